Source: an optimization exercise on an open RTL-to-GDS flow (aim: small area). Production flows keep margins and buffers that such runs may drop. RTL that was checked went through simulation tests only; none was proved equivalent to the original. Runs are listed by start time; runs that overlapped did not see each other's results, and the first one shown may already differ from the original design. The series may have gaps, and a smaller design here may also do less where the tests do not look. For runs 6 and 7, only the layout was checked, not whether the RTL still works. The clock cells of runs 5 to 8 come from the design's own scripts or RTL, not from TritonCTS. The flow treats the clock pin as an ideal source. Dropping or thinning the clock tree relies on that and would not hold on a real chip. Power and IR drop assume default switching activity.

==> flow/design.v <==
`timescale 1ns / 1ps
module led_driver(
 input clock,
 input rst,
 input [31:0] data,
 output [7:0] AN,
 output reg CA,
 output reg CB,
 output reg CC,
 output reg CD,
 output reg CE,
 output reg CF,
 output reg CG
 );
reg [2:0] counter;
reg [25:0] clock_division;
always@(posedge clock)
	if (rst)
		clock_division <= 26'b0;
	else
		clock_division <= clock_division + 1;
always@(posedge clock)
	if (rst)
		counter <= 3'b000;
	else if (clock_division[17:0] == 18'h1FFFF)
		counter <= counter + 1;
assign AN[0] = !((!counter[2])&(!counter[1])&(!counter[0]));
assign AN[1] = !((!counter[2])&(!counter[1])&(counter[0]));
assign AN[2] = !((!counter[2])&(counter[1])&(!counter[0]));
assign AN[3] = !((!counter[2])&(counter[1])&(counter[0]));
assign AN[4] = !((counter[2])&(!counter[1])&(!counter[0]));
assign AN[5] = !((counter[2])&(!counter[1])&(counter[0]));
assign AN[6] = !((counter[2])&(counter[1])&(!counter[0]));
assign AN[7] = !((counter[2])&(counter[1])&(counter[0]));
always@(posedge clock)
	begin
		CA <= 1;
		CB <= 1;
		CC <= 1;
		CD <= 1;
		CE <= 1;
		CF <= 1;
		CG <= 1;
		case(counter)
		3'b000: begin
		case(data[3:0])
			4'b0000: begin CA <= 0; CB <= 0; CC <= 0; CD <= 0; CE <= 0; CF <= 0; end
			4'b0001: begin CB <= 0; CC <= 0; end
			4'b0010: begin CA <= 0; CB <= 0; CG <= 0; CE <= 0; CD <= 0; end
			4'b0011: begin CA <= 0; CB <= 0; CG <= 0; CC <= 0; CD <= 0; end
			4'b0100: begin CB <= 0; CC <= 0; CF <= 0; CG <= 0;  end  
			4'b0101: begin CA <= 0; CF <= 0; CG <= 0; CC <= 0; CD <= 0; end  
			4'b0110: begin CA <= 0; CC <= 0; CD <=0; CE <= 0; CF <= 0; CG <= 0; end  
			4'b0111: begin CA <= 0; CB <= 0; CC <= 0; end 
			4'b1000: begin CA <= 0; CB <= 0; CC <= 0; CD <= 0; CE <= 0; CF <= 0; CG <= 0; end
			4'b1001: begin CA <= 0; CB <= 0; CC <= 0; CD <= 0; CF <= 0; CG <= 0; end
			4'b1010: begin CA <= 0; CB <= 0; CC <= 0; CE <= 0; CF <= 0; CG <= 0; end 
			4'b1011: begin CC <= 0; CD <= 0; CE <= 0; CF <= 0; CG <= 0; end
			4'b1100: begin CD <= 0; CE <= 0; CG <= 0; end
			4'b1101: begin CB <= 0; CC <= 0; CD <= 0; CE <= 0; CG <= 0; end
			4'b1110: begin CA <= 0; CD <= 0; CE <= 0; CF <= 0; CG <= 0; end
			4'b1111: begin CA <= 0; CE <= 0; CF <= 0; CG <= 0; end
			default: begin CA <= 0; CB <= 0; CC <= 0; CD <= 0; CE <= 0; CF <= 0; CG <= 0; end
		endcase
		end
		3'b001: begin
		case(data[7:4])
			4'b0000: begin CA <= 0; CB <= 0; CC <= 0; CD <= 0; CE <= 0; CF <= 0; end
			4'b0001: begin CB <= 0; CC <= 0; end
			4'b0010: begin CA <= 0; CB <= 0; CG <= 0; CE <= 0; CD <= 0; end
			4'b0011: begin CA <= 0; CB <= 0; CG <= 0; CC <= 0; CD <= 0; end
			4'b0100: begin CB <= 0; CC <= 0; CF <= 0; CG <= 0;  end  
			4'b0101: begin CA <= 0; CF <= 0; CG <= 0; CC <= 0; CD <= 0; end  
			4'b0110: begin CA <= 0; CC <= 0; CD <=0; CE <= 0; CF <= 0; CG <= 0; end  
			4'b0111: begin CA <= 0; CB <= 0; CC <= 0; end  
			4'b1000: begin CA <= 0; CB <= 0; CC <= 0; CD <= 0; CE <= 0; CF <= 0; CG <= 0; end
			4'b1001: begin CA <= 0; CB <= 0; CC <= 0; CD <= 0; CF <= 0; CG <= 0; end
			4'b1010: begin CA <= 0; CB <= 0; CC <= 0; CE <= 0; CF <= 0; CG <= 0; end 
			4'b1011: begin CC <= 0; CD <= 0; CE <= 0; CF <= 0; CG <= 0; end
			4'b1100: begin CD <= 0; CE <= 0; CG <= 0; end
			4'b1101: begin CB <= 0; CC <= 0; CD <= 0; CE <= 0; CG <= 0; end
			4'b1110: begin CA <= 0; CD <= 0; CE <= 0; CF <= 0; CG <= 0; end
			4'b1111: begin CA <= 0; CE <= 0; CF <= 0; CG <= 0; end
			default:begin CA <= 0; CB <= 0; CC <= 0; CD <= 0; CE <= 0; CF <= 0; CG <= 0; end
		endcase
		end
		3'b010: begin
		case(data[11:8])
			4'b0000: begin CA <= 0; CB <= 0; CC <= 0; CD <= 0; CE <= 0; CF <= 0; end
			4'b0001: begin CB <= 0; CC <= 0; end
			4'b0010: begin CA <= 0; CB <= 0; CG <= 0; CE <= 0; CD <= 0; end
			4'b0011: begin CA <= 0; CB <= 0; CG <= 0; CC <= 0; CD <= 0; end
			4'b0100: begin CB <= 0; CC <= 0; CF <= 0; CG <= 0;  end  
			4'b0101: begin CA <= 0; CF <= 0; CG <= 0; CC <= 0; CD <= 0; end  
			4'b0110: begin CA <= 0; CC <= 0; CD <=0; CE <= 0; CF <= 0; CG <= 0; end  
			4'b0111: begin CA <= 0; CB <= 0; CC <= 0; end 
			4'b1000: begin CA <= 0; CB <= 0; CC <= 0; CD <= 0; CE <= 0; CF <= 0; CG <= 0; end
			4'b1001: begin CA <= 0; CB <= 0; CC <= 0; CD <= 0; CF <= 0; CG <= 0; end
			4'b1010: begin CA <= 0; CB <= 0; CC <= 0; CE <= 0; CF <= 0; CG <= 0; end 
			4'b1011: begin CC <= 0; CD <= 0; CE <= 0; CF <= 0; CG <= 0; end
			4'b1100: begin CD <= 0; CE <= 0; CG <= 0; end
			4'b1101: begin CB <= 0; CC <= 0; CD <= 0; CE <= 0; CG <= 0; end
			4'b1110: begin CA <= 0; CD <= 0; CE <= 0; CF <= 0; CG <= 0; end
			4'b1111: begin CA <= 0; CE <= 0; CF <= 0; CG <= 0; end 
			default:begin CA <= 0; CB <= 0; CC <= 0; CD <= 0; CE <= 0; CF <= 0; CG <= 0; end
		endcase
		end
		3'b011: begin
		case(data[15:12])
			4'b0000: begin CA <= 0; CB <= 0; CC <= 0; CD <= 0; CE <= 0; CF <= 0; end
			4'b0001: begin CB <= 0; CC <= 0; end
			4'b0010: begin CA <= 0; CB <= 0; CG <= 0; CE <= 0; CD <= 0; end
			4'b0011: begin CA <= 0; CB <= 0; CG <= 0; CC <= 0; CD <= 0; end
			4'b0100: begin CB <= 0; CC <= 0; CF <= 0; CG <= 0;  end  
			4'b0101: begin CA <= 0; CF <= 0; CG <= 0; CC <= 0; CD <= 0; end  
			4'b0110: begin CA <= 0; CC <= 0; CD <=0; CE <= 0; CF <= 0; CG <= 0; end  
			4'b0111: begin CA <= 0; CB <= 0; CC <= 0; end  
			4'b1000: begin CA <= 0; CB <= 0; CC <= 0; CD <= 0; CE <= 0; CF <= 0; CG <= 0; end
			4'b1001: begin CA <= 0; CB <= 0; CC <= 0; CD <= 0; CF <= 0; CG <= 0; end
			4'b1010: begin CA <= 0; CB <= 0; CC <= 0; CE <= 0; CF <= 0; CG <= 0; end 
			4'b1011: begin CC <= 0; CD <= 0; CE <= 0; CF <= 0; CG <= 0; end
			4'b1100: begin CD <= 0; CE <= 0; CG <= 0; end
			4'b1101: begin CB <= 0; CC <= 0; CD <= 0; CE <= 0; CG <= 0; end
			4'b1110: begin CA <= 0; CD <= 0; CE <= 0; CF <= 0; CG <= 0; end
			4'b1111: begin CA <= 0; CE <= 0; CF <= 0; CG <= 0; end
			default:begin CA <= 0; CB <= 0; CC <= 0; CD <= 0; CE <= 0; CF <= 0; CG <= 0; end
		endcase
		end
		3'b100: begin
		case(data[19:16])
			4'b0000: begin CA <= 0; CB <= 0; CC <= 0; CD <= 0; CE <= 0; CF <= 0; end
			4'b0001: begin CB <= 0; CC <= 0; end
			4'b0010: begin CA <= 0; CB <= 0; CG <= 0; CE <= 0; CD <= 0; end
			4'b0011: begin CA <= 0; CB <= 0; CG <= 0; CC <= 0; CD <= 0; end
			4'b0100: begin CB <= 0; CC <= 0; CF <= 0; CG <= 0;  end  
			4'b0101: begin CA <= 0; CF <= 0; CG <= 0; CC <= 0; CD <= 0; end  
			4'b0110: begin CA <= 0; CC <= 0; CD <=0; CE <= 0; CF <= 0; CG <= 0; end  
			4'b0111: begin CA <= 0; CB <= 0; CC <= 0; end 
			4'b1000: begin CA <= 0; CB <= 0; CC <= 0; CD <= 0; CE <= 0; CF <= 0; CG <= 0; end
			4'b1001: begin CA <= 0; CB <= 0; CC <= 0; CD <= 0; CF <= 0; CG <= 0; end
			4'b1010: begin CA <= 0; CB <= 0; CC <= 0; CE <= 0; CF <= 0; CG <= 0; end 
			4'b1011: begin CC <= 0; CD <= 0; CE <= 0; CF <= 0; CG <= 0; end
			4'b1100: begin CD <= 0; CE <= 0; CG <= 0; end
			4'b1101: begin CB <= 0; CC <= 0; CD <= 0; CE <= 0; CG <= 0; end
			4'b1110: begin CA <= 0; CD <= 0; CE <= 0; CF <= 0; CG <= 0; end
			4'b1111: begin CA <= 0; CE <= 0; CF <= 0; CG <= 0; end 
			default:begin CA <= 0; CB <= 0; CC <= 0; CD <= 0; CE <= 0; CF <= 0; CG <= 0; end
		endcase
		end
		3'b101: begin
		case(data[23:20])
			4'b0000: begin CA <= 0; CB <= 0; CC <= 0; CD <= 0; CE <= 0; CF <= 0; end
			4'b0001: begin CB <= 0; CC <= 0; end
			4'b0010: begin CA <= 0; CB <= 0; CG <= 0; CE <= 0; CD <= 0; end
			4'b0011: begin CA <= 0; CB <= 0; CG <= 0; CC <= 0; CD <= 0; end
			4'b0100: begin CB <= 0; CC <= 0; CF <= 0; CG <= 0;  end  
			4'b0101: begin CA <= 0; CF <= 0; CG <= 0; CC <= 0; CD <= 0; end  
			4'b0110: begin CA <= 0; CC <= 0; CD <=0; CE <= 0; CF <= 0; CG <= 0; end  
			4'b0111: begin CA <= 0; CB <= 0; CC <= 0; end  
			4'b1000: begin CA <= 0; CB <= 0; CC <= 0; CD <= 0; CE <= 0; CF <= 0; CG <= 0; end
			4'b1001: begin CA <= 0; CB <= 0; CC <= 0; CD <= 0; CF <= 0; CG <= 0; end
			4'b1010: begin CA <= 0; CB <= 0; CC <= 0; CE <= 0; CF <= 0; CG <= 0; end 
			4'b1011: begin CC <= 0; CD <= 0; CE <= 0; CF <= 0; CG <= 0; end
			4'b1100: begin CD <= 0; CE <= 0; CG <= 0; end
			4'b1101: begin CB <= 0; CC <= 0; CD <= 0; CE <= 0; CG <= 0; end
			4'b1110: begin CA <= 0; CD <= 0; CE <= 0; CF <= 0; CG <= 0; end
			4'b1111: begin CA <= 0; CE <= 0; CF <= 0; CG <= 0; end
			default:begin CA <= 0; CB <= 0; CC <= 0; CD <= 0; CE <= 0; CF <= 0; CG <= 0; end
		endcase
		end
		3'b110: begin
		case(data[27:24])
			4'b0000: begin CA <= 0; CB <= 0; CC <= 0; CD <= 0; CE <= 0; CF <= 0; end
			4'b0001: begin CB <= 0; CC <= 0; end
			4'b0010: begin CA <= 0; CB <= 0; CG <= 0; CE <= 0; CD <= 0; end
			4'b0011: begin CA <= 0; CB <= 0; CG <= 0; CC <= 0; CD <= 0; end
			4'b0100: begin CB <= 0; CC <= 0; CF <= 0; CG <= 0;  end  
			4'b0101: begin CA <= 0; CF <= 0; CG <= 0; CC <= 0; CD <= 0; end  
			4'b0110: begin CA <= 0; CC <= 0; CD <=0; CE <= 0; CF <= 0; CG <= 0; end  
			4'b0111: begin CA <= 0; CB <= 0; CC <= 0; end  
			4'b1000: begin CA <= 0; CB <= 0; CC <= 0; CD <= 0; CE <= 0; CF <= 0; CG <= 0; end
			4'b1001: begin CA <= 0; CB <= 0; CC <= 0; CD <= 0; CF <= 0; CG <= 0; end
			4'b1010: begin CA <= 0; CB <= 0; CC <= 0; CE <= 0; CF <= 0; CG <= 0; end 
			4'b1011: begin CC <= 0; CD <= 0; CE <= 0; CF <= 0; CG <= 0; end
			4'b1100: begin CD <= 0; CE <= 0; CG <= 0; end
			4'b1101: begin CB <= 0; CC <= 0; CD <= 0; CE <= 0; CG <= 0; end
			4'b1110: begin CA <= 0; CD <= 0; CE <= 0; CF <= 0; CG <= 0; end
			4'b1111: begin CA <= 0; CE <= 0; CF <= 0; CG <= 0; end
			default:begin CA <= 0; CB <= 0; CC <= 0; CD <= 0; CE <= 0; CF <= 0; CG <= 0; end
		endcase
		end
		3'b111: begin
		case(data[31:28])
			4'b0000: begin CA <= 0; CB <= 0; CC <= 0; CD <= 0; CE <= 0; CF <= 0; end
			4'b0001: begin CB <= 0; CC <= 0; end
			4'b0010: begin CA <= 0; CB <= 0; CG <= 0; CE <= 0; CD <= 0; end
			4'b0011: begin CA <= 0; CB <= 0; CG <= 0; CC <= 0; CD <= 0; end
			4'b0100: begin CB <= 0; CC <= 0; CF <= 0; CG <= 0;  end  
			4'b0101: begin CA <= 0; CF <= 0; CG <= 0; CC <= 0; CD <= 0; end  
			4'b0110: begin CA <= 0; CC <= 0; CD <=0; CE <= 0; CF <= 0; CG <= 0; end  
			4'b0111: begin CA <= 0; CB <= 0; CC <= 0; end  
			4'b1000: begin CA <= 0; CB <= 0; CC <= 0; CD <= 0; CE <= 0; CF <= 0; CG <= 0; end
			4'b1001: begin CA <= 0; CB <= 0; CC <= 0; CD <= 0; CF <= 0; CG <= 0; end
			4'b1010: begin CA <= 0; CB <= 0; CC <= 0; CE <= 0; CF <= 0; CG <= 0; end 
			4'b1011: begin CC <= 0; CD <= 0; CE <= 0; CF <= 0; CG <= 0; end
			4'b1100: begin CD <= 0; CE <= 0; CG <= 0; end
			4'b1101: begin CB <= 0; CC <= 0; CD <= 0; CE <= 0; CG <= 0; end
			4'b1110: begin CA <= 0; CD <= 0; CE <= 0; CF <= 0; CG <= 0; end
			4'b1111: begin CA <= 0; CE <= 0; CF <= 0; CG <= 0; end
			default:begin CA <= 0; CB <= 0; CC <= 0; CD <= 0; CE <= 0; CF <= 0; CG <= 0; end
		endcase
		end	
		endcase
	end
endmodule
==> flow/run.sh <==
#!/bin/bash
# synth_recipe.tcl (not shown) runs the flow's synth.tcl, then flattens the netlist and writes it again
# the make line also repeats each setting of config.mk as NAME=value (left out here)
make -C /OpenROAD-flow-scripts/flow DESIGN_CONFIG=/design/flow/config.mk WORK_HOME=/design/flow/orfs CLKGATE_MAP_FILE= SYNTH_SCRIPT=/design/flow/synth_recipe.tcl finish
==> flow/config.mk <==
export PLATFORM = sky130hd
export DESIGN_NAME = led_driver
export DESIGN_NICKNAME = led_driver
export VERILOG_FILES = /design/flow/design.v
export SDC_FILE = /design/flow/constraint.sdc
export NUM_CORES = 4
export LEC_CHECK = 0
export CAP_MARGIN = 20
export CORE_MARGIN = 2
export CORE_UTILIZATION = 40
export SLEW_MARGIN = 20
==> flow/constraint.sdc <==
create_clock -name core_clock -period 5.0 [get_ports {clock}]
set_input_delay 1.0000 -clock core_clock [delete_from_list [all_inputs] [get_ports {clock}]]
set_output_delay 1.0000 -clock core_clock [all_outputs]
set_load 0.01 [all_outputs]
==> results.yml, run 1 <==
critical_path:
  critPathMaxFanout: 25
  cp_slowest_cell: "dfxtp_1"
  end_kind: "output pin"
  path_cells: "inv_1, nand3_1, clkdlybuf4s50_1"
  start_kind: "flop"
  crit_type: "flop to output pin"
  arrival_ns: 2.38
  worstPathRequired_ns: 4.00
  slowest_delay_ns: 0.90
  rr_worst_depth: 5
final_layout:
  antenna_cells: 0
  nets: 464
  drive_above_1_share_pct: 4.27
  area_growth_pct: 16.9
  fin_util_pct: 48.9
  stdcell_area_sq_um: 3380
  n_fill_cell: 696
timing:
  fin_crit_ns: 3.38
  max_freq_mhz: 296
  setup_tns_ns: 0
  worst_pin_slew_ns: 0.858
  clock-skew-final_ns: 0.0117
  hold_viol_final: 0
  setup_viol: 0
  slew_headroom_pct: 42.7
  slew_viol_final: 0
  period_share_pct: 67.6
  grt_setup_unrepaired: "no"
grt:
  grt_max_degree: 26
  track_usage_pct: 18.5
  grt_pass1_vias: 2479
  antenna_found_initial: 0
  grt_overflow: 0
  grt_pass1_wl_microns: 11800
floorplanning:
  die_h_microns: 89.0
  dieArea_sq_um: 7910
  die_x_microns: 89.0
  start_util_pct: 41.8
  core-area_sq_um: 6910
  ioPinCount: 49
  rows: 30
route:
  drtIter0Drc: 228
  antenna_left: 0
  drcViolationCount: 0
  wire_per_inst_microns: 13.9
  vias: 2896
  via_per_inst: 5.59
  first_pass_iters: 4
  routed_wl_microns: 7200
clock_tree:
  clock-root-buffer: "clkbuf_8"
  cts_max_level: 1
  cts.sinks: 28
  clockBufferDepth: 2
  postCtsSetupRepairBufs: 0
  ctsResizeCount: 0
  insertion_delay_ns: 0.28
  holdBufCountCts: 0
  clk_pin_slew_ns: 0.11
  cts_tree: "done"
  cts_buffers: 3
run:
  cap_violations: 0
status:
  outcome: "timing/DRC/antenna clean"
logic_synthesis:
  synth-edff-count: 0
  ys_seq_area_share_pct: 19.4
  avgSynthCellArea_sq_um: 7.11
  syn_nets: 447
  synthCells: 406
  ys.flop_type: "dfxtp_1"
  ys_warn_count: 1
  ys_seq_elements: 28
  synth_area_sq_um: 2890
  synth_cell_types: 66
  async_reset_ff_share_pct: 0
power:
  p_per_area_nw_per_um2: 170
  ir_drop_mv: 0.116
  p_leak_nw: 1.20
placed_design:
  place_area_sq_um: 3300
  gp_congestion: 0.822
  hpwl_microns: 5290
  portBuffers: 48
worst_hold_path:
  hp-class: "flop to flop"
  hold_depth: 1
power by group:
part	internal, mW	total (mW)	switching, mW
logic	0.0742	0.158	0.0833
registers	0.230	0.233	0.00293
clock network	0.107	0.184	0.0768
layout by cell type (no fill, tap or decap), types with 3 or more instances in the layout:
cell / synthesis / routed
nor2b_1: 19 / 19
a211oi_1: 9 / 9
a221oi_1: 3 / 3
o21ai_0: 26 / 26
dfxtp_1: 28 / 28
clkbuf_8: 0 / 3
nor3_1: 8 / 8
mux2i_1: 5 / 5
a22oi_1: 3 / 3
and3_1: 3 / 3
xnor2_1: 10 / 10
a31oi_1: 6 / 6
nand2_1: 31 / 31
xor2_1: 13 / 13
or3_1: 5 / 5
inv_1: 17 / 17
o22ai_1: 10 / 10
nand3_1: 21 / 21
ha_1: 7 / 7
o21a_1: 4 / 4
nor2_1: 31 / 31
nor4_1: 4 / 4
o221ai_1: 5 / 5
clkdlybuf4s50_1: 0 / 48
a21oi_1: 31 / 31
nand4_1: 10 / 10
nand2b_1: 11 / 11
critical path: cells and delay by family, from the launching register on:
kind | cells | cell delay (ns)
flip-flops | 1 | 0.90
buffers and inverters | 2 | 1.01
AND/OR/NAND/NOR | 1 | 0.18
cell families after synthesis:
logic type	synth area share (%)
AOI/OAI and AO/OA	27.3
DFF	19.4
and+or+nand+nor	30.8
muxes	3.03
adders and majority gates	3.73
xor gates and xnor gates	6.98
buffers and inverters	8.71
final timing paths:
kind | from | end | slack (ns)
max | counter[2] | AN[1] | 1.62
max reg2reg | counter[2] | CA | 2.28
min reg2reg | clock_division[0] | clock_division[0] | 0.46
min | clock_division[0] | clock_division[0] | 0.46
final cells by class:
class,count,area [sq um],share of cell area (%)
tap,96,120,3.56
clock buffer,3,41.3,1.22
inverter,18,67.6,2.00
clock inverter,1,30.0,0.890
multi-input combinational,324,2080,61.5
timing repair buffer,48,480,14.2
sequential,28,561,16.6
layer usage:
metal  track usage (%)  routed length [microns]  vias to the layer above
met3              2.03                      281                        5
met1              27.0                     3660                     1312
met5                 0                        0                        -
met4              2.85                       44                        0
li1                  -                        -                     1515
met2              30.1                     3210                       64
sequential cells by signal, summed over array words and instances, names as in the netlist:
name            flops
CF                  1
CG                  1
clock_division     18
CD                  1
CE                  1
CA                  1
CC                  1
counter             3
CB                  1
synth_stat cells (all sizes together) (6+ instances only):
library cell  instances  area (sq um)
a21oi                32           164
inv                  18          67.6
buf                  26           146
nand4                11          75.1
nor2                 32           123
o22ai                10          62.6
xor2                 13           114
clkbuf               10          37.5
a211oi                9          67.6
o21ai                26           130
dfxtp                28           561
nand2b               11          68.8
ha                    7          87.6
xnor2                10          87.6
a31oi                 6          37.5
nor3                  8          40.0
nand3                23           125
nand2                32           123
nor2b                19           119
through the flow:
step | hold slack, ns | power, mW | instances | setup WS [ns]
floorplan | 0.418 | 0.344 | 406 | 2.88
global placement | 0.432 | 0.393 | 514 | 2.02
detailed placement | 0.438 | 0.394 | 514 | 1.96
CTS | 0.463 | 0.580 | 518 | 1.64
global route | 0.509 | 0.605 | 518 | 1.41
finish | 0.463 | 0.575 | 518 | 1.62
==> run 2: changes to the inputs <==
==> flow/design.v (replaced) <==
`timescale 1ns / 1ps
module led_driver(
 input clock,
 input rst,
 input [31:0] data,
 output [7:0] AN,
 output CA,
 output CB,
 output CC,
 output CD,
 output CE,
 output CF,
 output CG
 );
localparam [17:0] P = 18'b101010101010101010;
localparam [17:0] R = 18'h08040;
reg [17:0] y;
wire [17:0] s = y ^ P;
wire z = (s[16:0] == 17'd0);
wire tick = z & ~s[17];
wire fb = s[17] ^ s[10] ^ z;
always @(posedge clock)
	if (rst)
		y <= R ^ P;
	else
		y <= {s[16:0], fb} ^ P;
reg [2:0] counter;
always @(posedge clock)
	if (rst)
		counter <= 3'b000;
	else if (tick)
		counter <= counter + 3'd1;
assign AN[0] = !((!counter[2])&(!counter[1])&(!counter[0]));
assign AN[1] = !((!counter[2])&(!counter[1])&(counter[0]));
assign AN[2] = !((!counter[2])&(counter[1])&(!counter[0]));
assign AN[3] = !((!counter[2])&(counter[1])&(counter[0]));
assign AN[4] = !((counter[2])&(!counter[1])&(!counter[0]));
assign AN[5] = !((counter[2])&(!counter[1])&(counter[0]));
assign AN[6] = !((counter[2])&(counter[1])&(!counter[0]));
assign AN[7] = !((counter[2])&(counter[1])&(counter[0]));
reg [3:0] nib;
always @(posedge clock) begin
	nib[0] <= &(AN | {data[28], data[24], data[20], data[16], data[12], data[8], data[4], data[0]});
	nib[1] <= &(AN | {data[29], data[25], data[21], data[17], data[13], data[9], data[5], data[1]});
	nib[2] <= &(AN | {data[30], data[26], data[22], data[18], data[14], data[10], data[6], data[2]});
	nib[3] <= &(AN | {data[31], data[27], data[23], data[19], data[15], data[11], data[7], data[3]});
end
localparam [15:0] TA = 16'b0011100000010010;
localparam [15:0] TB = 16'b1101100001100000;
localparam [15:0] TC = 16'b1101000000000100;
localparam [15:0] TD = 16'b1000010010010010;
localparam [15:0] TE = 16'b0000001010111010;
localparam [15:0] TF = 16'b0011000010001110;
localparam [15:0] TG = 16'b0000000010000011;
wire [6:0] seg = {TA[nib], TB[nib], TC[nib], TD[nib], TE[nib], TF[nib], TG[nib]};
assign {CA,CB,CC,CD,CE,CF,CG} = seg;
endmodule
==> flow/flow/run.sh (new file) <==
#!/bin/bash
# Own layout flow: the standard flow with
#  - synthesis mapped by flow/area.abc (area-oriented ABC script) and no adder
#    cell extraction (ADDER_MAP_FILE empty),
#  - port buffers of the smallest buffer cell, buf_1.
# Each step's full output goes to a log file in this folder.
set -euo pipefail
HERE=$(pwd)
export FLOW_ABC_SCRIPT=$HERE/flow/area.abc
{ head -n 1 synth_recipe.tcl; cat flow/abc_hook.tcl; tail -n +2 synth_recipe.tcl; } > flow_synth.tcl
ARGS=(ADDER_MAP_FILE= "BUFFER_PORTS_ARGS=-buffer_cell sky130_fd_sc_hd__buf_1")
bash standard.sh SYNTH_SCRIPT=$HERE/flow_synth.tcl "${ARGS[@]}" synth > flow_synth.log 2>&1
bash standard.sh "${ARGS[@]}" finish > flow_finish.log 2>&1
==> flow/flow/abc_hook.tcl (new file) <==
# Map with this flow's own ABC script (flow/area.abc) in place of ORFS's.
rename abc my_orfs_abc
proc abc {args} {
  set i [lsearch -exact $args -script]
  if { $i >= 0 } { lset args [expr { $i + 1 }] $::env(FLOW_ABC_SCRIPT) }
  puts "abc (flow hook): $args"
  my_orfs_abc {*}$args
}
==> flow/flow/area.abc (new file) <==
strash
dch -f
amap
==> flow/standard.sh (new file) <==
#!/bin/bash
# synth_recipe.tcl (not shown) runs the flow's synth.tcl, then flattens the netlist and writes it again
# the make line also repeats each setting of config.mk as NAME=value (left out here)
make -C /OpenROAD-flow-scripts/flow DESIGN_CONFIG=/design/flow/config.mk WORK_HOME=/design/flow/orfs CLKGATE_MAP_FILE= SYNTH_SCRIPT=/design/flow/synth_recipe.tcl "${@:-finish}"
removed: flow/run.sh
==> run 2 against run 1 <==
Against the previous run: the run now fails in synthesis.
==> results.yml, run 2 <==
logic_synthesis:
  ys_warn_count: 1
status:
  outcome: "stopped before the end"
  stop_stage: "synthesis"
  error: "ERROR: TCL interpreter returned an error: can't rename \"abc\": command doesn't exist"
==> run 3: changes to the inputs <==
==> flow/flow/run.sh (replaced) <==
#!/bin/bash
# Own layout flow: the standard flow with
#  - synthesis mapped by flow/area.abc (area-oriented ABC script) and no adder
#    cell extraction (ADDER_MAP_FILE empty),
#  - port buffers of the smallest buffer cell, buf_1,
#  - clock tree synthesis without dummy loads.
# Each step's full output goes to a log file in this folder.
set -euo pipefail
HERE=$(pwd)
export FLOW_ABC_SCRIPT=$HERE/flow/area.abc
{ head -n 1 synth_recipe.tcl; cat flow/abc_hook.tcl; tail -n +2 synth_recipe.tcl; } > flow_synth.tcl
ARGS=(ADDER_MAP_FILE= "BUFFER_PORTS_ARGS=-buffer_cell sky130_fd_sc_hd__buf_1"
      "CTS_ARGS=-sink_clustering_enable -repair_clock_nets -dont_use_dummy_load")
bash standard.sh SYNTH_SCRIPT=$HERE/flow_synth.tcl "${ARGS[@]}" synth > flow_synth.log 2>&1
bash standard.sh "${ARGS[@]}" finish > flow_finish.log 2>&1
==> flow/flow/abc_hook.tcl (replaced) <==
# Map with this flow's own ABC script (flow/area.abc) in place of ORFS's.
proc abc {args} {
  set i [lsearch -exact $args -script]
  if { $i >= 0 } { lset args [expr { $i + 1 }] $::env(FLOW_ABC_SCRIPT) }
  puts "abc (flow hook): $args"
  yosys abc {*}$args
}
--- a/flow/config.mk
+++ b/flow/config.mk
@@ -6,6 +6,6 @@
 export NUM_CORES = 4
 export LEC_CHECK = 0
 export CAP_MARGIN = 20
-export CORE_MARGIN = 2
-export CORE_UTILIZATION = 40
+export CORE_AREA = 5 5 85 85
+export DIE_AREA = 0 0 90 90
 export SLEW_MARGIN = 20
==> run 3 against run 2 <==
Against the previous run: now clean on timing, DRC and antenna.
==> results.yml, run 3 <==
critical_path:
  cp-endpoint: "CD"
  cp-startpoint: "nib[2]"
  rr_worst_depth: 5
  slowest_delay_ns: 0.39
  worstPathRequired_ns: 4.00
  start_kind: "flop"
  arrival_ns: 1.70
  crit_type: "flop to output pin"
  path_cells: "clkinv_1, or2_0, a21oi_1, o21a_1, nor2_1, o21ai_0, buf_1"
  r2r-end: "counter[0]"
  cp_slowest_cell: "dfxtp_1"
  critPathMaxFanout: 5
  end_kind: "output pin"
  r2r_setup_slack_ns: 3.00
  rr_startpoint: "y[8]"
route:
  routed_wl_microns: 3000
  wire_per_inst_microns: 12.0
  vias: 1071
  via_per_inst: 4.28
  antenna_left: 0
  drtIter0Drc: 94
  first_pass_iters: 4
  drcViolationCount: 0
clock_tree:
  cts_max_level: 1
  clockBufferDepth: 2
  cts_tree: "done"
  cts.sinks: 25
  cts_buffers: 3
  clk_pin_slew_ns: 0.07
  clock-root-buffer: "clkbuf_8"
  postCtsSetupRepairBufs: 0
  holdBufCountCts: 0
  insertion_delay_ns: 0.27
  ctsResizeCount: 0
logic_synthesis:
  synth_cell_types: 21
  synth_area_sq_um: 988
  synth-edff-count: 0
  ys_top_cells_by_area: "dfxtp_1 51%, o22ai_1 10%, nor2_1 8.0%"
  synth-adder-area-share_pct: 0
  syn_nets: 156
  ys_seq_area_share_pct: 50.6
  ys.flop_type: "dfxtp_1"
  synth_top_family_by_area: "simple AND/OR/NAND/NOR gates"
  avgSynthCellArea_sq_um: 8.10
  muxShareOfSynthArea_pct: 0
  synth.top_cell.area_share_pct: 50.6
  ys_seq_elements: 25
  synth_compound_area_share_pct: 20.0
  ys_warn_count: 1
  post-synth-top-count-cell: "dfxtp_1"
  synthXorXnorAreaFrac_pct: 0
  synthCells: 122
  async_reset_ff_share_pct: 0
  yosys-top-cells-count: "25 x dfxtp_1, 21 x nor2_1, 19 x nand2_1, 16 x o22ai_1, 8 x clkinv_1"
  synth_area_leader_cell: "dfxtp_1"
  synth-simple-area-share_pct: 26.3
final_layout:
  largest_register_ffs: 18
  multi_input_area_sq_um: 458
  nets: 209
  stdcell_area_sq_um: 1310
  antenna_cells: 0
  layout_commonest_cell: "buf_1"
  ff_latch_area_sq_um: 500
  regMostFlops: "y"
  fin_util_pct: 20.8
  top_regs: "y x18, nib x4, counter x3"
  n_fill_cell: 708
  area_growth_pct: 32.2
  drive_above_1_share_pct: 1.73
  final_cell_mix: "48 x buf_1, 25 x dfxtp_1, 21 x nor2_1, 19 x nand2_1, 16 x o22ai_1"
placed_design:
  gp_congestion: 0.821
  hpwl_microns: 2410
  portBuffers: 48
  place_area_sq_um: 1260
  preCtsSetupSlack_ns: 2.60
floorplanning:
  dieArea_sq_um: 8100
  rows: 29
  die_h_microns: 90
  start_util_pct: 15.7
  core-area_sq_um: 6280
  die_x_microns: 90
  ioPinCount: 49
timing:
  clock-skew-final_ns: 0.0152
  setup_tns_ns: 0
  fin_crit_ns: 2.70
  max_freq_mhz: 370
  setup_ws_ns: 2.30
  worst_pin_slew_ns: 0.478
  slew_viol_final: 0
  hold_viol_final: 0
  period_share_pct: 54.0
  setup_viol: 0
  slew_headroom_pct: 68.2
  grt_setup_unrepaired: "no"
grt:
  track_usage_pct: 7.10
  grt_pass1_vias: 977
  grt_overflow: 0
  grt_pass1_wl_microns: 4640
  grt_max_degree: 17
  antenna_found_initial: 0
status:
  outcome: "timing/DRC/antenna clean"
power:
  p_leak_nw: 0.450
  ir_drop_mv: 0.140
  p_per_area_nw_per_um2: 321
run:
  cap_violations: 0
worst_hold_path:
  hp-class: "flop to flop"
-- run 3: area by class of cell --
class                      count  share of cell area [%]
clock buffer                   3                    3.16
inverter                       8                    2.30
multi-input combinational     89                    35.1
sequential                    25                    38.3
tap                           77                    7.38
timing repair buffer          48                    13.8
-- run 3: metal layers --
layer	global-route usage, %	vias to the layer above	wire length [microns]
li1	-	548	-
met1	8.92	485	1350
met2	11.0	34	1390
met3	2.67	4	202
met4	2.73	0	56
met5	0	-	0
-- run 3: worst min path at each step --
| stage | startpoint | cells after the start | end | slack (ns) |
|---|---|---|---|---|
| after floorplan | y[4] | 1 | y[5] | 0.35 |
| after global placement | y[8] | 1 | y[9] | 0.36 |
| after detailed placement | y[0] | 1 | y[1] | 0.36 |
| after CTS | y[0] | 1 | y[1] | 0.38 |
| after global routing | y[5] | 1 | y[6] | 0.41 |
| final | y[0] | 1 | y[1] | 0.38 |
-- run 3: where the power goes --
group | internal, mW | leakage (nW) | total, mW | switching [mW]
Combinational | 0.0353 | 0.223 | 0.0881 | 0.0528
Clock | 0.0538 | 0.0216 | 0.113 | 0.0591
Sequential | 0.210 | 0.206 | 0.219 | 0.00891
Total | 0.299 | 0.450 | 0.420 | 0.121
-- run 3: through the flow --
step | power [mW] | hold WS [ns] | cells
2_1_floorplan | 0.277 | 0.352 | 122
3_3_place_gp | 0.311 | 0.365 | 247
3_5_place_dp | 0.312 | 0.365 | 247
4_1_cts | 0.426 | 0.385 | 250
5_1_grt | 0.445 | 0.406 | 250
6_report | 0.420 | 0.381 | 250
-- run 3: critical path, delay by kind of cell, from the launching register on --
| kind | cells | cell delay, ns |
|---|---|---|
| buffers and inverters | 2 | 0.32 |
| AO/OA/AOI/OAI | 3 | 0.44 |
| flip-flops | 1 | 0.39 |
| AND/OR/NAND/NOR | 2 | 0.30 |
-- run 3: kinds of logic (layout without fill, tap and decap cells) --
family	after synthesis	count (layout)
and+or+nand+nor	58	58
AOI/OAI and AO/OA	31	31
DFF	25	25
buffers and inverters	8	59
==> run 4: changes to the inputs <==
--- a/flow/flow/run.sh
+++ b/flow/flow/run.sh
@@ -1,6 +1,6 @@
 #!/bin/bash
 # Own layout flow: the standard flow with
-#  - synthesis mapped by flow/area.abc (area-oriented ABC script) and no adder
+#  - synthesis mapped by flow/area.abc (deepsyn, then area mapping) and no adder
 #    cell extraction (ADDER_MAP_FILE empty),
 #  - port buffers of the smallest buffer cell, buf_1,
 #  - clock tree synthesis without dummy loads.
==> flow/flow/area.abc (replaced) <==
strash
&get -n
&deepsyn -T 5
&put
amap
--- a/flow/config.mk
+++ b/flow/config.mk
@@ -6,6 +6,6 @@
 export NUM_CORES = 4
 export LEC_CHECK = 0
 export CAP_MARGIN = 20
-export CORE_AREA = 5 5 85 85
-export DIE_AREA = 0 0 90 90
+export CORE_AREA = 2.5 2.5 60.5 60.5
+export DIE_AREA = 0 0 63 63
 export SLEW_MARGIN = 20
==> run 4 against run 3 <==
Against the previous run: count of clock-buffer cells in the layout is the same; setup slack lost 0.25 ns; sequential power shrank 3%; die area shrank 51%; critical path depth grew 2; register-to-register slack lost 0.04 ns; combinational power shrank 31%; synthesized cell count shrank 4.1%; sequential share of layout area grew 2.6 points; sequential cell count is the same; routed wire length shrank 11%; worst hold slack gained 0.0085 ns.
==> results.yml, run 4 <==
logic_synthesis:
  ys_warn_count: 1
  ys_seq_elements: 25
  synth-adder-area-share_pct: 0
  synth.top_cell.area_share_pct: 51.9
  synth_top_family_by_area: "simple AND/OR/NAND/NOR gates"
  synth_area_sq_um: 963
  synth-simple-area-share_pct: 24.9
  ys_seq_area_share_pct: 51.9
  synth-edff-count: 0
  post-synth-top-count-cell: "dfxtp_1"
  ys_top_cells_by_area: "dfxtp_1 52%, o22ai_1 11%, nor2_1 7.4%"
  synth_area_leader_cell: "dfxtp_1"
  async_reset_ff_share_pct: 0
  ys.flop_type: "dfxtp_1"
  synth_cell_types: 17
  avgSynthCellArea_sq_um: 8.23
  muxShareOfSynthArea_pct: 0
  synth_compound_area_share_pct: 19.2
  yosys-top-cells-count: "25 x dfxtp_1, 19 x nor2_1, 17 x o22ai_1, 13 x nand2_1, 10 x clkinv_1"
  synthCells: 117
  synthXorXnorAreaFrac_pct: 0
  syn_nets: 151
route:
  vias: 1078
  first_pass_iters: 4
  wire_per_inst_microns: 12.5
  routed_wl_microns: 2680
  drcViolationCount: 0
  via_per_inst: 5.04
  drtIter0Drc: 86
  antenna_left: 0
floorplanning:
  die_h_microns: 63
  rows: 21
  dieArea_sq_um: 3970
  ioPinCount: 49
  die_x_microns: 63
  core-area_sq_um: 3280
  start_util_pct: 29.3
worst_hold_path:
  hp-class: "flop to flop"
  min_from: "y[6]"
  hold_depth: 1
  whs_endpoint: "y[7]"
final_layout:
  final_cell_mix: "48 x buf_1, 25 x dfxtp_1, 19 x nor2_1, 17 x o22ai_1, 13 x nand2_1"
  top_regs: "y x18, nib x4, counter x3"
  layout_commonest_cell: "buf_1"
  nets: 204
  multi_input_area_sq_um: 425
  antenna_cells: 0
  n_fill_cell: 362
  area_growth_pct: 27.0
  largest_register_ffs: 18
  ff_latch_area_sq_um: 500
  drive_above_1_share_pct: 1.79
  regMostFlops: "y"
clock_tree:
  cts.sinks: 25
  clock-root-buffer: "clkbuf_4"
  cts_tree: "done"
  postCtsSetupRepairBufs: 0
  insertion_delay_ns: 0.30
  clk_pin_slew_ns: 0.11
  cts_buffers: 3
  cts_max_level: 1
  clockBufferDepth: 2
  ctsResizeCount: 0
  holdBufCountCts: 0
critical_path:
  arrival_ns: 1.95
  r2r-end: "counter[2]"
  crit_type: "flop to output pin"
  cp_slowest_cell: "dfxtp_1"
  rr_worst_depth: 8
  path_cells: "clkinv_1, nor2_1, clkinv_1, nor2_1, o21a_1, a31o_1, nor2_1, o32ai_1, buf_1"
  slowest_delay_ns: 0.40
  r2r_setup_slack_ns: 2.96
  critPathMaxFanout: 4
  worstPathRequired_ns: 4.00
  end_kind: "output pin"
  start_kind: "flop"
  critical_path.most_common_cell: "nor2_1"
  rr_startpoint: "y[10]"
timing:
  setup_viol: 0
  period_share_pct: 59.0
  slew_headroom_pct: 66.2
  hold_viol_final: 0
  setup_tns_ns: 0
  grt_setup_unrepaired: "no"
  worst_pin_slew_ns: 0.506
  fin_crit_ns: 2.95
  whs_ns: 0.389
  clock-skew-final_ns: 0.00282
  slew_viol_final: 0
  max_freq_mhz: 339
grt:
  grt_pass1_wl_microns: 4550
  grt_overflow: 0
  antenna_found_initial: 0
  grt_pass1_vias: 1033
  grt_max_degree: 14
  track_usage_pct: 14.2
power:
  p_per_area_nw_per_um2: 289
  ir_drop_mv: 0.257
  p_leak_nw: 0.414
placed_design:
  gp_congestion: 0.824
  hpwl_microns: 2150
  portBuffers: 48
run:
  cap_violations: 0
status:
  outcome: "timing/DRC/antenna clean"
[run 4: power by group]
part	switching, mW	total [mW]	leakage (nW)	internal, mW
clock network	0.0510	0.0791	0.0138	0.0281
logic	0.0361	0.0611	0.195	0.0250
registers	0.00623	0.213	0.205	0.207
total	0.0933	0.353	0.414	0.260
[run 4: worst max-delay path by stage]
stage / from / slack, ns / depth (start not counted) / to
after floorplan: nib[2] / 2.60 / 7 / CF
after global placement: nib[2] / 2.53 / 8 / CF
after detailed placement: nib[2] / 2.43 / 9 / CA
after CTS: nib[2] / 2.07 / 9 / CA
after global routing: nib[2] / 1.77 / 9 / CA
final: nib[3] / 2.05 / 9 / CA
[run 4: logic make-up after synthesis]
kind of cell / after synthesis
compound gates: 28
buf+inv: 10
flops: 25
simple gates: 54
[run 4: per-stage QoR]
stage	util, %	total power [mW]	worst slack (ns)	instances	area, sq um
after global placement	36.6	0.275	2.53	211	1200
after detailed placement	36.6	0.278	2.43	211	1200
after CTS	37.3	0.357	2.07	214	1220
after global routing	37.3	0.373	1.77	214	1220
after floorplan	-	0.252	2.60	117	963
final	37.3	0.353	2.05	214	1220
[run 4: cell type report]
cell class / instances / share of cell area, %
Sequential cell: 25 / 40.9
Timing Repair Buffer: 48 / 14.7
Inverter: 10 / 3.07
Tap cell: 46 / 4.70
Clock buffer: 3 / 1.84
Multi-Input combinational cell: 82 / 34.8
[run 4: layer usage]
layer	share of wire, %	GRT usage (%)	routed length [microns]	up-vias
li1	-	-	-	529
met1	42	15.1	1130	484
met2	46	24.7	1220	57
met3	9.8	5.41	262	8
met4	2.4	6.11	64	0
met5	0	0	0	-
[run 4: critical path, delay by kind of cell, from the launching register on]
family                 cells  cell delay [ns]
buffers and inverters      3             0.40
flip-flops                 1             0.40
AO/OA/AOI/OAI              3             0.44
AND/OR/NAND/NOR            3             0.40
==> run 5: changes to the inputs <==
==> flow/flow/run.sh (replaced) <==
#!/bin/bash
# Own layout flow: the standard flow with
#  - synthesis mapped by the smallest of the mappings that flow/abc*.abc
#    (area-oriented ABC scripts) give, and no adder cell extraction
#    (ADDER_MAP_FILE empty),
#  - port buffers of the smallest buffer cell, buf_1,
#  - a clock tree of its own (flow/clktree.tcl): three clkbuf_4 buffers, each
#    driving a third of the flip-flops, driven straight from the clock port.
# Each step's full output goes to a log file in this folder.
set -euo pipefail
HERE=$(pwd)
export FLOW_ABC_DIR=$HERE/flow
{ head -n 1 synth_recipe.tcl; cat flow/abc_hook.tcl; tail -n +2 synth_recipe.tcl; } > flow_synth.tcl
export FLOW_CLK_GROUPS=3
export FLOW_CLK_BUF=sky130_fd_sc_hd__clkbuf_4
ARGS=(ADDER_MAP_FILE= "BUFFER_PORTS_ARGS=-buffer_cell sky130_fd_sc_hd__buf_1"
      PRE_CTS_TCL=$HERE/flow/clktree.tcl)
bash standard.sh SYNTH_SCRIPT=$HERE/flow_synth.tcl "${ARGS[@]}" synth > flow_synth.log 2>&1
bash standard.sh "${ARGS[@]}" finish > flow_finish.log 2>&1
==> flow/flow/abc0.abc (new file) <==
strash
&get -n
&deepsyn -T 5 -S 0
&put
amap
==> flow/flow/abc1.abc (new file) <==
strash
&get -n
&deepsyn -T 5 -S 1
&put
amap
==> flow/flow/abc2.abc (new file) <==
strash
&get -n
&deepsyn -T 5 -S 2
&put
amap
==> flow/flow/abc3.abc (new file) <==
strash
&get -n
&deepsyn -T 5 -S 3
&put
amap
==> flow/flow/abc4.abc (new file) <==
strash
&get -n
&deepsyn -T 5 -S 4
&put
amap
==> flow/flow/abc5.abc (new file) <==
strash
&get -n
&deepsyn -T 5 -S 5
&put
amap
==> flow/flow/abc6.abc (new file) <==
strash
&get -n
&deepsyn -T 5 -S 6
&put
dch -f
amap
==> flow/flow/abc7.abc (new file) <==
strash
dch -f
amap
==> flow/flow/abc_hook.tcl (replaced) <==
# Map with each of this flow's own ABC scripts (flow/abc*.abc, area-oriented)
# in place of ORFS's, and keep the mapping with the smallest cell area.
proc flow_area {} {
  set r [yosys tee -q -s result.string stat -liberty [lindex $::env(LIB_FILES) 0]]
  if { [regexp {Chip area for module [^:]*: *([0-9.]+)} $r -> a] } { return $a }
  return 1e9
}
proc abc {args} {
  set i [lsearch -exact $args -script]
  set best_area 1e9
  yosys design -save flow_pre_abc
  foreach script [lsort [glob $::env(FLOW_ABC_DIR)/abc*.abc]] {
    yosys design -load flow_pre_abc
    if { $i >= 0 } { lset args [expr { $i + 1 }] $script }
    puts "abc (flow hook): $args"
    yosys abc {*}$args
    set a [flow_area]
    puts "abc (flow hook): [file tail $script] gives cell area $a"
    if { $a < $best_area } {
      set best_area $a
      set best_script $script
      yosys design -save flow_best_abc
    }
  }
  yosys design -load flow_best_abc
  puts "abc (flow hook): kept [file tail $best_script], cell area $best_area"
}
==> flow/flow/clktree.tcl (new file) <==
# This flow's clock tree: the flip-flops are split by x position into
# FLOW_CLK_GROUPS groups of about equal size, and each group gets one clock
# buffer (FLOW_CLK_BUF) at its centre, driven straight from the clock port.
# Every flip-flop is one buffer from the port.
proc clock_tree_synthesis { args } {
  set k $::env(FLOW_CLK_GROUPS)
  set block [ord::get_db_block]
  set port_net [[$block findBTerm clock] getNet]
  set master [[ord::get_db] findMaster $::env(FLOW_CLK_BUF)]
  set sinks {}
  foreach iterm [$port_net getITerms] {
    set box [[$iterm getInst] getBBox]
    lappend sinks [list [expr { ([$box xMin] + [$box xMax]) / 2 }] \
      [expr { ([$box yMin] + [$box yMax]) / 2 }] $iterm]
  }
  set sinks [lsort -integer -index 0 $sinks]
  set n [llength $sinks]
  $port_net setSigType CLOCK
  for { set g 0 } { $g < $k } { incr g } {
    set first [expr { $g * $n / $k }]
    set last [expr { ($g + 1) * $n / $k - 1 }]
    set inst [odb::dbInst_create $block $master clkbuf_flow_$g]
    set net [odb::dbNet_create $block clknet_flow_$g]
    $net setSigType CLOCK
    [$inst findITerm A] connect $port_net
    [$inst findITerm X] connect $net
    set sx 0
    set sy 0
    foreach s [lrange $sinks $first $last] {
      lassign $s x y iterm
      $iterm disconnect
      $iterm connect $net
      incr sx $x
      incr sy $y
    }
    set m [expr { $last - $first + 1 }]
    $inst setLocation [expr { $sx / $m }] [expr { $sy / $m }]
    $inst setPlacementStatus PLACED
    puts "flow: clock buffer clkbuf_flow_$g ($::env(FLOW_CLK_BUF)) drives $m flip-flops"
  }
  set_propagated_clock [all_clocks]
}
removed: flow/flow/area.abc
==> run 5 against run 4 <==
Against the previous run: still clean on timing, DRC and antenna; fmax rose by 14%; area after synthesis down 1.7%; sequential share of layout area increased by 0.55 points; synthesized cell count decreased by 0.85%; design area down 1.3%; critical path type unchanged.
==> results.yml, run 5 <==
status:
  outcome: "timing/DRC/antenna clean"
logic_synthesis:
  synth_area_leader_cell: "dfxtp_1"
  synth_compound_area_share_pct: 18.1
  synthCells: 116
  synthXorXnorAreaFrac_pct: 0
  synth-edff-count: 0
  synth-simple-area-share_pct: 25.9
  synth_cell_types: 16
  synth-adder-area-share_pct: 0
  avgSynthCellArea_sq_um: 8.17
  synth_top_family_by_area: "simple AND/OR/NAND/NOR gates"
  ys_top_cells_by_area: "dfxtp_1 53%, o22ai_1 11%, nor2_1 7.5%"
  async_reset_ff_share_pct: 0
  ys_warn_count: 1
  synth_area_sq_um: 947
  muxShareOfSynthArea_pct: 0
  ys_seq_elements: 25
  syn_nets: 150
  synth.top_cell.area_share_pct: 52.8
  post-synth-top-count-cell: "dfxtp_1"
  ys.flop_type: "dfxtp_1"
  yosys-top-cells-count: "25 x dfxtp_1, 19 x nor2_1, 16 x o22ai_1, 14 x nand2_1, 9 x nand3_1"
  ys_seq_area_share_pct: 52.8
floorplanning:
  core-area_sq_um: 3280
  ioPinCount: 49
  dieArea_sq_um: 3970
  start_util_pct: 28.8
  die_h_microns: 63
  die_x_microns: 63
  rows: 21
final_layout:
  final_cell_mix: "48 x buf_1, 25 x dfxtp_1, 19 x nor2_1, 16 x o22ai_1, 14 x nand2_1"
  top_regs: "y x18, nib x4, counter x3"
  regMostFlops: "y"
  antenna_cells: 0
  fin_util_pct: 36.8
  nets: 203
  drive_above_1_share_pct: 1.80
  layout_commonest_cell: "buf_1"
  area_growth_pct: 27.5
  largest_register_ffs: 18
placed_design:
  portBuffers: 48
  hpwl_microns: 1850
  preCtsSetupSlack_ns: 2.62
  gp_congestion: 0.764
power:
  p_sw_mw: 0.0844
  pwr-share-comb_pct: 15.7
  p_per_area_nw_per_um2: 284
  p_sw_share_pct: 24.7
  ir_drop_mv: 0.211
  power_frac_clock_pct: 21.9
  p_int_mw: 0.258
  p_seq_share_pct: 62.4
  p_leak_nw: 0.412
run:
  cap_violations: 0
timing:
  setup_tns_ns: 0
  grt_setup_unrepaired: "no"
  worst_pin_slew_ns: 0.540
  hold_viol_final: 0
  setup_ws_ns: 2.40
  period_share_pct: 51.9
  slew_viol_final: 0
  slew_headroom_pct: 64.0
  max_freq_mhz: 385
  fin_crit_ns: 2.60
  setup_viol: 0
  clock-skew-final_ns: 0.0106
clock_tree:
  clk_pin_slew_ns: 0.09
  ctsResizeCount: 0
  postCtsSetupRepairBufs: 0
  insertion_delay_ns: 0.15
  holdBufCountCts: 0
route:
  routed_wl_microns: 2310
  via_per_inst: 4.74
  drtIter0Drc: 45
  antenna_left: 0
  wire_per_inst_microns: 10.8
  first_pass_iters: 4
  vias: 1009
  drcViolationCount: 0
grt:
  grt_max_degree: 14
  track_usage_pct: 11.4
  grt_pass1_vias: 908
  grt_overflow: 0
  antenna_found_initial: 0
  grt_pass1_wl_microns: 3950
critical_path:
  start_kind: "flop"
  end_kind: "output pin"
  critPathTopFamily: "flip-flops"
  critPathMaxFanout: 5
  critical_path.most_common_cell: "o21ai_0"
  crit_type: "flop to output pin"
  cp_slowest_cell: "dfxtp_1"
  path_buf_inv: 2
  slowest_delay_ns: 0.41
  path_cells: "clkinv_1, nor3_1, nor2_1, a21oi_1, o21ai_0, o21ai_0, buf_1"
  arrival_ns: 1.60
  worstPathRequired_ns: 4.00
worst_hold_path:
  hp-class: "flop to flop"
[run 5: kinds of logic after synthesis]
| kind of cell | count (synthesis) |
|---|---|
| and+or+nand+nor | 55 |
| AOI/OAI and AO/OA | 28 |
| DFF | 25 |
| buffers and inverters | 8 |
[run 5: power groups by stage]
| stage | Clock [mW] | Combinational (mW) | Sequential (mW) |
|---|---|---|---|
| after global placement | 0 | 0.0545 | 0.218 |
| after floorplan | 0 | 0.0316 | 0.217 |
| final | 0.0750 | 0.0537 | 0.214 |
| after global routing | 0.0846 | 0.0616 | 0.215 |
| after detailed placement | 0 | 0.0540 | 0.218 |
| after CTS | 0.0791 | 0.0543 | 0.214 |
[run 5: per-layer routing]
layer / track usage [%] / share of wire (%) / vias to the layer above
met5: 0 / 0 / -
li1: - / - / 526
met3: 2.34 / 8.5 / 2
met2: 20.2 / 44 / 35
met1: 14.9 / 47 / 446
met4: 0.556 / 0.43 / 0
[run 5: path summary, 6_finish.rpt]
check / from / end / slack, ns / cells after the start
hold reg to reg: y[6] / y[7] / 0.38 / 1
setup reg to reg: y[10] / counter[2] / 2.96 / 8
hold / removal: y[6] / y[7] / 0.38 / 1
setup / recovery: nib[2] / CA / 2.40 / 7
[run 5: cell type report]
cell class | count | area (sq um)
fill | 362 | 2080
timing repair buffer | 48 | 180
buffer | 3 | 22.5
multi-input combinational | 83 | 417
sequential | 25 | 500
inverter | 8 | 30.0
tap | 46 | 57.6
[run 5: through the flow]
step | hold slack, ns | std cells | power [mW] | instance area, sq um
detailed placement | 0.363 | 210 | 0.272 | 1180
finish | 0.377 | 213 | 0.342 | 1210
CTS | 0.383 | 213 | 0.347 | 1210
global placement | 0.364 | 210 | 0.273 | 1180
floorplan | 0.352 | 116 | 0.248 | 947
global route | 0.391 | 213 | 0.361 | 1210
==> run 6: changes to the inputs <==
==> flow/design.v (replaced) <==
`timescale 1ns / 1ps
module led_driver(
 input clock,
 input rst,
 input [31:0] data,
 output [7:0] AN,
 output CA,
 output CB,
 output CC,
 output CD,
 output CE,
 output CF,
 output CG
 );
localparam [17:0] P = 18'h2aaaa;
localparam [17:0] R = 18'h08040;
reg [17:0] y;
wire [17:0] s = y ^ P;
wire z = (s[16:0] == 17'd0);
wire tick = z & ~s[17];
wire fb = s[17] ^ s[10] ^ z;
always @(posedge clock)
	if (rst)
		y <= R ^ P;
	else
		y <= {s[16:0], fb} ^ P;
localparam [2:0] CI = 3'd2;
reg [2:0] cnt;
wire [2:0] counter = cnt ^ CI;
always @(posedge clock)
	if (rst)
		cnt <= CI;
	else
		cnt <= (counter + {2'b00, tick}) ^ CI;
assign AN[0] = !((!counter[2])&(!counter[1])&(!counter[0]));
assign AN[1] = !((!counter[2])&(!counter[1])&(counter[0]));
assign AN[2] = !((!counter[2])&(counter[1])&(!counter[0]));
assign AN[3] = !((!counter[2])&(counter[1])&(counter[0]));
assign AN[4] = !((counter[2])&(!counter[1])&(!counter[0]));
assign AN[5] = !((counter[2])&(!counter[1])&(counter[0]));
assign AN[6] = !((counter[2])&(counter[1])&(!counter[0]));
assign AN[7] = !((counter[2])&(counter[1])&(counter[0]));
localparam [3:0] NI = 4'd0;
reg [3:0] nr;
always @(posedge clock) begin
	nr[0] <= NI[0] ^ (&(AN | {data[28], data[24], data[20], data[16], data[12], data[8], data[4], data[0]}));
	nr[1] <= NI[1] ^ (&(AN | {data[29], data[25], data[21], data[17], data[13], data[9], data[5], data[1]}));
	nr[2] <= NI[2] ^ (&(AN | {data[30], data[26], data[22], data[18], data[14], data[10], data[6], data[2]}));
	nr[3] <= NI[3] ^ (&(AN | {data[31], data[27], data[23], data[19], data[15], data[11], data[7], data[3]}));
end
wire [3:0] nib = nr ^ NI;
localparam [15:0] TA = 16'b0011100000010010;
localparam [15:0] TB = 16'b1101100001100000;
localparam [15:0] TC = 16'b1101000000000100;
localparam [15:0] TD = 16'b1000010010010010;
localparam [15:0] TE = 16'b0000001010111010;
localparam [15:0] TF = 16'b0011000010001110;
localparam [15:0] TG = 16'b0000000010000011;
assign {CA,CB,CC,CD,CE,CF,CG} = {TA[nib], TB[nib], TC[nib], TD[nib], TE[nib], TF[nib], TG[nib]};
endmodule
==> run 6 against run 5 <==
Against the previous run: sequential cell count did not move; register-to-register slack improved by 0.05 ns; critical path depth did not move; largest power group unchanged; combinational power rose by 7.1%; power barely moved; fmax fell by 1.1%.
==> results.yml, run 6 <==
final_layout:
  nets: 201
  final_cell_mix: "48 x buf_1, 25 x dfxtp_1, 20 x nor2_1, 18 x o22ai_1, 10 x nand2_1"
  drive_above_1_share_pct: 1.82
  regMostFlops: "y"
  stdcell_area_sq_um: 1230
  fin_util_pct: 37.4
  n_fill_cell: 375
  antenna_cells: 0
  largest_register_ffs: 18
  layout_commonest_cell: "buf_1"
  top_regs: "y x18, nr x4, cnt x3"
  area_growth_pct: 26.9
timing:
  grt_setup_unrepaired: "no"
  setup_viol: 0
  worst_pin_slew_ns: 0.475
  max_freq_mhz: 381
  slew_viol_final: 0
  period_share_pct: 52.5
  slew_headroom_pct: 68.4
  setup_tns_ns: 0
  clock-skew-final_ns: 0.0142
  fin_crit_ns: 2.63
  hold_viol_final: 0
logic_synthesis:
  post-synth-top-count-cell: "dfxtp_1"
  synth_area_leader_cell: "dfxtp_1"
  synth_cell_types: 17
  async_reset_ff_share_pct: 0
  synth_area_sq_um: 967
  syn_nets: 148
  synth-edff-count: 0
  ys_top_cells_by_area: "dfxtp_1 52%, o22ai_1 12%, nor2_1 7.8%"
  ys_seq_elements: 25
  ys.flop_type: "dfxtp_1"
  ys_seq_area_share_pct: 51.7
  yosys-top-cells-count: "25 x dfxtp_1, 20 x nor2_1, 18 x o22ai_1, 10 x nand2_1, 9 x clkinv_1"
  synthCells: 114
  avgSynthCellArea_sq_um: 8.48
  synth.top_cell.area_share_pct: 51.7
  ys_warn_count: 1
critical_path:
  r2r-end: "cnt[2]"
  worstPathRequired_ns: 4.00
  critPathMaxFanout: 5
  arrival_ns: 1.63
  rr_worst_depth: 8
  crit_type: "flop to output pin"
  rr_startpoint: "y[6]"
  r2r_setup_slack_ns: 3.01
  cp-startpoint: "nr[1]"
  end_kind: "output pin"
  start_kind: "flop"
  cp-endpoint: "CG"
grt:
  track_usage_pct: 13.3
  grt_pass1_vias: 1053
  grt_pass1_wl_microns: 4480
  grt_overflow: 0
  antenna_found_initial: 0
  grt_max_degree: 12
power:
  p_total_mw: 0.343
  p_per_area_nw_per_um2: 279
  p_leak_nw: 0.410
  ir_drop_mv: 0.217
floorplanning:
  core-area_sq_um: 3280
  die_h_microns: 63
  rows: 21
  die_x_microns: 63
  dieArea_sq_um: 3970
  start_util_pct: 29.4
  ioPinCount: 49
route:
  antenna_left: 0
  routed_wl_microns: 2590
  vias: 1056
  via_per_inst: 5.00
  drcViolationCount: 0
  wire_per_inst_microns: 12.3
  first_pass_iters: 6
  drtIter0Drc: 59
status:
  outcome: "timing/DRC/antenna clean"
worst_hold_path:
  hp-class: "flop to flop"
  hold_depth: 1
placed_design:
  place_area_sq_um: 1200
  portBuffers: 48
  gp_congestion: 0.850
  hpwl_microns: 2110
clock_tree:
  ctsResizeCount: 0
  postCtsSetupRepairBufs: 0
  insertion_delay_ns: 0.15
  clk_pin_slew_ns: 0.09
  holdBufCountCts: 0
run:
  cap_violations: 0
[run 6: cell types whose count changed in the layout (fill, tap and decap cells not counted), sizes merged, moves of 2 or more]
| cell | before | now |
|---|---|---|
| a211oi | 3 | 1 |
| a21oi | 3 | 5 |
| nand2 | 14 | 10 |
| nand4bb | 0 | 4 |
| nor3 | 5 | 3 |
| o21ai | 4 | 2 |
| o22ai | 16 | 18 |
[run 6: cell families (layout without fill, tap and decap cells)]
| family | count (synthesis) | after routing | synth area share, % |
|---|---|---|---|
| AND/OR/NAND/NOR | 51 | 51 | 26.1 |
| AO/OA/AOI/OAI | 29 | 29 | 18.6 |
| buffers and inverters | 9 | 60 | 3.49 |
| flip-flops | 25 | 25 | 51.7 |
[run 6: where the power goes]
group / internal [mW] / total, mW / switching (mW)
registers: 0.207 / 0.212 / 0.00540
clock network: 0.0287 / 0.0730 / 0.0443
logic: 0.0229 / 0.0575 / 0.0346
[run 6: worst min path at each step]
stage | endpoint | from | slack (ns)
floorplan | y[13] | y[12] | 0.35
global placement | y[9] | y[8] | 0.36
detailed placement | y[1] | y[0] | 0.37
CTS | y[1] | y[0] | 0.38
global route | y[5] | y[4] | 0.40
finish | y[1] | y[0] | 0.37
[run 6: critical path, stage by stage (launching register included)]
cell      delay (ns)
dfxtp_1         0.37
clkinv_1        0.15
o22ai_1         0.24
a21oi_1         0.09
nor2b_1         0.22
nor2_1          0.09
nor3_1          0.14
buf_1           0.17
[run 6: per-layer routing]
metal / global-route usage, % / part of all wire, %
met3: 1.98 / 8.8
met5: 0 / 0
met2: 26.7 / 50
met4: 0.833 / 0.35
met1: 15.2 / 41
[run 6: layout make-up]
| class | instances | area [sq um] | area share [%] |
|---|---|---|---|
| Tap cell | 46 | 57.6 | 4.69 |
| Sequential cell | 25 | 500 | 40.8 |
| Timing Repair Buffer | 48 | 180 | 14.7 |
| Inverter | 9 | 33.8 | 2.75 |
| Buffer | 3 | 22.5 | 1.83 |
| Multi-Input combinational cell | 80 | 433 | 35.3 |
[run 6: through the flow]
step	std cells	hold WS, ns	worst slack (ns)
after detailed placement	208	0.367	2.60
after global routing	211	0.396	2.21
after floorplan	114	0.353	2.71
final	211	0.370	2.37
after CTS	211	0.378	2.41
after global placement	208	0.358	2.69
==> run 7: changes to the inputs <==
--- a/flow/design.v
+++ b/flow/design.v
@@ -24,7 +24,7 @@
 		y <= R ^ P;
 	else
 		y <= {s[16:0], fb} ^ P;
-localparam [2:0] CI = 3'd2;
+localparam [2:0] CI = 3'd6;
 reg [2:0] cnt;
 wire [2:0] counter = cnt ^ CI;
 always @(posedge clock)
==> run 7 against run 6 <==
Against the previous run: clock skew is 0.010 ns lower; register-to-register slack better by 0.04 ns; synthesized cell count is 0.88% higher; design area is 1.7% lower; worst hold slack better by 0.015 ns; combinational power hardly changed; fmax is 6.7% higher; core utilization is 0.65 points lower; sequential share of layout area is 0.72 points higher; sequential cell count stayed put; routed wire length is 4.7% lower; critical endpoint is now CA.
==> results.yml, run 7 <==
status:
  outcome: "timing/DRC/antenna clean"
placed_design:
  hpwl_microns: 2020
  portBuffers: 48
  gp_congestion: 0.849
final_layout:
  largest_register_ffs: 18
  drive_above_1_share_pct: 1.81
  n_fill_cell: 354
  regMostFlops: "y"
  area_growth_pct: 27.5
  layout_commonest_cell: "buf_1"
  antenna_cells: 0
  top_regs: "y x18, nr x4, cnt x3"
  final_cell_mix: "48 x buf_1, 25 x dfxtp_1, 21 x nor2_1, 17 x o22ai_1, 14 x nand2_1"
  nets: 202
grt:
  grt_max_degree: 13
  grt_pass1_wl_microns: 4400
  antenna_found_initial: 0
  grt_overflow: 0
  grt_pass1_vias: 1016
  track_usage_pct: 12.9
timing:
  worst_pin_slew_ns: 0.511
  slew_headroom_pct: 65.9
  clock-skew-final_ns: 0.00424
  fin_crit_ns: 2.46
  setup_viol: 0
  whs_ns: 0.385
  grt_setup_unrepaired: "no"
  period_share_pct: 49.2
  setup_tns_ns: 0
  slew_viol_final: 0
  hold_viol_final: 0
  max_freq_mhz: 406
logic_synthesis:
  avgSynthCellArea_sq_um: 8.23
  async_reset_ff_share_pct: 0
  synth.top_cell.area_share_pct: 52.9
  synth_area_sq_um: 946
  yosys-top-cells-count: "25 x dfxtp_1, 21 x nor2_1, 17 x o22ai_1, 14 x nand2_1, 9 x clkinv_1"
  ys_seq_area_share_pct: 52.9
  synthCells: 115
  ys_top_cells_by_area: "dfxtp_1 53%, o22ai_1 11%, nor2_1 8.3%"
  ys.flop_type: "dfxtp_1"
  ys_seq_elements: 25
  syn_nets: 149
  synth-edff-count: 0
  ys_warn_count: 1
  synth_area_leader_cell: "dfxtp_1"
  post-synth-top-count-cell: "dfxtp_1"
  synth_cell_types: 16
clock_tree:
  postCtsSetupRepairBufs: 0
  insertion_delay_ns: 0.15
  clk_pin_slew_ns: 0.08
  ctsResizeCount: 0
  holdBufCountCts: 0
worst_hold_path:
  hp-class: "flop to flop"
  hold_depth: 1
  min_from: "y[4]"
  whs_endpoint: "y[5]"
run:
  cap_violations: 0
floorplanning:
  ioPinCount: 49
  core-area_sq_um: 3280
  die_x_microns: 63
  start_util_pct: 28.8
  dieArea_sq_um: 3970
  rows: 21
  die_h_microns: 63
critical_path:
  worstPathRequired_ns: 4.00
  rr_worst_depth: 7
  arrival_ns: 1.46
  cp-startpoint: "nr[2]"
  start_kind: "flop"
  critPathMaxFanout: 6
  end_kind: "output pin"
  rr_startpoint: "y[10]"
  crit_type: "flop to output pin"
  r2r-end: "cnt[2]"
  r2r_setup_slack_ns: 3.05
route:
  via_per_inst: 4.92
  routed_wl_microns: 2460
  drcViolationCount: 0
  first_pass_iters: 4
  vias: 1044
  drtIter0Drc: 88
  antenna_left: 0
  wire_per_inst_microns: 11.6
power:
  p_sw_mw: 0.0851
  p_per_area_nw_per_um2: 285
  ir_drop_mv: 0.135
  pwr-share-comb_pct: 16.8
  p_leak_nw: 0.420
  p_int_mw: 0.258
  power_frac_clock_pct: 21.4
  p_sw_share_pct: 24.8
  p_seq_share_pct: 61.8
run 7: worst max-delay path, cell delays in order (launching register included):
cell and delay [ns]:
dfxtp_1 0.41, nand2_1 0.13, nor2_1 0.19, nor2_1 0.11
nor2_1 0.12, o21ai_0 0.09, o21ai_0 0.09, buf_1 0.17
run 7: cell type report:
type | instances | area [sq um] | share of cell area, %
multi-input cells | 81 | 412 | 34.1
repair buffers | 48 | 180 | 14.9
flip-flops and latches | 25 | 500 | 41.5
inverters | 9 | 33.8 | 2.80
well taps | 46 | 57.6 | 4.77
plain buffers | 3 | 22.5 | 1.87
run 7: worst max path at each step:
stage / slack (ns) / to
after global routing: 2.30 / CD
after global placement: 2.84 / CD
after detailed placement: 2.73 / CA
after floorplan: 2.73 / CD
after CTS: 2.54 / CA
final: 2.54 / CA
run 7: per-stage QoR:
stage	instance area (sq um)	setup WS, ns	cells	utilization, %	power, mW
6_report	1210	2.54	212	36.7	0.343
4_1_cts	1210	2.54	212	36.7	0.348
5_1_grt	1210	2.30	212	36.7	0.364
3_3_place_gp	1180	2.84	209	36.0	0.272
3_5_place_dp	1180	2.73	209	36.0	0.274
2_1_floorplan	946	2.73	115	-	0.249
run 7: power groups by stage:
stage	Clock [mW]	Sequential (mW)	Combinational, mW
after detailed placement	0	0.217	0.0574
after CTS	0.0777	0.212	0.0578
final	0.0734	0.212	0.0577
after global placement	0	0.217	0.0558
after floorplan	0	0.215	0.0336
after global routing	0.0848	0.214	0.0655
run 7: metal layers:
layer	track usage (%)	share of wire [%]
met1	14.8	41
met2	25.9	47
met3	2.16	11
met4	0.278	0
met5	0	0
run 7: cells by family after synthesis:
kind of cell           synth area share (%)
AND/OR/NAND/NOR                        24.5
AO/OA/AOI/OAI                          19.0
flip-flops                             52.9
buffers and inverters                  3.57
==> run 8: changes to the inputs <==
==> flow/design.v (replaced) <==
`timescale 1ns / 1ps
module led_driver(
 input clock,
 input rst,
 input [31:0] data,
 output [7:0] AN,
 output CA,
 output CB,
 output CC,
 output CD,
 output CE,
 output CF,
 output CG
 );
localparam [17:0] P = 18'b101010101010101010;
localparam [17:0] R = 18'h08040;
reg [17:0] y;
wire [17:0] s = y ^ P;
wire z = (s[16:0] == 17'd0);
wire tick = z & ~s[17];
wire fb = s[17] ^ s[10] ^ z;
always @(posedge clock)
	if (rst)
		y <= R ^ P;
	else
		y <= {s[16:0], fb} ^ P;
reg [2:0] counter;
always @(posedge clock)
	if (rst)
		counter <= 3'b000;
	else if (tick)
		counter <= counter + 3'd1;
assign AN[0] = !((!counter[2])&(!counter[1])&(!counter[0]));
assign AN[1] = !((!counter[2])&(!counter[1])&(counter[0]));
assign AN[2] = !((!counter[2])&(counter[1])&(!counter[0]));
assign AN[3] = !((!counter[2])&(counter[1])&(counter[0]));
assign AN[4] = !((counter[2])&(!counter[1])&(!counter[0]));
assign AN[5] = !((counter[2])&(!counter[1])&(counter[0]));
assign AN[6] = !((counter[2])&(counter[1])&(!counter[0]));
assign AN[7] = !((counter[2])&(counter[1])&(counter[0]));
reg [3:0] nib;
always @(posedge clock) begin
	nib[0] <= &(AN | {data[28], data[24], data[20], data[16], data[12], data[8], data[4], data[0]});
	nib[1] <= &(AN | {data[29], data[25], data[21], data[17], data[13], data[9], data[5], data[1]});
	nib[2] <= &(AN | {data[30], data[26], data[22], data[18], data[14], data[10], data[6], data[2]});
	nib[3] <= &(AN | {data[31], data[27], data[23], data[19], data[15], data[11], data[7], data[3]});
end
localparam [15:0] TA = 16'b0011100000010010;
localparam [15:0] TB = 16'b1101100001100000;
localparam [15:0] TC = 16'b1101000000000100;
localparam [15:0] TD = 16'b1000010010010010;
localparam [15:0] TE = 16'b0000001010111010;
localparam [15:0] TF = 16'b0011000010001110;
localparam [15:0] TG = 16'b0000000010000011;
wire [6:0] seg = {TA[nib], TB[nib], TC[nib], TD[nib], TE[nib], TF[nib], TG[nib]};
assign {CA,CB,CC,CD,CE,CF,CG} = seg;
endmodule
==> flow/flow/run.sh (replaced) <==
#!/bin/bash
# Own layout flow: the standard flow with
#  - synthesis mapped by the smallest of the mappings that flow/abc*.abc
#    (area-oriented ABC scripts) give, and no adder cell extraction
#    (ADDER_MAP_FILE empty),
#  - port buffers of the smallest buffer cell, buf_1,
#  - a clock tree of its own (flow/clktree.tcl): one level of three clock
#    buffers (clkbuf_4, clkbuf_2, clkbuf_4 for 2/5, 1/5 and 2/5 of the
#    flip-flops), driven straight from the clock port.
# Each step's full output goes to a log file in this folder.
set -euo pipefail
HERE=$(pwd)
export FLOW_ABC_DIR=$HERE/flow
{ head -n 1 synth_recipe.tcl; cat flow/abc_hook.tcl; tail -n +2 synth_recipe.tcl; } > flow_synth.tcl
export FLOW_CLK_BUFS="sky130_fd_sc_hd__clkbuf_4:2 sky130_fd_sc_hd__clkbuf_2:1 sky130_fd_sc_hd__clkbuf_4:2"
ARGS=(ADDER_MAP_FILE= "BUFFER_PORTS_ARGS=-buffer_cell sky130_fd_sc_hd__buf_1"
      PRE_CTS_TCL=$HERE/flow/clktree.tcl)
bash standard.sh SYNTH_SCRIPT=$HERE/flow_synth.tcl "${ARGS[@]}" synth > flow_synth.log 2>&1
bash standard.sh "${ARGS[@]}" finish > flow_finish.log 2>&1
==> flow/flow/abc00.abc (new file) <==
strash
&get -n
&deepsyn -T 5 -S 0
&put
amap
==> flow/flow/abc01.abc (new file) <==
strash
&get -n
&deepsyn -T 5 -S 1
&put
amap
==> flow/flow/abc02.abc (new file) <==
strash
&get -n
&deepsyn -T 5 -S 2
&put
amap
==> flow/flow/abc03.abc (new file) <==
strash
&get -n
&deepsyn -T 5 -S 3
&put
amap
==> flow/flow/abc04.abc (new file) <==
strash
&get -n
&deepsyn -T 5 -S 4
&put
amap
==> flow/flow/abc05.abc (new file) <==
strash
&get -n
&deepsyn -T 5 -S 5
&put
amap
==> flow/flow/abc06.abc (new file) <==
strash
&get -n
&deepsyn -T 5 -S 6
&put
amap
==> flow/flow/abc07.abc (new file) <==
strash
&get -n
&deepsyn -T 5 -S 7
&put
amap
==> flow/flow/abc08.abc (new file) <==
strash
&get -n
&deepsyn -T 5 -S 8
&put
amap
==> flow/flow/abc09.abc (new file) <==
strash
&get -n
&deepsyn -T 5 -S 9
&put
amap
==> flow/flow/abc10.abc (new file) <==
strash
&get -n
&deepsyn -T 5 -S 10
&put
amap
==> flow/flow/abc11.abc (new file) <==
strash
&get -n
&deepsyn -T 5 -S 11
&put
amap
==> flow/flow/abc12.abc (new file) <==
strash
&get -n
&deepsyn -T 5 -S 12
&put
amap
==> flow/flow/abc13.abc (new file) <==
strash
&get -n
&deepsyn -T 5 -S 13
&put
amap
==> flow/flow/abc14.abc (new file) <==
strash
&get -n
&deepsyn -T 5 -S 14
&put
dch -f
amap
==> flow/flow/abc15.abc (new file) <==
strash
dch -f
amap
==> flow/flow/clktree.tcl (replaced) <==
# This flow's clock tree: one level of clock buffers, each driven straight
# from the clock port. FLOW_CLK_BUFS lists the buffers as cell:share; the
# flip-flops, taken in order of x position, are split among them in
# proportion to their shares, and each buffer sits at the centre of its
# flip-flops. Every flip-flop is one buffer from the port.
proc clock_tree_synthesis { args } {
  set block [ord::get_db_block]
  set port_net [[$block findBTerm clock] getNet]
  set sinks {}
  foreach iterm [$port_net getITerms] {
    set box [[$iterm getInst] getBBox]
    lappend sinks [list [expr { ([$box xMin] + [$box xMax]) / 2 }] \
      [expr { ([$box yMin] + [$box yMax]) / 2 }] $iterm]
  }
  set sinks [lsort -integer -index 0 $sinks]
  set n [llength $sinks]
  set total 0
  foreach b $::env(FLOW_CLK_BUFS) { incr total [lindex [split $b :] 1] }
  $port_net setSigType CLOCK
  set g 0
  set acc 0
  set first 0
  foreach b $::env(FLOW_CLK_BUFS) {
    lassign [split $b :] cell share
    incr acc $share
    set last [expr { round(double($acc) * $n / $total) - 1 }]
    set inst [odb::dbInst_create $block [[ord::get_db] findMaster $cell] clkbuf_flow_$g]
    set net [odb::dbNet_create $block clknet_flow_$g]
    $net setSigType CLOCK
    [$inst findITerm A] connect $port_net
    [$inst findITerm X] connect $net
    set sx 0
    set sy 0
    foreach s [lrange $sinks $first $last] {
      lassign $s x y iterm
      $iterm disconnect
      $iterm connect $net
      incr sx $x
      incr sy $y
    }
    set m [expr { $last - $first + 1 }]
    $inst setLocation [expr { $sx / $m }] [expr { $sy / $m }]
    $inst setPlacementStatus PLACED
    puts "flow: clock buffer clkbuf_flow_$g ($cell) drives $m flip-flops"
    set first [expr { $last + 1 }]
    incr g
  }
  set_propagated_clock [all_clocks]
}
removed: flow/flow/abc0.abc
removed: flow/flow/abc1.abc
removed: flow/flow/abc2.abc
removed: flow/flow/abc3.abc
removed: flow/flow/abc4.abc
removed: flow/flow/abc5.abc
removed: flow/flow/abc6.abc
removed: flow/flow/abc7.abc
==> run 8 against run 7 <==
Against the previous run: design area decreased by 0.10%; still clean; critical path type unchanged; critical endpoint unchanged; worst hold slack got worse by 0.0035 ns; highest routed layer is now met4; global-route usage decreased by 1.4 points.
==> results.yml, run 8 <==
logic_synthesis:
  ys_seq_elements: 25
  ys.flop_type: "dfxtp_1"
  synth_area_sq_um: 947
  ys_seq_area_share_pct: 52.8
  synth_area_leader_cell: "dfxtp_1"
  synth-edff-count: 0
  synth.top_cell.area_share_pct: 52.8
  synth_cell_types: 16
  yosys-top-cells-count: "25 x dfxtp_1, 19 x nor2_1, 16 x o22ai_1, 14 x nand2_1, 9 x nand3_1"
  avgSynthCellArea_sq_um: 8.17
  async_reset_ff_share_pct: 0
  ys_warn_count: 1
  ys_top_cells_by_area: "dfxtp_1 53%, o22ai_1 11%, nor2_1 7.5%"
  syn_nets: 150
  post-synth-top-count-cell: "dfxtp_1"
  synthCells: 116
timing:
  setup_tns_ns: 0
  fin_crit_ns: 2.61
  slew_viol_final: 0
  grt_setup_unrepaired: "no"
  setup_ws_ns: 2.39
  whs_ns: 0.381
  period_share_pct: 52.1
  slew_headroom_pct: 64.1
  clock-skew-final_ns: 0.0342
  hold_viol_final: 0
  setup_viol: 0
  worst_pin_slew_ns: 0.538
  max_freq_mhz: 384
critical_path:
  critPathMaxFanout: 5
  arrival_ns: 1.61
  path_cells: "clkinv_1, nor3_1, nor2_1, a21oi_1, o21ai_0, o21ai_0, buf_1"
  cp_slowest_cell: "dfxtp_1"
  critical_path.most_common_cell: "o21ai_0"
  start_kind: "flop"
  worstPathRequired_ns: 4.00
  crit_type: "flop to output pin"
  slowest_delay_ns: 0.41
  end_kind: "output pin"
final_layout:
  antenna_cells: 0
  layout_commonest_cell: "buf_1"
  final_cell_mix: "48 x buf_1, 25 x dfxtp_1, 19 x nor2_1, 16 x o22ai_1, 14 x nand2_1"
  nets: 203
  n_fill_cell: 363
  largest_register_ffs: 18
  multi_input_area_sq_um: 417
  regMostFlops: "y"
  drive_above_1_share_pct: 1.80
  top_regs: "y x18, nib x4, counter x3"
  area_growth_pct: 27.2
  final_cell_count_no_fill: 213
  ff_latch_area_sq_um: 500
clock_tree:
  clk_pin_slew_ns: 0.10
  holdBufCountCts: 0
  ctsResizeCount: 0
  insertion_delay_ns: 0.16
  postCtsSetupRepairBufs: 0
power:
  p_total_mw: 0.339
  p_per_area_nw_per_um2: 281
  p_leak_nw: 0.412
  ir_drop_mv: 0.191
route:
  antenna_left: 0
  wire_per_inst_microns: 11.0
  routed_wl_microns: 2340
  drtIter0Drc: 38
  first_pass_iters: 4
  drcViolationCount: 0
  vias: 1006
  via_per_inst: 4.72
floorplanning:
  die_h_microns: 63
  die_x_microns: 63
  dieArea_sq_um: 3970
  start_util_pct: 28.8
  rows: 21
  core-area_sq_um: 3280
  ioPinCount: 49
grt:
  grt_pass1_vias: 915
  grt_pass1_wl_microns: 3990
  grt_overflow: 0
  track_usage_pct: 11.5
  grt_max_degree: 14
  antenna_found_initial: 0
worst_hold_path:
  hp-class: "flop to flop"
placed_design:
  portBuffers: 48
  hpwl_microns: 1850
  gp_congestion: 0.764
  dp_cells: 210
  preCtsSetupSlack_ns: 2.62
status:
  outcome: "timing/DRC/antenna clean"
run:
  cap_violations: 0
==> run 8: cell count changes in the layout (fill, tap and decap cells not counted), sizes merged, moves of 2 or more <==
cell,delta
nor2,-2
nor3,+2
o221ai,-2
a21oi,+2
==> run 8: cell families after synthesis <==
family	after synthesis	share of synthesized area [%]
and+or+nand+nor	55	25.9
AOI/OAI and AO/OA	28	18.1
DFF	25	52.8
buffers and inverters	8	3.17
==> run 8: cell type report <==
cell class / count / share of cell area, %
buffer: 3 / 1.66
inverter: 8 / 2.49
multi-input combinational: 83 / 34.6
sequential: 25 / 41.5
tap: 46 / 4.78
timing repair buffer: 48 / 15.0
==> run 8: worst max-delay path: cells and delay by family, from the launching register on <==
family,cells,cell delay [ns]
flip-flops,1,0.41
AND/OR/NAND/NOR,2,0.35
buffers and inverters,2,0.28
AO/OA/AOI/OAI,3,0.40
==> run 8: final timing paths <==
path	startpoint	endpoint	slack [ns]	cells past startpoint
setup / recovery	nib[2]	CA	2.39	7
hold / removal	y[6]	y[7]	0.38	1
setup reg to reg	y[10]	counter[2]	2.99	8
hold reg to reg	y[6]	y[7]	0.38	1
==> run 8: per-layer routing <==
layer	global-route usage (%)	routed length (microns)	vias up
met3	2.34	195	2
met5	0	0	-
met4	0.556	17	0
met2	20.5	1020	36
met1	15.0	1110	442
li1	-	-	526
==> run 8: metrics by stage <==
stage | instance area, sq um | utilization (%)
finish | 1200 | 36.7
detailed placement | 1180 | 36.1
global placement | 1180 | 36.1
floorplan | 947 | -
CTS | 1200 | 36.7
global route | 1200 | 36.7
==> run 8: report_power, final <==
| group | internal, mW | switching [mW] |
|---|---|---|
| sequential | 0.207 | 0.00691 |
| combinational | 0.0225 | 0.0312 |
| clock | 0.0248 | 0.0463 |
| total | 0.254 | 0.0844 |

separate check: timing with driven ports:
Ports are ideal in the flow. The routed layouts listed here were re-timed in OpenROAD.
Step 1 sets driving cells, clkbuf_16 on the clock port and buf_2 on the other inputs (assumed; they add their load-dependent delay and slew).
Step 2, shift: input delay + t, output delay - t, t = (earliest + latest rising clock arrival at the registers) / 2. This alone moves slack from input paths to output paths.
Slacks: ideal ports / drivers / drivers and shift; pairs: ideal ports / drivers.
run	shift t [ns]	setup slack, ns	worst register clock-pin slew, ns
run 1	0.307	1.618 / 1.590 / 1.897	0.11 / 0.11
run 3	0.286	2.301 / 2.275 / 2.561	0.09 / 0.09
run 4	0.322	2.051 / 2.031 / 2.352	0.11 / 0.11
run 5	0.175	2.403 / 2.374 / 2.549	0.09 / 0.09
run 6	0.175	2.374 / 2.346 / 2.521	0.09 / 0.09
run 7	0.175	2.538 / 2.509 / 2.684	0.08 / 0.08
run 8	0.171	2.393 / 2.363 / 2.534	0.10 / 0.10
After both steps every run listed still meets setup and hold.
